Source: an optimization exercise on an open RTL-to-GDS flow (aim: small area and a short achievable clock period). Production flows keep margins and buffers that such runs may drop.
Where RTL was checked, it was by simulation tests only, not by an equivalence proof against the original.
The runs stand in the order in which they began. Some may have run side by side, so a run need not build on the results above it, and the first need not be the original design.
The series may have gaps, and a smaller design here may also do less where the tests do not look.
Function not checked in runs 1 to 4: the RTL went through the layout flow alone.
Power is estimated from default activity; no workload was simulated.

<file path="flow/config.mk">
export PLATFORM = sky130hd
export DESIGN_NAME = cpu_top
export DESIGN_NICKNAME = cpu_top
export VERILOG_FILES = /design/flow/design.v
export SDC_FILE = /design/flow/constraint.sdc
export NUM_CORES = 4
export LEC_CHECK = 0
export CAP_MARGIN = 30
export CORE_MARGIN = 2
export CORE_UTILIZATION = 30
export PLACE_DENSITY = 0.45
export SLEW_MARGIN = 20
</file>
<file path="flow/constraint.sdc">
create_clock -name core_clock -period 28.0 [get_ports {clk}]
set_input_delay 5.6000 -clock core_clock [delete_from_list [all_inputs] [get_ports {clk}]]
set_output_delay 5.6000 -clock core_clock [all_outputs]
set_load 0.01 [all_outputs]
</file>
<file path="flow/design.v">
module full_adder(
    input a,
    input b,
    input cin,
    output sum,
    output cout
);
    wire temp1, temp2, temp3;
    xor(temp1, a, b);
    xor(sum, temp1, cin);
    and(temp2, a, b);
    and(temp3, cin, temp1);
    or(cout, temp2, temp3);
endmodule
module adder_64bit(
    input [63:0] a,
    input [63:0] b,
    input cin,
    output [63:0] sum,
    output cout
);
    wire [64:0] carry;  
    assign carry[0] = cin;
    genvar i;
    generate
        for(i = 0; i < 64; i = i +1) begin : adders
            full_adder fa(
                .a(a[i]),
                .b(b[i]),
                .cin(carry[i]),
                .sum(sum[i]),
                .cout(carry[i+1])
            );
        end
    endgenerate
    assign cout = carry[64];
endmodule
module subtractor_64bit(
    input [63:0] a,
    input [63:0] b,
    output [63:0] diff
);
    wire [63:0] b_complement;
    wire cout;
    genvar i;
    generate
        for(i = 0; i < 64; i = i + 1) begin : complement
            not(b_complement[i], b[i]);
        end
    endgenerate
    adder_64bit final_add(
        .a(a),
        .b(b_complement),
        .cin(1'b1),
        .sum(diff),
        .cout(cout)
    );
endmodule
module logical_operators(
    input [63:0] a,
    input [63:0] b,
    output [63:0] xor_final,
    output [63:0] and_final,
    output [63:0] or_final
);
    genvar i;
    generate
        for(i = 0; i < 64; i = i + 1) begin : bitwiseops
            or(or_final[i], a[i], b[i]);
            and(and_final[i], a[i], b[i]);
            xor(xor_final[i], a[i], b[i]);
        end
    endgenerate
endmodule
module shift_operators(
    input [63:0] a,
    input [63:0] b,  
    output reg [63:0] sll_final,
    output reg [63:0] srl_final,
    output reg [63:0] sra_final
);
    reg [63:0] temp_sll;
    reg [63:0] temp_srl;
    reg [63:0] temp_sra;
    always @(*) begin
        temp_sll = a;
        temp_srl = a;
        temp_sra = a;
        if (|b[63:6]) begin
            temp_sll = 64'b0;
            temp_srl = 64'b0;
            temp_sra = {64{a[63]}};
        end
        else begin
            if (b[0]) temp_sll = {temp_sll[62:0], 1'b0};
            if (b[1]) temp_sll = {temp_sll[61:0], 2'b0};
            if (b[2]) temp_sll = {temp_sll[59:0], 4'b0};
            if (b[3]) temp_sll = {temp_sll[55:0], 8'b0};
            if (b[4]) temp_sll = {temp_sll[47:0], 16'b0};
            if (b[5]) temp_sll = {temp_sll[31:0], 32'b0};
            if (b[0]) temp_srl = {1'b0, temp_srl[63:1]};
            if (b[1]) temp_srl = {2'b0, temp_srl[63:2]};
            if (b[2]) temp_srl = {4'b0, temp_srl[63:4]};
            if (b[3]) temp_srl = {8'b0, temp_srl[63:8]};
            if (b[4]) temp_srl = {16'b0, temp_srl[63:16]};
            if (b[5]) temp_srl = {32'b0, temp_srl[63:32]};
            if (b[0]) temp_sra = {temp_sra[63], temp_sra[63:1]};
            if (b[1]) temp_sra = {{2{temp_sra[63]}}, temp_sra[63:2]};
            if (b[2]) temp_sra = {{4{temp_sra[63]}}, temp_sra[63:4]};
            if (b[3]) temp_sra = {{8{temp_sra[63]}}, temp_sra[63:8]};
            if (b[4]) temp_sra = {{16{temp_sra[63]}}, temp_sra[63:16]};
            if (b[5]) temp_sra = {{32{temp_sra[63]}}, temp_sra[63:32]};
        end
        sll_final = temp_sll;
        srl_final = temp_srl;
        sra_final = temp_sra;
    end
endmodule
module comparator(
    input [63:0] a,
    input [63:0] b,
    output [63:0] slt_final,
    output [63:0] sltu_final
);
    wire [63:0] sub;
    wire is_less_s;
    wire is_less_u;
    wire [62:0] zeros;
    wire diff_sign;
    wire a_neg;
    wire [63:0] eq; 
    wire [63:0] gt;  
    wire [63:0] lt;   
    wire [64:0] prop; 
    wire [63:0] lt_temp;
    subtractor_64bit compare(
        .a(a),
        .b(b),
        .diff(sub)
    );
    xor sign_gate(diff_sign, a[63], b[63]);
    and neg_gate(a_neg, a[63], ~b[63]);
    genvar i;
    generate
        for(i = 0; i < 64; i = i + 1) begin : compare_each_bit
            xnor eq_gate(eq[i], a[i], b[i]);
            and  lt_gate(lt[i], ~a[i], b[i]);
            and  gt_gate(gt[i], a[i], ~b[i]);
        end
    endgenerate
    assign prop[64] = 1'b0;
    generate
        for(i = 0; i < 64; i = i + 1) begin : priority_chain
            and prop_gate(prop[i], eq[i], prop[i+1]);
            or  final_gate(lt_temp[i], lt[i], prop[i+1] & lt[i]);
        end
    endgenerate
    wire sub_neg;
    wire same_less;
    and sub_gate(sub_neg, sub[63], 1'b1);
    and same_gate(same_less, ~diff_sign, sub_neg);
    or less_gate(is_less_s, a_neg, same_less);
    assign is_less_u = lt_temp[0];
    assign zeros = 63'b0;
    assign slt_final = {zeros, is_less_s};
    assign sltu_final = {zeros, is_less_u};
endmodule
module alu(
    input [2:0] funct3,
    input [6:0] funct7,
    input [63:0] rs1,
    input [63:0] rs2,
    output reg [63:0] rd
);
    wire [63:0] add_final;
    wire [63:0] sub_final;
    wire [63:0] and_final;
    wire [63:0] or_final;
    wire [63:0] xor_final;
    wire [63:0] sll_final;
    wire [63:0] srl_final;
    wire [63:0] sra_final;
    wire [63:0] slt_final;
    wire [63:0] sltu_final;
    wire is_add = (funct3 == 3'b000) && (funct7 == 7'b0000000);
    wire is_sub = (funct3 == 3'b000) && (funct7 == 7'b0100000);
    wire is_xor = (funct3 == 3'b100) && (funct7 == 7'b0000000);
    wire is_or  = (funct3 == 3'b110) && (funct7 == 7'b0000000);
    wire is_and = (funct3 == 3'b111) && (funct7 == 7'b0000000);
    wire is_sll = (funct3 == 3'b001) && (funct7 == 7'b0000000);
    wire is_srl = (funct3 == 3'b101) && (funct7 == 7'b0000000);
    wire is_sra = (funct3 == 3'b101) && (funct7 == 7'b0100000);
    wire is_slt = (funct3 == 3'b010) && (funct7 == 7'b0000000);
    wire is_sltu = (funct3 == 3'b011) && (funct7 == 7'b0000000);
    always @(*) begin
        case (1'b1)
            is_add:  rd = add_final;
            is_sub:  rd = sub_final;
            is_xor:  rd = xor_final;
            is_or:   rd = or_final;
            is_and:  rd = and_final;
            is_sll:  rd = sll_final;
            is_srl:  rd = srl_final;
            is_sra:  rd = sra_final;
            is_slt:  rd = slt_final;
            is_sltu: rd = sltu_final;
            default: rd = 64'b0;
        endcase
    end
    adder_64bit add(
        .a(rs1),
        .b(rs2),
        .cin(1'b0),
        .sum(add_final),
        .cout()
    );
    subtractor_64bit sub(
        .a(rs1),
        .b(rs2),
        .diff(sub_final)
    );
    logical_operators logical_operations(
        .a(rs1),
        .b(rs2),
        .and_final(and_final),
        .or_final(or_final),
        .xor_final(xor_final)
    );
    shift_operators shift_operations(
        .a(rs1),
        .b(rs2),
        .sll_final(sll_final),
        .srl_final(srl_final),
        .sra_final(sra_final)
    );
    comparator comparison_operations(
        .a(rs1),
        .b(rs2),
        .slt_final(slt_final),
        .sltu_final(sltu_final)
    );
endmodule
module control_unit(
    input wire [6:0] opcode,
    input wire [2:0] funct3,
    input wire [6:0] funct7,
    output reg mem_read,
    output reg mem_write,
    output reg reg_write,
    output reg branch,
    output reg [2:0] alu_funct3,
    output reg [6:0] alu_funct7,
    output reg [2:0] imm_type,
    output reg alu_src_b_sel
);
    localparam R_TYPE    = 7'b0110011;  
    localparam I_TYPE    = 7'b0010011;  
    localparam I_TYPE_LD = 7'b0000011;  
    localparam S_TYPE    = 7'b0100011;  
    localparam B_TYPE    = 7'b1100011;  
    localparam IMM_I = 3'b000;
    localparam IMM_S = 3'b001;
    localparam IMM_B = 3'b010;
    always @(*) begin
        mem_read = 1'b0;
        mem_write = 1'b0;
        reg_write = 1'b0;
        branch = 1'b0;
        alu_funct3 = funct3;
        alu_funct7 = funct7;
        imm_type = IMM_I;
        alu_src_b_sel = 1'b0;
        case (opcode)
            R_TYPE: begin
                reg_write = 1'b1;
            end
            I_TYPE: begin
                reg_write = 1'b1;
                alu_src_b_sel = 1'b1;
            end
            I_TYPE_LD: begin
                mem_read = 1'b1;
                reg_write = 1'b1;
                alu_src_b_sel = 1'b1;
            end
            S_TYPE: begin
                mem_write = 1'b1;
                alu_src_b_sel = 1'b1;
                imm_type = IMM_S;
            end
            B_TYPE: begin
                branch = 1'b1;
                imm_type = IMM_B;
            end
            default: begin
                mem_read = 1'b0;
                mem_write = 1'b0;
                reg_write = 1'b0;
                branch = 1'b0;
            end
        endcase
    end
endmodule
module immediate_generator (
    input wire [31:0] instruction,
    input wire [2:0] imm_type,
    output reg [63:0] immediate
);
    localparam IMM_I = 3'b000;   
    localparam IMM_S = 3'b001;   
    localparam IMM_B = 3'b010;   
    wire [11:0] i_imm;
    wire [11:0] s_imm;
    wire [12:0] b_imm;
    assign i_imm = instruction[31:20];
    assign s_imm = {instruction[31:25], instruction[11:7]};
    assign b_imm = {instruction[31], instruction[7], instruction[30:25], instruction[11:8], 1'b0};
    always @(*) begin
        case (imm_type)
            IMM_I: immediate = {{52{instruction[31]}}, instruction[31:20]};
            IMM_S: immediate = {{52{instruction[31]}}, instruction[31:25], instruction[11:7]};
            IMM_B: immediate = {{52{instruction[31]}}, instruction[7], instruction[30:25], 
                               instruction[11:8]};
            default: immediate = 64'b0;
        endcase
    end
endmodule 
module register_file (
    input wire clk,
    input wire rst,
    input wire [4:0] rs1_addr,
    input wire [4:0] rs2_addr,
    input wire [4:0] rd_addr,
    input wire [63:0] rd_data,
    input wire reg_write,
    output reg [63:0] rs1_data,
    output reg [63:0] rs2_data
);
    reg [63:0] registers [0:31];   
    integer i;
    always @(*) begin
        if (rs1_addr == 5'b00000)
            rs1_data = 64'h0;
        else
            rs1_data = registers[rs1_addr];
        if (rs2_addr == 5'b00000)
            rs2_data = 64'h0;
        else
            rs2_data = registers[rs2_addr];
    end
    always @(posedge clk) begin
        if (rst) begin
            for (i = 0; i < 32; i = i + 1)
                registers[i] <= 64'h0;
        end
        else if (reg_write && rd_addr != 5'b0) begin   
            registers[rd_addr] <= rd_data;
        end
    end
endmodule
module branch_unit (
    input wire [63:0] rs1_data,         
    input wire [63:0] rs2_data,         
    input wire branch,                  
    input wire [2:0] funct3,           
    input wire [63:0] pc,              
    input wire [63:0] imm,             
    output reg take_branch,            
    output reg [63:0] branch_target    
);
    wire equal = (rs1_data == rs2_data);
    always @(*) begin
        take_branch = 1'b0;
        branch_target = pc + imm;   
        if (branch) begin
            case (funct3)
                3'b000: begin  
                    take_branch = equal;
                end
                3'b001: begin  
                    take_branch = !equal;
                end
                default: begin
                    take_branch = 1'b0;
                end
            endcase
        end
    end
endmodule
module forwarding_unit (
    input wire [4:0] ex_rs1_addr,
    input wire [4:0] ex_rs2_addr,
    input wire [4:0] mem_rd_addr,
    input wire [4:0] wb_rd_addr,
    input wire mem_reg_write,
    input wire wb_reg_write,
    output reg [1:0] forward_a,   
    output reg [1:0] forward_b    
);
    always @(*) begin
        forward_a = 2'b00;
        forward_b = 2'b00;
        if (mem_reg_write && (mem_rd_addr != 0)) begin
            if (mem_rd_addr == ex_rs1_addr) begin
                forward_a = 2'b10;
            end
            if (mem_rd_addr == ex_rs2_addr) begin
                forward_b = 2'b10;
            end
        end
        if (wb_reg_write && (wb_rd_addr != 0)) begin
            if ((wb_rd_addr == ex_rs1_addr) && (mem_rd_addr != ex_rs1_addr)) begin
                forward_a = 2'b01;
            end
            if ((wb_rd_addr == ex_rs2_addr) && (mem_rd_addr != ex_rs2_addr)) begin
                forward_b = 2'b01;
            end
        end
    end
endmodule
module hazard_detection_unit (
    input wire [4:0] id_rs1_addr,
    input wire [4:0] id_rs2_addr,
    input wire [4:0] ex_rd_addr,
    input wire [4:0] mem_rd_addr,
    input wire ex_mem_read,
    input wire id_branch,
    input wire branch_taken,
    output reg stall_if,
    output reg stall_id,
    output reg flush_ex
);
    always @(*) begin
        stall_if = 1'b0;
        stall_id = 1'b0;
        flush_ex = 1'b0;
        if (ex_mem_read && 
            ((ex_rd_addr == id_rs1_addr) || (ex_rd_addr == id_rs2_addr)) &&
            (ex_rd_addr != 5'b0)) begin
            stall_if = 1'b1;
            stall_id = 1'b1;
            flush_ex = 1'b1;
        end
        if (id_branch && ex_rd_addr != 5'b0 &&
            ((ex_rd_addr == id_rs1_addr) || (ex_rd_addr == id_rs2_addr))) begin
            stall_if = 1'b1;
            stall_id = 1'b1;
            flush_ex = 1'b1;
        end
        if (branch_taken) begin
            flush_ex = 1'b1;
        end
    end
endmodule
module pipeline_registers (
    input wire clk,
    input wire rst,
    input wire stall_if_id,
    input wire flush_if_id,
    input wire stall_id_ex,
    input wire flush_id_ex,
    input wire stall_ex_mem,
    input wire flush_ex_mem,
    input wire stall_mem_wb,
    input wire flush_mem_wb,
    input wire [63:0] if_pc,
    input wire [31:0] if_instruction,
    output reg [63:0] id_pc,
    output reg [31:0] id_instruction,
    input wire [63:0] id_rs1_data,
    input wire [63:0] id_rs2_data,
    input wire [63:0] id_immediate,
    input wire [4:0] id_rs1_addr,
    input wire [4:0] id_rs2_addr,
    input wire [4:0] id_rd_addr,
    input wire [2:0] id_funct3,
    input wire [6:0] id_funct7,
    input wire id_mem_read,
    input wire id_mem_write,
    input wire id_reg_write,
    input wire id_alu_src_b_sel,
    output reg [63:0] ex_rs1_data,
    output reg [63:0] ex_rs2_data,
    output reg [63:0] ex_immediate,
    output reg [4:0] ex_rs1_addr,
    output reg [4:0] ex_rs2_addr,
    output reg [4:0] ex_rd_addr,
    output reg [2:0] ex_funct3,
    output reg [6:0] ex_funct7,
    output reg ex_mem_read,
    output reg ex_mem_write,
    output reg ex_reg_write,
    output reg ex_alu_src_b_sel,
    input wire [63:0] ex_alu_result,
    input wire [63:0] ex_rs2_data_fwd,
    output reg [63:0] mem_alu_result,
    output reg [63:0] mem_write_data,
    output reg [4:0] mem_rd_addr,
    output reg mem_mem_read,
    output reg mem_mem_write,
    output reg mem_reg_write,
    input wire [63:0] mem_read_data,
    input wire [63:0] mem_alu_result_in,
    output reg [63:0] wb_read_data,
    output reg [63:0] wb_alu_result,
    output reg [4:0] wb_rd_addr,
    output reg wb_reg_write,
    output reg wb_mem_read
);
    always @(posedge clk) begin
        if (rst || flush_if_id) begin
            id_pc <= 64'b0;
            id_instruction <= 32'b0;
        end
        else if (!stall_if_id) begin
            id_pc <= if_pc;
            id_instruction <= if_instruction;
        end
    end
    always @(posedge clk) begin
        if (rst || flush_id_ex) begin
            ex_rs1_data <= 64'b0;
            ex_rs2_data <= 64'b0;
            ex_immediate <= 64'b0;
            ex_rs1_addr <= 5'b0;
            ex_rs2_addr <= 5'b0;
            ex_rd_addr <= 5'b0;
            ex_funct3 <= 3'b0;
            ex_funct7 <= 7'b0;
            ex_mem_read <= 1'b0;
            ex_mem_write <= 1'b0;
            ex_reg_write <= 1'b0;
            ex_alu_src_b_sel <= 1'b0;
        end
        else if (!stall_id_ex) begin
            ex_rs1_data <= id_rs1_data;
            ex_rs2_data <= id_rs2_data;
            ex_immediate <= id_immediate;
            ex_rs1_addr <= id_rs1_addr;
            ex_rs2_addr <= id_rs2_addr;
            ex_rd_addr <= id_rd_addr;
            ex_funct3 <= id_funct3;
            ex_funct7 <= id_funct7;
            ex_mem_read <= id_mem_read;
            ex_mem_write <= id_mem_write;
            ex_reg_write <= id_reg_write;
            ex_alu_src_b_sel <= id_alu_src_b_sel;
        end
    end
    always @(posedge clk) begin
        if (rst || flush_ex_mem) begin
            mem_alu_result <= 64'b0;
            mem_write_data <= 64'b0;
            mem_rd_addr <= 5'b0;
            mem_mem_read <= 1'b0;
            mem_mem_write <= 1'b0;
            mem_reg_write <= 1'b0;
        end
        else if (!stall_ex_mem) begin
            mem_alu_result <= ex_alu_result;
            mem_write_data <= ex_rs2_data_fwd;
            mem_rd_addr <= ex_rd_addr;
            mem_mem_read <= ex_mem_read;
            mem_mem_write <= ex_mem_write;
            mem_reg_write <= ex_reg_write;
        end
    end
    always @(posedge clk) begin
        if (rst || flush_mem_wb) begin
            wb_read_data <= 64'b0;
            wb_alu_result <= 64'b0;
            wb_rd_addr <= 5'b0;
            wb_reg_write <= 1'b0;
            wb_mem_read <= 1'b0;
        end
        else if (!stall_mem_wb) begin
            wb_read_data <= mem_read_data;
            wb_alu_result <= mem_alu_result_in;
            wb_rd_addr <= mem_rd_addr;
            wb_reg_write <= mem_reg_write;
            wb_mem_read <= mem_mem_read;
        end
    end
endmodule
module cpu_top(
    input wire clk,
    input wire rst,
    output wire [63:0] imem_addr,
    input wire [31:0] imem_rdata,
    output wire [63:0] dmem_addr,
    output wire [63:0] dmem_wdata,
    output wire dmem_re,
    output wire dmem_we,
    input wire [63:0] dmem_rdata
);
    wire [63:0] if_pc;
    wire [31:0] if_instruction;
    wire stall_if, stall_id, flush_ex;
    wire [1:0] forward_a, forward_b;
    reg [63:0] pc_reg;
    wire [63:0] next_pc;
    wire [63:0] branch_target;
    wire branch_taken;
    wire [63:0] id_pc;
    wire [31:0] id_instruction;
    wire [63:0] id_rs1_data, id_rs2_data, id_immediate;
    wire id_mem_read, id_mem_write, id_reg_write, id_alu_src_b_sel;
    wire [2:0] id_alu_funct3;
    wire [6:0] id_alu_funct7;
    wire [2:0] id_imm_type;
    wire id_branch;
    wire [63:0] ex_rs1_data_fwd, ex_rs2_data_fwd;
    wire [63:0] ex_alu_result;
    wire [63:0] mem_read_data;
    wire [63:0] wb_data;
    wire [63:0] ex_rs1_data, ex_rs2_data, ex_immediate;
    wire [4:0] ex_rs1_addr, ex_rs2_addr, ex_rd_addr;
    wire [2:0] ex_funct3;
    wire [6:0] ex_funct7;
    wire ex_mem_read, ex_mem_write, ex_reg_write, ex_alu_src_b_sel;
    wire [63:0] mem_alu_result, mem_write_data;
    wire [4:0] mem_rd_addr;
    wire mem_mem_read, mem_mem_write, mem_reg_write;
    wire [63:0] wb_read_data, wb_alu_result;
    wire [4:0] wb_rd_addr;
    wire wb_reg_write, wb_mem_read;
    assign if_pc = pc_reg;
    assign next_pc = (branch_taken) ? branch_target : (pc_reg + 4);
    always @(posedge clk) begin
        if (rst) begin
            pc_reg <= 64'h0;
        end else if (!stall_if) begin
            pc_reg <= next_pc;
        end
    end
    assign imem_addr = if_pc;
    assign if_instruction = imem_rdata;
    pipeline_registers pipe_regs (
        .clk(clk),
        .rst(rst),
        .stall_if_id(stall_if),
        .flush_if_id(branch_taken),
        .stall_id_ex(stall_id),
        .flush_id_ex(flush_ex),
        .stall_ex_mem(1'b0),
        .flush_ex_mem(1'b0),
        .stall_mem_wb(1'b0),
        .flush_mem_wb(1'b0),
        .if_pc(if_pc),
        .if_instruction(if_instruction),
        .id_pc(id_pc),
        .id_instruction(id_instruction),
        .ex_rs1_data(ex_rs1_data),
        .ex_rs2_data(ex_rs2_data),
        .ex_immediate(ex_immediate),
        .ex_rs1_addr(ex_rs1_addr),
        .ex_rs2_addr(ex_rs2_addr),
        .ex_rd_addr(ex_rd_addr),
        .ex_funct3(ex_funct3),
        .ex_funct7(ex_funct7),
        .ex_mem_read(ex_mem_read),
        .ex_mem_write(ex_mem_write),
        .ex_reg_write(ex_reg_write),
        .ex_alu_src_b_sel(ex_alu_src_b_sel),
        .id_rs1_data(id_rs1_data),
        .id_rs2_data(id_rs2_data),
        .id_immediate(id_immediate),
        .id_rs1_addr(id_instruction[19:15]),
        .id_rs2_addr(id_instruction[24:20]),
        .id_rd_addr(id_instruction[11:7]),
        .id_funct3(id_alu_funct3),
        .id_funct7(id_alu_funct7),
        .id_mem_read(id_mem_read),
        .id_mem_write(id_mem_write),
        .id_reg_write(id_reg_write),
        .id_alu_src_b_sel(id_alu_src_b_sel),
        .ex_alu_result(ex_alu_result),
        .ex_rs2_data_fwd(ex_rs2_data_fwd),
        .mem_alu_result(mem_alu_result),
        .mem_write_data(mem_write_data),
        .mem_rd_addr(mem_rd_addr),
        .mem_mem_read(mem_mem_read),
        .mem_mem_write(mem_mem_write),
        .mem_reg_write(mem_reg_write),
        .mem_read_data(mem_read_data),
        .mem_alu_result_in(mem_alu_result),
        .wb_read_data(wb_read_data),
        .wb_alu_result(wb_alu_result),
        .wb_rd_addr(wb_rd_addr),
        .wb_reg_write(wb_reg_write),
        .wb_mem_read(wb_mem_read)
    );
    assign ex_rs1_data_fwd = 
        (forward_a == 2'b10) ? mem_alu_result :   
        (forward_a == 2'b01) ? wb_data :                    
        ex_rs1_data;                             
    assign ex_rs2_data_fwd = 
        (forward_b == 2'b10) ? mem_alu_result :   
        (forward_b == 2'b01) ? wb_data :                    
        ex_rs2_data;                             
    hazard_detection_unit hazard_unit (
        .id_rs1_addr(id_instruction[19:15]),
        .id_rs2_addr(id_instruction[24:20]),
        .ex_rd_addr(ex_rd_addr),
        .mem_rd_addr(mem_rd_addr),
        .ex_mem_read(ex_mem_read),
        .id_branch(id_branch),
        .branch_taken(branch_taken),
        .stall_if(stall_if),
        .stall_id(stall_id),
        .flush_ex(flush_ex)
    );
    forwarding_unit forward_unit (
        .ex_rs1_addr(ex_rs1_addr),
        .ex_rs2_addr(ex_rs2_addr),
        .mem_rd_addr(mem_rd_addr),
        .wb_rd_addr(wb_rd_addr),
        .mem_reg_write(mem_reg_write),
        .wb_reg_write(wb_reg_write),
        .forward_a(forward_a),
        .forward_b(forward_b)
    );
    control_unit ctrl (
        .opcode(id_instruction[6:0]),
        .funct3(id_instruction[14:12]),
        .funct7(id_instruction[31:25]),
        .mem_read(id_mem_read),
        .mem_write(id_mem_write),
        .reg_write(id_reg_write),
        .branch(id_branch),
        .alu_funct3(id_alu_funct3),
        .alu_funct7(id_alu_funct7),
        .imm_type(id_imm_type),
        .alu_src_b_sel(id_alu_src_b_sel)
    );
    register_file regfile (
        .clk(clk),
        .rst(rst),
        .rs1_addr(id_instruction[19:15]),
        .rs2_addr(id_instruction[24:20]),
        .rd_addr(wb_rd_addr),
        .rd_data(wb_data),
        .reg_write(wb_reg_write),
        .rs1_data(id_rs1_data),
        .rs2_data(id_rs2_data)
    );
    immediate_generator imm_gen (
        .instruction(id_instruction),
        .imm_type(id_imm_type),
        .immediate(id_immediate)
    );
    alu alu_unit (
        .funct3(ex_funct3),
        .funct7(ex_funct7),
        .rs1(ex_rs1_data_fwd),
        .rs2(ex_alu_src_b_sel ? ex_immediate : ex_rs2_data_fwd),
        .rd(ex_alu_result)
    );
    branch_unit br_unit (
        .rs1_data(id_rs1_data),
        .rs2_data(id_rs2_data),
        .branch(id_branch),
        .funct3(id_alu_funct3),
        .pc(id_pc),
        .imm(id_immediate),
        .take_branch(branch_taken),
        .branch_target(branch_target)
    );
    assign dmem_addr = mem_alu_result;
    assign dmem_wdata = mem_write_data;
    assign dmem_re = mem_mem_read;
    assign dmem_we = mem_mem_write;
    assign mem_read_data = dmem_rdata;
    assign wb_data = wb_mem_read ? wb_read_data : wb_alu_result;
endmodule
</file>
<file path="flow/run.sh">
#!/bin/bash
# synth_recipe.tcl (not shown) runs the flow's synth.tcl, then flattens the netlist and writes it again
# the make line also repeats each setting of config.mk as NAME=value (left out here)
make -C /OpenROAD-flow-scripts/flow DESIGN_CONFIG=/design/flow/config.mk WORK_HOME=/design/flow/orfs CLKGATE_MAP_FILE= SYNTH_SCRIPT=/design/flow/synth_recipe.tcl finish
</file>
==> out/qor.yml, run 1 <==
synth_warnings: 10
clkSinkCount: 2659
antenna_left: 0
skew_ns: 0.107
routed_wl_mm: 824
rsz0062_at_grt: "false"
crit_type: "register to register"
top_register: "regfile.registers"
p_int_mw: 7.35
power_density_nw_per_um2: 61.7
cts_hold_buf: 0
fillCellCount: 48500
wire_per_inst_um: 42.1
dp_cells: 18900
numCtsBuffers: 319
start_kind: "register"
multiInputGateArea_um2: 71300
ys_types: 94
antenna_found_initial: 98
first_iter_violations: 19900
final_cell_count_no_fill: 19600
run_status: "timing/DRC/antenna clean"
clk_latency_ns: 1.05
synth_mux_area_share_pct: 20.2
p_clk_share_pct: 39.3
seqPwrFrac_pct: 42.4
drt-pass1-iter-count: 6
async_reset_ff_share_pct: 0
worst_slew_pin_slew_ns: 1.27
fin_util_pct: 35.0
p_total_mw: 10.6
crit_top_cell: "fa_2"
cts_tree: "done"
period_minus_slack_ns: 27.50
p_leak_nw: 58.6
synthAdderAreaFrac_pct: 3.85
portBuffers: 291
syn-cell-area_um2: 148000
clk_pin_slew_ns: 0.06
synthCells: 12600
synth_compound_area_share_pct: 9.05
row_count: 258
vias_per_cell: 6.21
yosys.area_share.simple_pct: 12.5
regToRegSetupSlack_ns: 0.50
grt_pass1_wl_mm: 1090
slowest_delay_ns: 0.57
relSlewSlack_pct: 15.4
largest_reg_flops: 2048
cp.required_ns: 28.89
nNetsFinal: 13300
die_width_um: 707
dieArea_um2: 500000
synth_top_family_by_area: "multiplexers"
grt_pass1_vias: 115000
peakVddDrop_v: 0.0000461
hpwlAfterDp_mm: 550
timing.final.hold_violations: 0
synthXorXnorAreaFrac_pct: 0.780
num_vias: 122000
met3WireLength_mm: 92.3
maxCapViolations: 0
start_util_pct: 30.1
critPathSlowestCell: "or4_4"
ys.flop_type: "edfxtp_1"
track_usage_pct: 31.9
fmax_mhz: 36.4
die_height_um: 707
worst-path-max-fanout: 8
hold_path_class: "register to register"
cts_max_level: 5
overflow: 0
drive_above_1_share_pct: 20.1
finalSetupViolCount: 0
combinationalPowerShare_pct: 18.3
io_pins: 292
root_buffer: "clkbuf_16"
syn_avg_cell_area_um2: 11.8
cp.arrival_ns: 28.39
met2RoutedLength_mm: 347
synth_edf_count: 2048
synth_seq_area_share_pct: 49.7
finalMaxSlewViolations: 0
grt_max_degree: 143
highest_layer: "met5"
core_area_um2: 493000
swShare_pct: 31.0
regArea_um2: 73800
p_sw_mw: 3.30
wl_met1_mm: 325
min_period_over_period_pct: 98.2
end_kind: "register"
cts_buffer_depth: 4
syn_to_final_growth_pct: 16.4
globalplace.congestion: 1.05
drc_errors: 0
synth_seq_cells: 2659
-- cells by family after synthesis --
group / after synthesis
AO/OA/AOI/OAI: 2005
XOR/XNOR: 132
adder cells (fa/ha/maj): 381
buffers and inverters: 1352
flip-flops: 2659
multiplexers: 1718
other: 1
AND/OR/NAND/NOR: 4348
-- layout by cell type (no fill, tap or decap), types with 122 or more instances in the layout --
cell             count
nor2_1            2563
edfxtp_1          2048
mux4_2            1009
nand2_1            728
buf_4              643
dfxtp_1            592
mux2i_1            581
a21oi_1            473
clkbuf_16          327
a22oi_1            326
clkdlybuf4s50_1    290
o21ai_0            277
ha_1               253
nand3_1            174
nor2b_1            172
and2_1             170
inv_1              149
o211ai_1           127
fa_2               122
-- final cells by class --
cell class / instances / share of cell area, %
inverters: 161 / 0.362
diodes: 66 / 0.0957
flip-flops and latches: 2659 / 42.7
repair buffers: 984 / 4.96
multi-input cells: 8648 / 41.3
clock buffers: 428 / 5.08
well taps: 6500 / 4.71
clock inverters: 139 / 0.750
-- routing by layer --
layer  vias to the layer above  track usage [%]
met2                      8622             45.9
met3                      1858             8.35
li1                      47400                -
met4                        44             19.6
met5                         -            0.231
met1                     63700             42.9
-- cells in the mapped netlist, types with 82 or more instances --
cell | count | share of area [%]
nor2_1 | 2584 | 6.5
edfxtp_1 | 2048 | 41
mux4_2 | 1009 | 15
nand2_1 | 794 | 2.0
clkbuf_1 | 704 | 1.8
mux2i_1 | 648 | 4.4
dfxtp_1 | 611 | 8.2
a21oi_1 | 475 | 1.6
a22oi_1 | 326 | 1.7
o21ai_0 | 289 | 0.98
ha_1 | 255 | 2.2
buf_2 | 212 | 0.72
nor2b_1 | 187 | 0.79
buf_1 | 186 | 0.47
nand3_1 | 175 | 0.59
and2_1 | 174 | 0.73
inv_1 | 156 | 0.39
o211ai_1 | 127 | 0.64
fa_1 | 126 | 1.7
nor3_1 | 120 | 0.41
o22ai_1 | 114 | 0.48
a211oi_1 | 94 | 0.48
a221oi_1 | 82 | 0.48
xnor2_1 | 82 | 0.48
-- timing repair --
item / in CTS / in global routing
gates cloned: 0 / 0
endpoints found under the setup margin: 4 / 4
gates resized for setup: 10 / 11
pin swaps: 39 / 108
setup buffers: 1 / 0
-- worst paths after layout --
| check | startpoint | end | cells after the start |
|---|---|---|---|
| min reg2reg | pipe_regs.id_pc[4]$_SDFFE_PP0N_ | pipe_regs.id_pc[4]$_SDFFE_PP0N_ | 2 |
| min | pipe_regs.id_pc[4]$_SDFFE_PP0N_ | pipe_regs.id_pc[4]$_SDFFE_PP0N_ | 2 |
| max reg2reg | pipe_regs.mem_rd_addr[1]$_SDFF_PP0_ | pipe_regs.mem_alu_result[62]$_SDFF_PP0_ | 75 |
| max | pipe_regs.mem_rd_addr[1]$_SDFF_PP0_ | pipe_regs.mem_alu_result[62]$_SDFF_PP0_ | 75 |
-- critical path: cells and delay by family (launching register included) --
family,cells,cell delay (ns)
fa+ha+maj,63,24.90
compound gates,5,1.10
simple gates,3,0.73
buf+inv,4,0.36
flops,1,0.32
-- power groups by stage --
stage	clock [mW]	sequential [mW]	combinational, mW
3_5_place_dp	0	4.59	1.86
2_1_floorplan	0	4.53	0.970
3_3_place_gp	0	4.58	1.86
6_report	4.19	4.51	1.95
5_1_grt	4.36	4.52	1.96
4_1_cts	4.22	4.51	1.87
-- per-stage QoR --
step	area, um^2	hold WS (ns)	TNS (ns)	setup slack [ns]
6_report	173000	0.452	0	0.503
5_1_grt	173000	0.475	0	0.00178
4_1_cts	172000	0.457	0	0.0177
3_5_place_dp	162000	0.448	-2.30	-0.749
3_3_place_gp	162000	0.444	-2.46	-0.788
2_1_floorplan	149000	0.414	0	0.000641
==> run 2: changes to the inputs <==
==> flow/design.v (replaced) <==
module cpu_top(
    input wire clk,
    input wire rst,
    output wire [63:0] imem_addr,
    input wire [31:0] imem_rdata,
    output wire [63:0] dmem_addr,
    output wire [63:0] dmem_wdata,
    output wire dmem_re,
    output wire dmem_we,
    input wire [63:0] dmem_rdata
);
    integer i, l;
    genvar gi;
    reg [63:0] pc;
    reg        id_valid;
    reg [31:0] id_ins;
    reg [31:1] id_oh1, id_oh2;      
    reg [63:0] ex_a, ex_b;
    reg [6:0]  ex_immhi;
    reg [4:0]  ex_immlo;
    reg        ex_alusrc;
    reg        ex_fa_mem, ex_fa_wb, ex_fb_mem, ex_fb_wb;
    reg        ex_sub, ex_sel_add, ex_sel_slt, ex_sel_sltu;
    reg        ex_sel_xor, ex_sel_or, ex_sel_and;
    reg        ex_sel_sh, ex_sh_left, ex_sh_arith;
    reg        ex_mr, ex_mw, ex_rw;
    reg [4:0]  ex_rd;
    reg [63:0] mem_alu, mem_wd;
    reg        mem_mr, mem_mw, mem_rw;
    reg [4:0]  mem_rd;
    reg [63:0] wb_data;
    reg        wb_rw;
    reg [4:0]  wb_rd;
    wire [6:0] opc = id_ins[6:0];
    wire [2:0] f3  = id_ins[14:12];
    wire [6:0] f7  = id_ins[31:25];
    wire [4:0] rs1 = id_ins[19:15];
    wire [4:0] rs2 = id_ins[24:20];
    wire [4:0] rd  = id_ins[11:7];
    wire is_r  = id_valid & (opc == 7'b0110011);
    wire is_i  = id_valid & (opc == 7'b0010011);
    wire is_ld = id_valid & (opc == 7'b0000011);
    wire is_st = id_valid & (opc == 7'b0100011);
    wire is_br = id_valid & (opc == 7'b1100011);
    wire d_rw  = is_r | is_i | is_ld;
    wire f7_zero = (f7 == 7'b0000000);
    wire f7_alt  = (f7 == 7'b0100000);
    wire d_add  = (f3 == 3'b000) & f7_zero;
    wire d_sub  = (f3 == 3'b000) & f7_alt;
    wire d_sll  = (f3 == 3'b001) & f7_zero;
    wire d_slt  = (f3 == 3'b010) & f7_zero;
    wire d_sltu = (f3 == 3'b011) & f7_zero;
    wire d_xor  = (f3 == 3'b100) & f7_zero;
    wire d_srl  = (f3 == 3'b101) & f7_zero;
    wire d_sra  = (f3 == 3'b101) & f7_alt;
    wire d_or   = (f3 == 3'b110) & f7_zero;
    wire d_and  = (f3 == 3'b111) & f7_zero;
    reg  [31:1] rf_valid;
    wire [63:0] rf_q [1:31];
    wire [31:1] sel1, sel2;
    generate
        for (gi = 1; gi < 32; gi = gi + 1) begin : rf
            reg [63:0] q;
            wire we = wb_rw & (wb_rd == gi);
            always @(posedge clk) begin
                if (we) q <= wb_data;
                if (rst) rf_valid[gi] <= 1'b0;
                else if (we) rf_valid[gi] <= 1'b1;
            end
            assign rf_q[gi] = q;
            assign sel1[gi] = rf_valid[gi] & id_oh1[gi];
            assign sel2[gi] = rf_valid[gi] & id_oh2[gi];
        end
    endgenerate
    wire [63:0] rv1, rv2;
    wire [32:0] sel1x = {1'b0, sel1, 1'b0};
    wire [32:0] sel2x = {1'b0, sel2, 1'b0};
    generate
        for (gi = 0; gi < 64; gi = gi + 1) begin : rdp
            wire [10:0] t1, t2;
            genvar k;
            for (k = 0; k < 11; k = k + 1) begin : g
                wire qa = (k == 0) ? 1'b0 : rf_q[(k == 0) ? 1 : 3*k][gi];
                wire qb = rf_q[3*k+1][gi];
                wire qc = (k == 10) ? 1'b0 : rf_q[(k == 10) ? 1 : 3*k+2][gi];
                rf_aoi3 u1 (.a(qa), .b(qb), .c(qc), .sa(sel1x[3*k]), .sb(sel1x[3*k+1]), .sc(sel1x[3*k+2]), .y(t1[k]));
                rf_aoi3 u2 (.a(qa), .b(qb), .c(qc), .sa(sel2x[3*k]), .sb(sel2x[3*k+1]), .sc(sel2x[3*k+2]), .y(t2[k]));
            end
            assign rv1[gi] = ~&t1;
            assign rv2[gi] = ~&t2;
        end
    endgenerate
    wire ex_rd_nz = (ex_rd != 5'b0);
    wire hit1 = ex_rd_nz & (ex_rd == rs1);
    wire hit2 = ex_rd_nz & (ex_rd == rs2);
    wire stall = id_valid & (hit1 | hit2) & (ex_mr | is_br);
    wire eq = (rv1 == rv2);
    wire taken = is_br & (f3[2:1] == 2'b00) & (eq ^ f3[0]);
    wire [11:0] v12 = {id_ins[31], id_ins[7], id_ins[30:25], id_ins[11:8]};
    wire [12:0] w13 = {v12[11], v12} - 13'd4;
    wire        ws  = w13[12];
    wire [13:0] tlo = {1'b0, pc[12:0]} + {1'b0, w13};
    wire        tc  = tlo[13];
    reg [63:13] pinc, pdec;
    always @(*) begin
        pinc = 51'b0;
        pdec = 51'b0;
        for (i = 13; i < 64; i = i + 1) begin
            pinc[i] = 1'b1;
            pdec[i] = 1'b1;
            for (l = 13; l < i; l = l + 1) begin
                pinc[i] = pinc[i] & pc[l];
                pdec[i] = pdec[i] & ~pc[l];
            end
        end
    end
    wire        lo_all = &pc[12:2];
    wire [10:0] inc_lo = pc[12:2] + 11'd1;
    wire        g_inc  = taken ? (tc & ~ws) : lo_all;
    wire        g_dec  = taken & ~tc & ws;
    wire [63:0] next_pc;
    assign next_pc[12:0] = taken ? tlo[12:0] : {inc_lo, pc[1:0]};
    generate
        for (gi = 13; gi < 64; gi = gi + 1) begin : npc
            if (gi == 63)
                assign next_pc[gi] = pc[gi] ^ ((pinc[gi] & g_inc) | (pdec[gi] & g_dec))
                                     ^ (taken & id_ins[31]);
            else
                assign next_pc[gi] = pc[gi] ^ ((pinc[gi] & g_inc) | (pdec[gi] & g_dec));
        end
    endgenerate
    always @(posedge clk) begin
        if (rst) pc <= 64'b0;
        else if (!stall) pc <= next_pc;
        if (rst | taken) id_valid <= 1'b0;
        else if (!stall) id_valid <= 1'b1;
        if (!stall) begin
            id_ins <= imem_rdata;
            for (i = 1; i < 32; i = i + 1) begin
                id_oh1[i] <= (imem_rdata[19:15] == i);
                id_oh2[i] <= (imem_rdata[24:20] == i);
            end
        end
    end
    wire flush = rst | stall | taken;
    always @(posedge clk) begin
        ex_a <= rv1;
        ex_b <= rv2;
        ex_immhi <= id_ins[31:25];
        ex_immlo <= is_st ? id_ins[11:7] : id_ins[24:20];
        ex_alusrc <= is_i | is_ld | is_st;
        ex_fa_mem <= ex_rw & ex_rd_nz & (ex_rd == rs1);
        ex_fb_mem <= ex_rw & ex_rd_nz & (ex_rd == rs2);
        ex_fa_wb  <= mem_rw & (mem_rd != 5'b0) & (mem_rd == rs1) & (ex_rd != rs1);
        ex_fb_wb  <= mem_rw & (mem_rd != 5'b0) & (mem_rd == rs2) & (ex_rd != rs2);
        ex_sub      <= d_sub | d_slt;
        ex_sel_add  <= d_add | d_sub;
        ex_sel_slt  <= d_slt;
        ex_sel_sltu <= d_sltu;
        ex_sel_xor  <= d_xor;
        ex_sel_or   <= d_or;
        ex_sel_and  <= d_and;
        ex_sel_sh   <= d_sll | d_srl | d_sra;
        ex_sh_left  <= d_sll;
        ex_sh_arith <= d_sra;
        if (flush) begin
            ex_mr <= 1'b0;
            ex_mw <= 1'b0;
            ex_rw <= 1'b0;
            ex_rd <= 5'b0;
        end else begin
            ex_mr <= is_ld;
            ex_mw <= is_st;
            ex_rw <= d_rw;
            ex_rd <= id_valid ? rd : 5'b0;
        end
    end
    wire [63:0] opa = ex_fa_mem ? mem_alu : (ex_fa_wb ? wb_data : ex_a);
    wire [63:0] opbf = ex_fb_mem ? mem_alu : (ex_fb_wb ? wb_data : ex_b);
    wire [63:0] imm = {{52{ex_immhi[6]}}, ex_immhi, ex_immlo};
    wire [63:0] opb = ex_alusrc ? imm : opbf;
    wire [63:0] bx = opb ^ {64{ex_sub}};
    wire [63:0] pp = opa ^ bx;
    wire [63:0] gg = opa & bx;
    reg  [63:0] G, P;
    always @(*) begin
        G = gg;
        P = pp;
        G[0] = gg[0] | (pp[0] & ex_sub);
        for (l = 0; l < 6; l = l + 1)
            for (i = 0; i < 64; i = i + 1)
                if (((i + 1) % (2 << l)) == 0) begin
                    G[i] = G[i] | (P[i] & G[i - (1 << l)]);
                    P[i] = P[i] & P[i - (1 << l)];
                end
        for (l = 4; l >= 0; l = l - 1)
            for (i = 0; i < 64; i = i + 1)
                if ((i >= (3 << l) - 1) && (((i + 1 - (1 << l)) % (2 << l)) == 0)) begin
                    G[i] = G[i] | (P[i] & G[i - (1 << l)]);
                    P[i] = P[i] & P[i - (1 << l)];
                end
    end
    wire [63:0] sum = pp ^ {G[62:0], ex_sub};
    wire slt  = (opa[63] & ~opb[63]) | (~(opa[63] ^ opb[63]) & sum[63]);
    wire sltu = ~opa[0] & opb[0];
    reg [63:0] sh_in, sh_t, sh_out;
    wire sh_fill = ex_sh_arith & opa[63];
    always @(*) begin
        for (i = 0; i < 64; i = i + 1)
            sh_in[i] = ex_sh_left ? opa[63 - i] : opa[i];
        sh_t = sh_in;
        for (l = 0; l < 6; l = l + 1)
            if (opb[l])
                for (i = 0; i < 64; i = i + 1)
                    sh_t[i] = (i + (1 << l) < 64) ? sh_t[i + (1 << l)] : sh_fill;
        if (|opb[63:6]) sh_t = {64{sh_fill}};
        for (i = 0; i < 64; i = i + 1)
            sh_out[i] = ex_sh_left ? sh_t[63 - i] : sh_t[i];
    end
    wire [63:0] alu_res =
          ({64{ex_sel_add}} & sum)
        | ({64{ex_sel_sh}}  & sh_out)
        | ({64{ex_sel_xor}} & pp)
        | ({64{ex_sel_and}} & gg)
        | ({64{ex_sel_or}}  & (pp | gg))
        | {63'b0, (ex_sel_slt & slt) | (ex_sel_sltu & sltu)};
    always @(posedge clk) begin
        mem_alu <= alu_res;
        mem_wd  <= opbf;
        mem_rd  <= ex_rd;
        if (rst) begin
            mem_mr <= 1'b0;
            mem_mw <= 1'b0;
            mem_rw <= 1'b0;
        end else begin
            mem_mr <= ex_mr;
            mem_mw <= ex_mw;
            mem_rw <= ex_rw;
        end
        wb_data <= mem_mr ? dmem_rdata : mem_alu;
        wb_rd   <= mem_rd;
        if (rst) wb_rw <= 1'b0;
        else wb_rw <= mem_rw;
    end
    assign imem_addr  = pc;
    assign dmem_addr  = mem_alu;
    assign dmem_wdata = mem_wd;
    assign dmem_re    = mem_mr;
    assign dmem_we    = mem_mw;
endmodule
module rf_aoi3(input wire a, input wire b, input wire c,
               input wire sa, input wire sb, input wire sc, output wire y);
    assign y = ~((a & sa) | (b & sb) | (c & sc));
endmodule
--- a/flow/config.mk
+++ b/flow/config.mk
@@ -10,3 +10,4 @@
 export CORE_UTILIZATION = 30
 export PLACE_DENSITY = 0.45
 export SLEW_MARGIN = 20
+export SYNTH_HIERARCHICAL = 1
==> run 2 against run 1 <==
Effect of this change:
- sequential power fell by 8.9%
- critical path depth decreased by 49
- global-route usage shrank 3.0 points
- critical path type unchanged
- cell count fell by 29%
==> out/qor.yml, run 2 <==
min_period_over_period_pct: 29.3
hold-worst-slack_ns: 0.403
p_sw_mw: 2.03
start_util_pct: 30.1
yosysMostFrequentCell: "edfxtp_1"
drt-pass1-iter-count: 14
run_status: "timing/DRC/antenna clean"
slowest_delay_ns: 0.73
synth_area_leader_cell: "edfxtp_1"
first_iter_violations: 22100
hold_path_class: "register to register"
p_leak_nw: 49.1
antenna_left: 0
cp.arrival_ns: 9.01
hpwlAfterDp_mm: 361
vias_per_cell: 6.47
worst-path-max-fanout: 35
row_count: 223
numCtsBuffers: 297
reg2reg_from: "ex_fb_wb$_DFF_P_"
layout_common_cells: "edfxtp_1, a222oi_1, conb_1"
postCtsSetupBuffers: 0
synthCells: 7641
die_width_um: 612
globalplace.congestion: 0.957
io_pins: 292
critPathLaunch: "ex_fb_wb$_DFF_P_"
relSlewSlack_pct: 18.4
dieArea_um2: 374000
fillCellCount: 35400
syn_avg_cell_area_um2: 14.5
finalSetupViolCount: 0
overflow: 0
layout_commonest_cell: "edfxtp_1"
hp-start: "mem_rd[1]$_DFF_P_"
timing.final.hold_violations: 0
nNetsFinal: 9148
rsz0062_at_grt: "false"
p_clk_share_pct: 45.0
antenna_found_initial: 51
grt_pass1_vias: 85800
synth_common_cells: "edfxtp_1, a222oi_1, dfxtp_1, nor2_1, nand2_1"
largest_reg_flops: 1984
root_buffer: "clkbuf_16"
start_kind: "register"
cp.required_ns: 28.81
drive_above_1_share_pct: 12.3
clk_latency_ns: 0.94
track_usage_pct: 28.9
p_int_mw: 6.48
ys_types: 84
tns_ns: 0
finalMaxSlewViolations: 0
synth_area_leaders: "edfxtp_1, a222oi_1, dfxtp_1"
routed_wl_mm: 565
end_kind: "register"
grt_pass1_wl_mm: 745
die_height_um: 612
crit_top_cell: "o21ai_0"
swShare_pct: 23.8
peakVddDrop_v: 0.0000413
post_cts_resized: 0
core_area_um2: 368000
grt_max_degree: 77
cts_buffer_depth: 4
power_density_nw_per_um2: 63.7
fmax_mhz: 122
syn_to_final_growth_pct: 20.6
num_vias: 90500
top_register: "rf.q"
synth_edf_count: 2078
fin_util_pct: 36.3
ys.flop_type: "edfxtp_1"
synth_warnings: 7
skew_ns: 0.0669
worst_slew_pin_slew_ns: 1.22
critPathSlowestCell: "dfxtp_4"
seqPwrFrac_pct: 48.3
syn-cell-area_um2: 111000
clkSinkCount: 2543
combinationalPowerShare_pct: 6.7
async_reset_ff_share_pct: 0
cts_tree: "done"
synth_seq_area_share_pct: 64.8
cts_hold_buf: 0
crit_type: "register to register"
synth_top_area_share_pct: 56.4
cts_max_level: 5
period_minus_slack_ns: 8.20
synth_seq_cells: 2543
portBuffers: 291
clk_pin_slew_ns: 0.06
drc_errors: 0
wire_per_inst_um: 40.4
maxCapViolations: 0
==> run 2: changes by cell type in the layout (fill, tap and decap cells not counted), moves of 132 or more <==
cell      delta
a222oi_1  +1407
dfxtp_1    -146
a22oi_1    -315
mux2i_1    -301
nand4_1    +252
and2_1     -160
nand2_1    -419
mux4_2     -941
conb_1     +448
buf_4      -307
nor2_1    -2209
a21oi_1    -297
or3_1      +132
nor2b_1    -155
==> run 2: layer usage <==
layer / track usage [%] / routed length (um) / share of wire (%) / vias to the layer above
li1: - / - / - / 35600
met3: 7.18 / 66700 / 12 / 1320
met1: 37.5 / 214000 / 38 / 46500
met2: 43.8 / 248000 / 44 / 7028
met4: 16.8 / 36000 / 6.4 / 10
met5: 0.0904 / 70 / 0.012 / -
==> run 2: logic make-up (layout without fill, tap and decap cells) <==
kind of cell	Yosys count	in the layout	share of synthesized area, %
simple gates	1620	1620	7.41
mux	472	472	5.18
fa+ha+maj	177	177	2.22
flops	2543	2543	64.8
compound gates	2150	2150	17.1
xor+xnor	217	217	1.72
other cells	1	552	0.00339
buf+inv	461	1416	1.65
==> run 2: layout make-up <==
cell class / count / area (um^2) / share of cell area (%)
Multi-Input combinational cell: 5148 / 39600 / 29.7
Tap cell: 4837 / 6050 / 4.53
Inverter: 232 / 873 / 0.654
Timing Repair Buffer: 651 / 5760 / 4.31
Clock inverter: 119 / 1030 / 0.774
Antenna cell: 40 / 100 / 0.0750
Clock buffer: 414 / 8350 / 6.25
Sequential cell: 2543 / 71800 / 53.7
==> run 2: worst paths after layout <==
path	slack (ns)	cells after the start	endpoint
min	0.40	0	wb_rd[1]$_DFF_P_
max	19.80	26	mem_alu[0]$_DFF_P_
max reg2reg	19.80	26	mem_alu[0]$_DFF_P_
min reg2reg	0.40	0	wb_rd[1]$_DFF_P_
==> run 2: modules after synthesis (local to each module, per instance) <==
module   cells inside  flip-flops and latches  cell area (um^2)
cpu_top          6233                    2543             96600
rf_aoi3             1                       0              10.0
==> run 2: power groups by stage <==
stage | logic [mW] | clock network (mW) | registers [mW]
after floorplan | 0.290 | 0 | 4.18
after global placement | 0.555 | 0 | 4.19
after detailed placement | 0.557 | 0 | 4.19
after CTS | 0.559 | 3.87 | 4.11
after global routing | 0.600 | 4.00 | 4.11
final | 0.574 | 3.83 | 4.11
==> run 2: stage by stage <==
stage | power, mW | cells | worst slack [ns] | area, um^2
floorplan | 4.47 | 8152 | 21.40 | 113000
global route | 8.71 | 14000 | 19.34 | 134000
finish | 8.51 | 14000 | 19.80 | 134000
detailed placement | 4.74 | 13400 | 19.88 | 124000
CTS | 8.54 | 13900 | 19.86 | 133000
global placement | 4.74 | 13400 | 19.68 | 124000
==> run 2: critical path: cells and delay by family, from the launching register on <==
family	cells	cell delay, ns
xor gates and xnor gates	2	0.39
buffers and inverters	3	1.15
and+or+nand+nor	2	0.26
muxes	1	0.28
DFF	1	0.73
AOI/OAI and AO/OA	16	4.48
adders and majority gates	2	0.78
==> run 3: changes to the inputs <==
==> flow/flow/run.sh (new file) <==
#!/bin/bash
# Standard ORFS layout, with repair_timing asked to leave 20 ns of setup slack
# at the design's period (the SDC is unchanged).
set -o pipefail
bash standard.sh SETUP_SLACK_MARGIN=20 finish > orfs_flow.log 2>&1
==> flow/standard.sh (new file) <==
#!/bin/bash
# synth_recipe.tcl (not shown) runs the flow's synth.tcl, then flattens the netlist and writes it again
# the make line also repeats each setting of config.mk as NAME=value (left out here)
make -C /OpenROAD-flow-scripts/flow DESIGN_CONFIG=/design/flow/config.mk WORK_HOME=/design/flow/orfs CLKGATE_MAP_FILE= SYNTH_SCRIPT=/design/flow/synth_recipe.tcl "${@:-finish}"
removed: flow/run.sh
==> run 3 against run 2 <==
Effect of this change:
- critical endpoint is now dmem_addr[0]
- cell count barely moved
- critical path type is now register to output pin
- critical path depth shrank 25
- area after synthesis unchanged
- still clean
- routed wire length barely moved
- clock power hardly changed
- setup slack gained 0.20 ns
- via count is essentially flat
- clock-buffer cell count unchanged
- utilization hardly changed
- combinational power about the same
- first-iteration DRC count decreased by 0.44%
==> out/qor.yml, run 3 <==
run_status: "timing/DRC/antenna clean"
antenna_found_initial: 51
period_minus_slack_ns: 8.00
crit_family: "buffers and inverters"
finalMaxSlewViolations: 0
rsz0062_at_grt: "false"
vias_per_cell: 6.46
synthCells: 7641
combinationalPowerShare_pct: 6.7
fillCellCount: 35400
dp_cells: 13400
crit_type: "register to output pin"
cp.arrival_ns: 2.40
drc_errors: 0
final_cell_area_um2: 134000
cts_buffer_depth: 4
layout_commonest_cell: "edfxtp_1"
timing.final.hold_violations: 0
syn_to_final_growth_pct: 20.7
syn_avg_cell_area_um2: 14.5
worst_slew_pin_slew_ns: 1.25
antenna_left: 0
power_density_nw_per_um2: 63.7
p_clk_share_pct: 45.0
grt_pass1_wl_mm: 745
tns_ns: 0
io_pins: 292
top_register: "rf.q"
dieArea_um2: 374000
start_kind: "register"
globalplace.congestion: 0.957
routed_wl_mm: 566
syn-cell-area_um2: 111000
first_iter_violations: 22000
critPathLaunch: "mem_alu[0]$_DFF_P_"
grt_pass1_vias: 85800
skew_ns: 0.0672
postPlaceCellArea_um2: 124000
p_sw_mw: 2.03
nNetsFinal: 9150
slowest_delay_ns: 0.77
root_buffer: "clkbuf_16"
die_height_um: 612
largest_reg_flops: 1984
reg2reg_from: "ex_fb_wb$_DFF_P_"
fmax_mhz: 125
clkSinkCount: 2543
critPathSlowestCell: "clkdlybuf4s50_1"
synth_edf_count: 2078
peakVddDrop_v: 0.0000416
cp.required_ns: 22.40
track_usage_pct: 28.9
min_period_over_period_pct: 28.6
maxCapViolations: 0
synth_common_cells: "edfxtp_1, a222oi_1, dfxtp_1, nor2_1, nand2_1"
clk_pin_slew_ns: 0.06
yosysMostFrequentCell: "edfxtp_1"
start_util_pct: 30.1
numCtsBuffers: 297
path_cells: "clkdlybuf4s50_1"
worst-path-max-fanout: 4
drt-pass1-iter-count: 14
p_total_mw: 8.51
finalSetupViolCount: 0
num_vias: 90400
synth_area_leader_cell: "edfxtp_1"
dp_slack_ns: 19.88
async_reset_ff_share_pct: 0
core_area_um2: 368000
swShare_pct: 23.9
synth_seq_cells: 2543
grt_max_degree: 77
row_count: 223
synth_area_leaders: "edfxtp_1, a222oi_1, dfxtp_1"
relSlewSlack_pct: 16.3
drive_above_1_share_pct: 12.4
ys_types: 84
cts_max_level: 5
synth_seq_area_share_pct: 64.8
worst_slack_ns: 20.00
p_int_mw: 6.48
synth_warnings: 7
portBuffers: 291
hp-start: "mem_rd[1]$_DFF_P_"
final_cell_count_no_fill: 14000
ys.flop_type: "edfxtp_1"
path_buf_inv: 1
layout_common_cells: "edfxtp_1, a222oi_1, conb_1"
hold_path_class: "register to register"
overflow: 0
die_width_um: 612
cts_tree: "done"
p_leak_nw: 49.1
synth_top_area_share_pct: 56.4
end_kind: "output pin"
hpwlAfterDp_mm: 361
clk_latency_ns: 0.94
wire_per_inst_um: 40.4
seqPwrFrac_pct: 48.3
## run 3: final timing paths
kind | endpoint | cells after the start | slack, ns
setup / recovery | dmem_addr[0] | 1 | 20.00
hold / removal | wb_rd[1]$_DFF_P_ | 0 | 0.40
setup reg to reg | mem_alu[0]$_DFF_P_ | 26 | 20.41
hold reg to reg | wb_rd[1]$_DFF_P_ | 0 | 0.40
## run 3: per-stage QoR
stage	hold slack (ns)	util [%]
final	0.404	36.3
after global routing	0.418	36.3
after CTS	0.402	36.2
after detailed placement	0.400	33.7
after global placement	0.403	33.6
after floorplan	0.378	-
## run 3: Yosys stat by module, one instance, submodules excluded
module,times used,cell area [um^2],cells inside
rf_aoi3,1408,10.0,1
cpu_top,1,96600,6233
## run 3: logic make-up (layout without fill, tap and decap cells)
| kind of cell | count (synthesis) | in the layout | share of synthesized area [%] |
|---|---|---|---|
| other | 1 | 554 | 0.00339 |
| xor gates and xnor gates | 217 | 217 | 1.72 |
| adders and majority gates | 177 | 177 | 2.22 |
| buffers and inverters | 461 | 1418 | 1.65 |
| AOI/OAI and AO/OA | 2150 | 2150 | 17.1 |
| DFF | 2543 | 2543 | 64.8 |
| muxes | 472 | 472 | 5.18 |
| and+or+nand+nor | 1620 | 1620 | 7.41 |
## run 3: layout make-up
type / instances / area (um^2) / share of cell area [%]
flip-flops and latches: 2543 / 71800 / 53.7
multi-input cells: 5148 / 39600 / 29.7
clock buffers: 414 / 8350 / 6.25
well taps: 4837 / 6050 / 4.53
repair buffers: 653 / 5810 / 4.35
clock inverters: 119 / 1030 / 0.773
inverters: 232 / 873 / 0.654
diodes: 42 / 105 / 0.0787
## run 3: layer usage
| layer | vias to the layer above | GRT usage [%] | routed length, um |
|---|---|---|---|
| met4 | 16 | 16.8 | 36600 |
| met3 | 1368 | 7.18 | 67000 |
| li1 | 35600 | - | - |
| met1 | 46400 | 37.5 | 214000 |
| met5 | - | 0.0904 | 130 |
| met2 | 7017 | 43.8 | 247000 |
## run 3: repair_timing
action | in CTS | in global routing
endpoints found under the setup margin | 10 | 3
hold buffers | 0 | 0
cloned | 0 | 0
buffers inserted | 0 | 2
gates resized for setup | 9 | 3
## run 3: power by group through the flow
stage	clock, mW	combinational [mW]	sequential, mW
after floorplan	0	0.290	4.18
after global placement	0	0.555	4.19
after detailed placement	0	0.557	4.19
after CTS	3.87	0.559	4.11
after global routing	4.00	0.601	4.11
final	3.83	0.574	4.11
==> run 4: changes to the inputs <==
==> flow/flow/run.sh (replaced) <==
#!/bin/bash
# Standard ORFS layout, with repair_timing asked to leave 21 ns of setup slack
# at the design's period (the SDC is unchanged).
set -o pipefail
bash standard.sh SETUP_SLACK_MARGIN=21 finish > orfs_flow.log 2>&1
--- a/flow/config.mk
+++ b/flow/config.mk
@@ -7,7 +7,7 @@
 export LEC_CHECK = 0
 export CAP_MARGIN = 30
 export CORE_MARGIN = 2
-export CORE_UTILIZATION = 30
-export PLACE_DENSITY = 0.45
+export CORE_UTILIZATION = 50
+export PLACE_DENSITY = 0.6
 export SLEW_MARGIN = 20
 export SYNTH_HIERARCHICAL = 1
==> run 4 against run 3 <==
Effect of this change:
- area after synthesis is the same
- clock skew grew 0.0051 ns
- non-clock buffer count grew 125
- cell area shrank 0.69%
- cell count shrank 13%
- critical endpoint is now dmem_addr[11]
- largest power group unchanged
==> out/qor.yml, run 4 <==
synth_seq_cells: 2543
die_height_um: 475
run_status: "timing/DRC/antenna clean"
globalplace.congestion: 0.999
first_iter_violations: 26900
synth_top_area_share_pct: 56.4
path_cells: "buf_6"
rsz0062_at_grt: "true"
syn_to_final_growth_pct: 19.8
period_minus_slack_ns: 7.24
cts_tree: "done"
drc_errors: 0
io_pins: 292
yosys.area_share.simple_pct: 7.41
synth_top_family_by_area: "compound AO/OA/AOI/OAI gates"
finalMaxSlewViolations: 0
maxCapViolations: 0
path_buf_inv: 1
routed_wl_mm: 528
antenna_left: 0
cts_max_level: 5
worst_slew_pin_slew_ns: 1.22
hold_path_class: "register to register"
wl_met1_mm: 174
synth_mux_area_share_pct: 5.18
crit_family: "flip-flops"
track_usage_pct: 45.6
cp.arrival_ns: 1.64
cp.required_ns: 22.40
fillCellCount: 17100
grt_max_degree: 79
dieArea_um2: 225000
highest_layer: "met5"
cts_hold_buf: 0
ys.flop_type: "edfxtp_1"
syn_avg_cell_area_um2: 14.5
root_buffer: "clkbuf_16"
synth_area_leaders: "edfxtp_1, a222oi_1, dfxtp_1"
p_leak_nw: 50.2
relSlewSlack_pct: 18.4
num_vias: 93500
largest_reg_flops: 1984
grt_pass1_vias: 88500
synthAdderAreaFrac_pct: 2.22
async_reset_ff_share_pct: 0
ys_types: 84
worst-path-max-fanout: 2
crit_type: "register to output pin"
met2RoutedLength_mm: 217
yosysMostFrequentCell: "edfxtp_1"
start_kind: "register"
fmax_mhz: 138
min_period_over_period_pct: 25.8
synth_edf_count: 2078
peakVddDrop_v: 0.0000728
top_register: "rf.q"
hpwlAfterDp_mm: 330
grt_pass1_wl_mm: 708
clk_pin_slew_ns: 0.06
core_area_um2: 220000
nNetsFinal: 9261
tns_ns: 0
drive_above_1_share_pct: 17.5
clk_latency_ns: 0.95
drt-pass1-iter-count: 17
synthXorXnorAreaFrac_pct: 1.72
die_width_um: 475
synth_area_leader_cell: "edfxtp_1"
clkSinkCount: 2543
critPathSlowestCell: "dfxtp_4"
synth_warnings: 7
syn-cell-area_um2: 111000
synth_common_cells: "edfxtp_1, a222oi_1, dfxtp_1, nor2_1, nand2_1"
hold-worst-slack_ns: 0.402
antenna_found_initial: 51
start_util_pct: 50.3
cts_buffer_depth: 4
met3WireLength_mm: 87.7
row_count: 172
finalSetupViolCount: 0
portBuffers: 291
slowest_delay_ns: 0.54
end_kind: "output pin"
synth_seq_area_share_pct: 64.8
numCtsBuffers: 283
wire_per_inst_um: 43.4
layout_common_cells: "edfxtp_1, a222oi_1, conb_1"
skew_ns: 0.0722
vias_per_cell: 7.68
synthCells: 7641
timing.final.hold_violations: 0
synth_compound_area_share_pct: 17.1
overflow: 0
power_density_nw_per_um2: 62.6
layout_commonest_cell: "edfxtp_1"
run 4: repair_timing:
| item | 4_1_cts | 5_1_grt |
|---|---|---|
| buffers inserted | 125 | 29 |
| endpoints found under the setup margin | 227 | 174 |
| resized for setup | 1288 | 29 |
| pin swaps | 0 | 5 |
run 4: stage by stage:
| stage | cell area, um^2 | total power, mW | setup slack, ns | std cells | util (%) |
|---|---|---|---|---|---|
| after detailed placement | 122000 | 4.71 | 20.18 | 11500 | 55.3 |
| after global placement | 121000 | 4.70 | 20.08 | 11500 | 55.1 |
| final | 133000 | 8.31 | 20.76 | 12200 | 60.3 |
| after global routing | 133000 | 8.48 | 20.77 | 12200 | 60.3 |
| after floorplan | 113000 | 4.47 | 21.40 | 8152 | - |
| after CTS | 132000 | 8.27 | 20.80 | 12100 | 60.1 |
run 4: layout make-up:
class | count | area, um^2 | area share [%]
Antenna cell | 33 | 82.6 | 0.0622
Timing Repair Buffer | 778 | 7150 | 5.39
Tap cell | 2958 | 3700 | 2.79
Multi-Input combinational cell | 5148 | 39800 | 30.0
Clock buffer | 382 | 7820 | 5.89
Clock inverter | 110 | 1060 | 0.798
Inverter | 232 | 873 | 0.658
Sequential cell | 2543 | 72200 | 54.4
run 4: cells by family (layout without fill, tap and decap cells):
family / count (synthesis) / in the layout
AOI/OAI and AO/OA: 2150 / 2150
xor gates and xnor gates: 217 / 217
adders and majority gates: 177 / 177
buffers and inverters: 461 / 1502
DFF: 2543 / 2543
muxes: 472 / 472
other: 1 / 545
and+or+nand+nor: 1620 / 1620
run 4: per-module statistics from Yosys, one instance, submodules excluded:
module / cells inside / cell area (um^2) / copies in the design
cpu_top: 6233 / 96600 / 1
rf_aoi3: 1 / 10.0 / 1408
run 4: layer usage:
layer / track usage [%] / vias up
met2: 64.2 / 9620
met4: 34.2 / 32
met3: 17.2 / 2215
met5: 0.238 / -
met1: 56.9 / 45900
li1: - / 35800
run 4: path summary, 6_finish.rpt:
check / startpoint / endpoint / slack (ns) / cells after the start
min: mem_rd[3]$_DFF_P_ / wb_rd[3]$_DFF_P_ / 0.40 / 0
max: mem_alu[11]$_DFF_P_ / dmem_addr[11] / 20.76 / 1
min reg2reg: mem_rd[3]$_DFF_P_ / wb_rd[3]$_DFF_P_ / 0.40 / 0
max reg2reg: id_oh2[23]$_DFFE_PN_ / pc[25]$_SDFFE_PP0N_ / 20.91 / 17
run 4: power breakdown:
group	total (mW)	internal (mW)	switching, mW	leakage [nW]
combinational	0.560	0.192	0.368	18.3
clock	3.65	2.12	1.52	4.34
sequential	4.10	4.07	0.0304	27.6
==> run 5: changes to the inputs <==
--- a/flow/design.v
+++ b/flow/design.v
@@ -73,19 +73,18 @@
         end
     endgenerate
     wire [63:0] rv1, rv2;
-    wire [32:0] sel1x = {1'b0, sel1, 1'b0};
-    wire [32:0] sel2x = {1'b0, sel2, 1'b0};
     generate
         for (gi = 0; gi < 64; gi = gi + 1) begin : rdp
             wire [10:0] t1, t2;
             genvar k;
-            for (k = 0; k < 11; k = k + 1) begin : g
-                wire qa = (k == 0) ? 1'b0 : rf_q[(k == 0) ? 1 : 3*k][gi];
-                wire qb = rf_q[3*k+1][gi];
-                wire qc = (k == 10) ? 1'b0 : rf_q[(k == 10) ? 1 : 3*k+2][gi];
-                rf_aoi3 u1 (.a(qa), .b(qb), .c(qc), .sa(sel1x[3*k]), .sb(sel1x[3*k+1]), .sc(sel1x[3*k+2]), .y(t1[k]));
-                rf_aoi3 u2 (.a(qa), .b(qb), .c(qc), .sa(sel2x[3*k]), .sb(sel2x[3*k+1]), .sc(sel2x[3*k+2]), .y(t2[k]));
-            end
+            for (k = 0; k < 10; k = k + 1) begin : g
+                rf_aoi3 u1 (.a(rf_q[3*k+1][gi]), .b(rf_q[3*k+2][gi]), .c(rf_q[3*k+3][gi]),
+                            .sa(sel1[3*k+1]), .sb(sel1[3*k+2]), .sc(sel1[3*k+3]), .y(t1[k]));
+                rf_aoi3 u2 (.a(rf_q[3*k+1][gi]), .b(rf_q[3*k+2][gi]), .c(rf_q[3*k+3][gi]),
+                            .sa(sel2[3*k+1]), .sb(sel2[3*k+2]), .sc(sel2[3*k+3]), .y(t2[k]));
+            end
+            assign t1[10] = ~(rf_q[31][gi] & sel1[31]);
+            assign t2[10] = ~(rf_q[31][gi] & sel2[31]);
             assign rv1[gi] = ~&t1;
             assign rv2[gi] = ~&t2;
         end
@@ -116,19 +115,21 @@
     end
     wire        lo_all = &pc[12:2];
     wire [10:0] inc_lo = pc[12:2] + 11'd1;
-    wire        g_inc  = taken ? (tc & ~ws) : lo_all;
-    wire        g_dec  = taken & ~tc & ws;
-    wire [63:0] next_pc;
-    assign next_pc[12:0] = taken ? tlo[12:0] : {inc_lo, pc[1:0]};
+    wire        t_inc = tc & ~ws;
+    wire        t_dec = ~tc & ws;
+    wire [63:0] tgt, pc4;
+    assign tgt[12:0] = tlo[12:0];
+    assign pc4[12:0] = {inc_lo, pc[1:0]};
     generate
         for (gi = 13; gi < 64; gi = gi + 1) begin : npc
             if (gi == 63)
-                assign next_pc[gi] = pc[gi] ^ ((pinc[gi] & g_inc) | (pdec[gi] & g_dec))
-                                     ^ (taken & id_ins[31]);
+                assign tgt[gi] = pc[gi] ^ ((pinc[gi] & t_inc) | (pdec[gi] & t_dec)) ^ id_ins[31];
             else
-                assign next_pc[gi] = pc[gi] ^ ((pinc[gi] & g_inc) | (pdec[gi] & g_dec));
+                assign tgt[gi] = pc[gi] ^ ((pinc[gi] & t_inc) | (pdec[gi] & t_dec));
+            assign pc4[gi] = pc[gi] ^ (pinc[gi] & lo_all);
         end
     endgenerate
+    wire [63:0] next_pc = taken ? tgt : pc4;
     always @(posedge clk) begin
         if (rst) pc <= 64'b0;
         else if (!stall) pc <= next_pc;
@@ -201,7 +202,7 @@
                 end
     end
     wire [63:0] sum = pp ^ {G[62:0], ex_sub};
-    wire slt  = (opa[63] & ~opb[63]) | (~(opa[63] ^ opb[63]) & sum[63]);
+    wire slt  = (opa[63] & ~opb[63]) | (~(opa[63] ^ opb[63]) & ~G[63]);
     wire sltu = ~opa[0] & opb[0];
     reg [63:0] sh_in, sh_t, sh_out;
     wire sh_fill = ex_sh_arith & opa[63];
--- a/flow/config.mk
+++ b/flow/config.mk
@@ -7,7 +7,9 @@
 export LEC_CHECK = 0
 export CAP_MARGIN = 30
 export CORE_MARGIN = 2
-export CORE_UTILIZATION = 50
-export PLACE_DENSITY = 0.6
+export CORE_UTILIZATION = 60
+export CTS_CLUSTER_DIAMETER = 60
+export CTS_CLUSTER_SIZE = 30
+export PLACE_DENSITY = 0.7
 export SLEW_MARGIN = 20
 export SYNTH_HIERARCHICAL = 1
==> run 5 against run 4 <==
Effect of this change:
- non-clock buffer count shrank 16
- cell count shrank 8.4%
- setup slack gained 0.12 ns
- routed wire length shrank 4.4%
- maximum frequency grew 1.7%
- clock skew grew 0.021 ns
- area after synthesis grew 1.6%
- via count grew 0.73%
- sequential share of layout area grew 2.1 points
- utilization grew 8.5 points
- critical endpoint is now dmem_addr[26]
- highest routed layer unchanged
==> out/qor.yml, run 5 <==
run_status: "timing/DRC/antenna clean"
first_iter_violations: 27700
clkSinkCount: 2543
cts_tree: "done"
root_buffer: "clkbuf_16"
synth_top_area_share_pct: 55.4
core_area_um2: 186000
hpwlAfterDp_mm: 320
slowest_delay_ns: 0.36
row_count: 158
synth_area_leader_cell: "edfxtp_1"
die_width_um: 437
synth_warnings: 7
synthCells: 7852
yosysMostFrequentCell: "edfxtp_1"
regArea_um2: 72200
layout_common_cells: "edfxtp_1, a222oi_1, nand2_1"
hold-worst-slack_ns: 0.419
portBuffers: 291
finalSetupViolCount: 0
drc_errors: 0
grt_pass1_wl_mm: 682
worst_slew_pin_slew_ns: 1.19
grt_pass1_vias: 88000
grt_max_degree: 101
crit_type: "register to output pin"
finalMaxSlewViolations: 0
hold_path_class: "register to register"
min_period_over_period_pct: 25.4
multiInputGateArea_um2: 39500
ys_types: 88
end_kind: "output pin"
relSlewSlack_pct: 20.5
path_cells: "buf_12 -> buf_6"
wire_per_inst_um: 45.2
routed_wl_mm: 505
fmax_mhz: 141
async_reset_ff_share_pct: 0
fillCellCount: 13000
antenna_found_initial: 49
layout_commonest_cell: "edfxtp_1"
cp.arrival_ns: 1.52
dieArea_um2: 191000
synth_seq_cells: 2543
tns_ns: 0
io_pins: 292
globalplace.congestion: 1.05
track_usage_pct: 51.3
die_height_um: 437
syn-cell-area_um2: 113000
path_buf_inv: 2
synth_edf_count: 2078
cp.required_ns: 22.40
top_register: "rf.q"
maxCapViolations: 0
start_util_pct: 60.6
largest_reg_flops: 1984
crit_family: "flip-flops"
cts_buffer_depth: 3
worst-path-max-fanout: 6
critPathSlowestCell: "dfxtp_2"
numCtsBuffers: 153
start_kind: "register"
syn_avg_cell_area_um2: 14.3
synth_seq_area_share_pct: 63.7
vias_per_cell: 8.44
cts_max_level: 4
num_vias: 94200
nNetsFinal: 8776
antenna_left: 0
drive_above_1_share_pct: 18.4
synth_area_leaders: "edfxtp_1, a222oi_1, dfxtp_1"
rsz0062_at_grt: "true"
overflow: 0
syn_to_final_growth_pct: 13.6
synth_common_cells: "edfxtp_1, a222oi_1, dfxtp_1, nand2_1, nor2_1"
period_minus_slack_ns: 7.12
clk_latency_ns: 0.93
drt-pass1-iter-count: 23
timing.final.hold_violations: 0
skew_ns: 0.0930
clk_pin_slew_ns: 0.10
ys.flop_type: "edfxtp_1"
run 5: changes by cell type in the layout (fill, tap and decap cells not counted), sizes merged, moves of 124 or more:
cell	delta
a2111o	+126
or3	-124
mux2	+138
clkbuf	-216
nand2	+154
conb	-512
a222oi	-128
run 5: metal layers:
layer | up-vias | share of wire (%) | global-route usage (%)
met4 | 32 | 10 | 41.3
met3 | 2539 | 18 | 22.9
met1 | 45600 | 31 | 62.9
met2 | 10600 | 40 | 69.8
met5 | - | 0.12 | 1.94
li1 | 35400 | - | -
run 5: kinds of logic (layout without fill, tap and decap cells):
logic type / after synthesis / count (layout) / synth area share [%]
AO/OA/AOI/OAI: 2184 / 2184 / 17.4
multiplexers: 553 / 553 / 6.03
other: 0 / 53 / 0
buffers and inverters: 497 / 1277 / 1.68
AND/OR/NAND/NOR: 1705 / 1705 / 7.53
XOR/XNOR: 191 / 191 / 1.49
adder cells (fa/ha/maj): 179 / 179 / 2.21
flip-flops: 2543 / 2543 / 63.7
run 5: timing repair:
item                        CTS  global route
hold buffers                  0             0
setup endpoints to repair   234            54
pin swaps                     0             3
setup buffers               121             5
resized for setup          1113            23
run 5: cell type report:
class                           count  area share (%)
Sequential cell                  2543            56.5
Multi-Input combinational cell   4812            30.9
Timing Repair Buffer              762            5.06
Clock buffer                      164            3.10
Tap cell                         2480            2.43
Clock inverter                    124            1.26
Inverter                          227           0.671
Antenna cell                       53           0.104
run 5: per-stage QoR:
stage | util, % | instance area, um^2 | std cells | setup WS, ns
after global routing | 68.8 | 128000 | 11100 | 20.90
after global placement | 64.7 | 120000 | 10600 | 20.18
after floorplan | - | 113000 | 7852 | 21.34
after detailed placement | 65.0 | 121000 | 10700 | 20.12
after CTS | 68.5 | 127000 | 11100 | 20.87
final | 68.8 | 128000 | 11200 | 20.88
run 5: final timing paths:
check                             from                   to  slack [ns]  cells past startpoint
min reg2reg          mem_rd[4]$_DFF_P_     wb_rd[4]$_DFF_P_        0.42                      0
min                  mem_rd[4]$_DFF_P_     wb_rd[4]$_DFF_P_        0.42                      0
max                mem_alu[26]$_DFF_P_        dmem_addr[26]       20.88                      2
max reg2reg  rf_valid[16]$_SDFFE_PP0P_  pc[26]$_SDFFE_PP0N_       20.90                     16
run 5: per-module statistics from Yosys (local to each module, per instance):
module   cells  flops+latches  times used
rf_aoi3      1              0        1280
cpu_top   6572           2543           1
Power of run 5 is not shown: the default activity estimate is doubtful for this run.

[static timing again, ports no longer ideal]
The flow's constraints put no driver on any port. The routed layouts listed below were extracted and timed again, unchanged, in two steps.
Step 1 (the two cells are an assumption about what drives the block):
set clk [get_ports {clk}]
set_driving_cell -lib_cell sky130_fd_sc_hd__clkbuf_16 $clk
set_driving_cell -lib_cell sky130_fd_sc_hd__buf_2 [delete_from_list [all_inputs] $clk]
Step 2 also shifts input and output timing later by t, the mid clock arrival at the registers, as if the neighbouring blocks saw the same clock.
Three values: ideal ports, drivers, drivers and shift; two values: the first two.
run | t (ns) | slack for setup (ns) | clock arrival spread, ns | slew at the worst register clock pin (ns)
run 1 | 1.137 | 0.503 / 0.503 / 0.503 | 0.109 / 0.109 | 0.07 / 0.07
run 2 | 1.020 | 19.802 / 19.802 / 19.802 | 0.075 / 0.075 | 0.07 / 0.07
run 3 | 1.024 | 20.003 / 19.892 / 20.361 | 0.077 / 0.077 | 0.07 / 0.07
run 4 | 1.025 | 20.764 / 20.658 / 20.381 | 0.074 / 0.074 | 0.07 / 0.07
run 5 | 0.976 | 20.885 / 20.792 / 20.324 | 0.093 / 0.093 | 0.11 / 0.11
After both steps setup and hold are still met in every run listed. For run 5, which loses most, drivers alone change the setup slack by -0.093 ns; drivers and shift together by -0.561 ns.
